This is an optimization exercise on Yosys and OpenROAD, whose aim is small area, a short achievable clock period and few clock cycles per item, not a production implementation. Where RTL was checked, it was by simulation tests only, not by an equivalence proof against the original. Order is by start time. A run may have started before the one above it ended, and the first run may already hold edits. Some runs may be left out. An edit can pass the tests and still lose a function that they never use. No functional check of the RTL was part of run 2. Power is estimated from default activity; no workload was simulated.

===== flow/design.v =====
module learnCosts(clock, nrst, en, fsourceID, fbatteryStat, fValue, fclusterID, initial_epsilon, address, wr_en, data_in, data_out, done);
	input clock, nrst, en;
	input [16-1:0] fsourceID, fbatteryStat, fValue, fclusterID, data_in, initial_epsilon;
	output done, wr_en;
	output [10:0] address;
	output [16-1: 0] data_out;
	reg [10:0] address_count;
	reg [16-1:0] data_out_buf, neighborCount, neighborCount_buf, knownSinkCount, cur_nID, cur_knownSink, cur_qValue, sinkID_address_buf;
	reg done_buf, found, reinit, wr_en_buf;
	reg [16-1:0] n, k;
	reg [4:0] state;
	always @ (posedge clock) begin
		if (!nrst) begin
			done_buf <= 0;
			state <= 22;	 
			address_count <= 0;
			wr_en_buf <= 0;
			found <= 0;
			reinit <= 0;
			n = 0;
			k = 0;
		end
		else begin
			case (state)
				0: begin
					state <= 1;
					address_count <= 11'h68A;  
				end
				1: begin
					neighborCount <= data_in;
					state <= 2;
					address_count <= 11'h688;  
				end
				2: begin
					knownSinkCount <= data_in;
					state <= 3;
				end
				3: begin
					if (n == neighborCount)
						state <= 12;
					else begin
						address_count <= 11'h48 + n*2;  
						state <= 4;
					end
				end
				4: begin
					cur_nID = data_in;	 
					if (cur_nID == fsourceID) begin
						found <= 1;
						state <= 5;
						sinkID_address_buf <= 16'h248 + 16*n;
					end
					else begin
						n = n + 1;
						state <= 3;
					end
				end
				5: begin
					if (k == knownSinkCount) begin
						data_out_buf = k;
						address_count <= 11'h68E + 2*n;  
						wr_en_buf <= 1;
						state <= 8;
					end
					else begin
						address_count <= 11'h8 + k*2;  
						state <= 6;
					end
				end
				6: begin
					cur_knownSink = data_in;  
					data_out_buf = cur_knownSink;
					address_count <= sinkID_address_buf + k*2;	 
					wr_en_buf <= 1;
					state <= 7;
				end
				7: begin
					wr_en_buf <= 0;
					k = k + 1;
					state <= 5;
				end
				8: begin
					data_out_buf = fbatteryStat;
					address_count <= 11'h148 + n*2;  
					wr_en_buf <= 1;
					state <= 9;
				end
				9: begin
					wr_en_buf <= 0;
					address_count <= 11'h1C8 + n*2;  
					state <= 10;
				end
				10: begin
					cur_qValue = data_in;
					data_out_buf = cur_qValue;
					wr_en_buf <= 1;
					if (cur_qValue < fValue)
						reinit <= 1;
					else
						reinit <= 0;
					state <= 11;
				end
				11: begin
					if (found) begin
						if (reinit) begin
							data_out_buf = initial_epsilon;
							address_count <= 11'h4;	 
							wr_en_buf <= 1;
							state <= 20;
						end
						else begin
							wr_en_buf <= 0;
							state <= 21;  
						end
					end
					else begin
						wr_en_buf <= 0;
						state <= 21;	 
					end
				end
				12: begin
					address_count <= 11'h48 + neighborCount*2;  
					data_out_buf = fsourceID;
					wr_en_buf <= 1;
					state <= 13;
				end
				13: begin
					address_count <= 11'h148 + neighborCount*2;  
					data_out_buf = fbatteryStat;
					wr_en_buf <= 1;
					state <= 14;	
				end
				14: begin
					address_count <= 11'h1C8 + neighborCount*2;  
					data_out_buf = fValue;
					wr_en_buf <= 1;
					state <= 15;
				end
				15: begin
					address_count <= 11'hC8 + neighborCount*2;
					data_out_buf = fclusterID;
					wr_en_buf <= 1;
					k = 0;
					sinkID_address_buf <= 16'h248 + 16*neighborCount;
					state <= 16; 
				end
				16: begin
					if (k == knownSinkCount) begin
						state <= 19;
						address_count <= 11'h68E + 2*neighborCount;  
						data_out_buf = k;
						wr_en_buf <= 1;
					end
					else begin
						address_count <= 11'h8 + k*2;  
						wr_en_buf <= 0;
						state <= 17;
					end
				end
				17: begin
					cur_knownSink = data_in;
					data_out_buf = cur_knownSink;
					address_count <= sinkID_address_buf + 2*k;  
					wr_en_buf <= 1;
					state <= 18;
				end
				18: begin
					wr_en_buf <= 0;
					k = k + 1;
					state <= 16;
				end
				19: begin
					data_out_buf = neighborCount + 1;
					address_count <= 11'h68A;	 
					wr_en_buf <= 1;
					state <= 20;
				end
				20: begin
					wr_en_buf <= 0;
					state <= 21;
				end
				21: begin
					done_buf <= 1;
					state <= 22;
				end
				22: begin	 
					if (en) begin
						state <= 0;
						done_buf <= 0;
						wr_en_buf <= 0;
						found <= 0;
						reinit <= 0;
						n = 0;
						k = 0;
					end
					else
						state <= 22;
				end
				default: 
					state <= 22;
			endcase
		end
	end
	assign done = done_buf;
	assign address = address_count;
	assign data_out = data_out_buf;
	assign wr_en = wr_en_buf;
endmodule

===== flow/run.sh =====
#!/bin/bash
# synth_recipe.tcl (not shown) runs the flow's synth.tcl, then flattens the netlist and writes it again
# the make line also repeats each setting of config.mk as NAME=value (left out here)
make -C /OpenROAD-flow-scripts/flow DESIGN_CONFIG=/design/flow/config.mk WORK_HOME=/design/flow/orfs CLKGATE_MAP_FILE= SYNTH_SCRIPT=/design/flow/synth_recipe.tcl finish

===== flow/constraint.sdc =====
create_clock -name core_clock -period 10.0 [get_ports {clock}]
set_input_delay 2.0000 -clock core_clock [delete_from_list [all_inputs] [get_ports {clock}]]
set_output_delay 2.0000 -clock core_clock [all_outputs]
set_load 0.01 [all_outputs]

===== flow/config.mk =====
export PLATFORM = sky130hd
export DESIGN_NAME = learnCosts
export DESIGN_NICKNAME = learnCosts
export VERILOG_FILES = /design/flow/design.v
export SDC_FILE = /design/flow/constraint.sdc
export NUM_CORES = 4
export LEC_CHECK = 0
export CAP_MARGIN = 20
export CORE_MARGIN = 2
export CORE_UTILIZATION = 40
export PLACE_DENSITY = 0.6
export SLEW_MARGIN = 20

==> qor.yml, run 1 <==
critical_path:
  cp_slowest_cell: "a21boi_2"
  cp.arrival_ns: 4.67
  crit_buf_inv: 1
  reg2reg_depth: 5
  cp-end-kind: "register"
  critPathLaunchType: "input port"
  cp_cell_sequence: "clkdlybuf4s50_1 -> xor2_1 -> nor4_1 -> nand4_1 -> a21boi_2 -> nor3_1 -> xnor2_1 -> nor2_1"
  rrSetupSlack_ns: 6.44
  cp.required_ns: 10.24
  path_class: "input port to register"
  crit_family: "simple AND/OR/NAND/NOR gates"
  reg2reg_to: "sinkID_address_buf[6]$_DFFE_PP_"
  cp_max_fo: 14
  slowest_delay_ns: 0.66
  worstReg2RegStart: "state[3]$_SDFF_PN0_"
logic_synthesis:
  synth.area.top_cells: "edfxtp_1, dfxtp_1, xnor2_1, xor2_1, ha_1"
  synthAdderAreaFrac_pct: 5.933
  synthMuxAreaShare_pct: 1.404
  ys_seq_area_share_pct: 33.71
  synth_top_area_cell: "edfxtp_1"
  synth_area_um2: 7929
  synth_seq_cells: 106
  synth-async-reset-ratio_pct: 0
  synth-simple-area-share_pct: 18.84
  synth-edff-count: 55
  ys.warnings.count: 1
  synth.top_cell.area_share_pct: 20.83
  synth_top_family_by_area: "compound AO/OA/AOI/OAI gates"
  synth.avg_cell_area_um2: 8.849
  ys_types: 81
  synth-main-ff-cell: "edfxtp_1"
  yosys.area_share.xor_xnor_pct: 14.33
  synth_nets: 1032
  syn_inst: 896
  synth-compound-area-share_pct: 19.57
global_routing:
  grt-ovfl-total: 0
  grt_pass1_vias: 6858
  grt_usage_pct: 27.27
  met3_usage_pct: 5.067
  grtUsageMet2_pct: 42.40
  grt_most_used_layer: "met2"
  grt_antenna_before_repair: 0
  grt_max_degree: 30
  met1_usage_pct: 38.59
  grt_pass1_wl_mm: 42.11
finish:
  finalNonFillerCells: 1250
  layout_commonest_cell: "clkdlybuf4s50_1"
  n_antenna_cell: 0
  fin_util_pct: 49.24
  final_cell_mix: "clkdlybuf4s50_1, nand2_1, xnor2_1"
  drive_gt1_share_pct: 5.990
  area_delta_synth_final_pct: 20.88
  design_area_um2: 9584
  fin_nets: 1116
clock_tree:
  cts_made_buffers: 9
  path_clk_slew_ns: 0.08
  hold_buffers: 0
  cts-root-buf: "clkbuf_16"
  cts_tree: "yes"
  htreeDepth: 3
  clk_path_buf_depth: 2
  cts_sinks: 106
  clk-insertion-delay-late_ns: 0.37
  ctsResizeCount: 0
  post_cts_buffers: 0
pwr:
  powerDensity_nw_per_um2: 165.4
  leakagePower_nw: 3.416
  combPwrFrac_pct: 41.3
  finalPower_mw: 1.585
  power_switching_mw: 0.6324
  ir_worst_vdd_mv: 0.07873
  p_int_mw: 0.9524
  swShare_pct: 39.90
  p_seq_share_pct: 35.2
  p_clk_share_pct: 23.5
timing:
  finalSetupTns_ns: 0
  final-hold-violation-count: 0
  timing.fmax_ghz: 0.2254
  hold_ws_ns: 0.4763
  rsz0062_at_grt: "false"
  finalWorstSetupSlack_ns: 5.563
  drv_slew: 0
  fin_worst_skew_ns: 0.01448
  worstMarginPinSlew_ns: 0.9585
  period_share_pct: 44.37
  setup_viol: 0
  fin_crit_ns: 4.437
  slew_headroom_pct: 36.10
hold_path:
  hold_class: "register to register"
  hold_start: "address_count[8]$_SDFFE_PN0P_"
  worstHoldPathCells: 1
  worstHoldEndpoint: "address_count[8]$_SDFFE_PN0P_"
route:
  vias_per_cell: 5.870
  drt_first_pass_iters: 6
  initialDrtViolationCount: 976
  num_vias: 7337
  route.detailed.drc: 0
  wl_per_cell_um: 22.71
  drt.antenna.violating_nets: 0
  wl_mm: 28.39
placed_design:
  gp_congestion: 1.007
  dpl_cell_area_um2: 9260
  io_buffers: 126
  place_ws_ns: 5.288
  dp.cells: 1233
  dpl.hpwl_mm: 22.07
floorplanning:
  rows: 51
  die_h_um: 144.8
  die_w_um: 144.8
  io_pins: 128
  die_area_um2: 20960
  core_um2: 19460
  start_util_pct: 40.74
run:
  drv_cap: 0
run_status:
  status: "complete, no violations"
[worst register-to-register path: cells and delay by family, from the launching register on]
kind / cells / cell delay [ns]
and+or+nand+nor: 3 / 1.52
DFF: 1 / 0.88
AOI/OAI and AO/OA: 2 / 0.81
[cell families (layout without fill, tap and decap cells)]
family                   Yosys count  after routing
multiplexers                      11             11
buffers and inverters            100            189
other                              1              1
flip-flops                       106            106
XOR/XNOR                         128            128
adder cells (fa/ha/maj)           37             37
AO/OA/AOI/OAI                    228            228
AND/OR/NAND/NOR                  285            285
[state kept, by name (all words and copies together) (netlist names), 5 cells and up]
| register | count |
|---|---|
| address_count | 10 |
| data_out_buf | 16 |
| k | 16 |
| knownSinkCount | 16 |
| n | 16 |
| neighborCount | 16 |
| sinkID_address_buf | 7 |
| state | 5 |
[power groups by stage]
stage / registers [mW] / logic, mW / clock network [mW]
6_report: 0.557 / 0.655 / 0.373
5_1_grt: 0.562 / 0.708 / 0.397
4_1_cts: 0.558 / 0.646 / 0.382
3_5_place_dp: 0.568 / 0.643 / 0
3_3_place_gp: 0.566 / 0.645 / 0
2_1_floorplan: 0.564 / 0.387 / 0
[how the worst max path moves through the flow]
stage                from                          to  cells after the start
3_3_place_gp   data_in[4]           n[5]$_SDFFE_PN0P_                      8
4_1_cts        data_in[4]          n[10]$_SDFFE_PN0P_                      8
6_report       data_in[4]           n[5]$_SDFFE_PN0P_                      8
5_1_grt        data_in[4]           n[8]$_SDFFE_PN0P_                      8
2_1_floorplan        nrst  neighborCount[0]$_DFFE_PP_                      3
3_5_place_dp   data_in[4]           n[5]$_SDFFE_PN0P_                      8
[synth_stat cells (3+ instances only)]
master	n
a22oi_1	40
o21ai_1	11
a221o_1	3
nor2b_1	18
inv_1	32
a21boi_0	3
nor4_2	3
edfxtp_1	55
buf_2	42
nor2_1	53
buf_4	8
and3_1	10
a21oi_1	45
a31oi_1	4
or3_1	4
a21o_1	11
o22ai_1	13
nand3_1	28
o21a_1	3
nand2_1	81
xnor2_1	72
o21ai_0	37
dfxtp_1	51
nor4_1	7
buf_6	4
ha_1	36
nand4_1	20
nand3b_1	3
mux2i_1	10
nand2b_1	8
xor2_1	54
a222oi_1	12
nor3_1	22
a211oi_1	4
o211ai_1	5
clkbuf_1	11
o2bb2ai_1	3
o21bai_1	4
a221oi_1	6
a21boi_1	3
and2_1	6
[layer usage]
| metal | share of wire, % | up-vias |
|---|---|---|
| li1 | - | 3413 |
| met1 | 44 | 3571 |
| met2 | 46 | 309 |
| met3 | 7.5 | 44 |
| met4 | 2.6 | 0 |
| met5 | 0 | - |
[final cells by class]
class,count,area [um^2]
Inverter,34,127.6
Sequential cell,106,2673
Tap cell,265,331.6
Fill cell,1842,9878
Clock inverter,7,88.84
Timing Repair Buffer,139,1359
Clock buffer,9,225.2
Multi-Input combinational cell,690,4780
Testbench counts, summed over its fixed seeds: cycles 71,475, items 1,600.
==> inputs of run 2 (changes only) <==
==> flow/design.v (replaced) <==
module learnCosts(clock, nrst, en, fsourceID, fbatteryStat, fValue, fclusterID, initial_epsilon, address, wr_en, data_in, data_out, done);
	input clock, nrst, en;
	input [15:0] fsourceID, fbatteryStat, fValue, fclusterID, data_in, initial_epsilon;
	output done, wr_en;
	output [10:0] address;
	output [15:0] data_out;
	localparam S_IDLE = 4'd0,  S_SRCH = 4'd1,  S_CHK = 4'd2,  S_QRD = 4'd3,
	           S_KSC  = 4'd4,  S_SRD  = 4'd5,  S_CNT = 4'd6,  S_SWR = 4'd7,
	           S_BAT  = 4'd8,  S_EPS  = 4'd9,  S_IDW = 4'd10, S_QVW = 4'd11,
	           S_CLW  = 4'd12, S_NCW  = 4'd13;
	reg [3:0]  st;
	reg [10:0] addr;
	reg [15:0] dout;
	reg        wr, done_r;
	reg [6:0]  u;        
	reg [5:0]  rem;      
	reg        hj;       
	reg [3:0]  k;        
	reg        isnew, reinit;
	wire c1 = data_in[15:8] == fsourceID[7:0];
	wire c2 = data_in[7:0]  == fsourceID[15:8];
	wire c3 = data_in[15:8] == fsourceID[15:8];
	wire last0 = rem == 6'd1;
	wire last1 = rem == 6'd2;
	wire [6:0] u1 = u + 7'd1;
	wire [6:0] u2 = u + 7'd2;
	wire [7:0] ucnt = {1'b0, u} + 8'h23;
	wire [3:0] kd = k - 4'd1;
	wire [10:0] a_id  = {3'b000, u, 1'b0};
	wire [10:0] a_q   = {1'b0, u[6], ~u[6], ~u[6], u[5:0], 1'b0};
	wire [10:0] a_cl  = {3'b000, u[6], ~u[6], u[5:0], 1'b0};
	wire [10:0] a_bat = {3'b001, u, 1'b0};
	wire [10:0] a_cnt = {2'b11, ucnt, 1'b0};
	wire [10:0] a_dst = {k[2] ? u1 : u, ~k[2], k[1:0], 1'b0};
	wire [10:0] a_src = {6'd0, kd[2], ~kd[2], kd[1:0], 1'b0};
	task finish;
		begin
			st     <= S_IDLE;
			done_r <= 1'b1;
			wr     <= 1'b0;
			addr   <= 11'h68A;
		end
	endtask
	always @(posedge clock) begin
		if (!nrst) begin
			st     <= S_IDLE;
			done_r <= 1'b0;
			wr     <= 1'b0;
			addr   <= 11'h68A;
		end else begin
			case (st)
				S_IDLE: if (en) begin
					done_r <= 1'b0;
					rem    <= data_in[5:0];
					u      <= 7'h24;
					hj     <= 1'b0;
					isnew  <= 1'b1;
					if (data_in[5:0] == 6'd0) begin
						st   <= S_KSC;
						addr <= 11'h688;
					end else begin
						st   <= S_SRCH;
						addr <= 11'h049;
					end
				end
				S_SRCH: begin
					if (c1) begin
						st   <= hj ? S_QRD : S_CHK;
						addr <= hj ? a_q : a_id;
					end else if (last0) begin
						st   <= S_KSC;
						addr <= 11'h688;
						u    <= u1;
					end else if (c2) begin
						addr <= {3'b000, u1, 1'b1};
						u    <= u1;
						rem  <= rem - 6'd1;
						hj   <= 1'b1;
					end else if (last1) begin
						st   <= S_KSC;
						addr <= 11'h688;
						u    <= u2;
					end else begin
						addr <= {3'b000, u2, 1'b1};
						u    <= u2;
						rem  <= rem - 6'd2;
						hj   <= 1'b0;
					end
				end
				S_CHK: begin
					if (c3) begin
						st   <= S_QRD;
						addr <= a_q;
					end else begin
						st   <= last0 ? S_KSC : S_SRCH;
						addr <= last0 ? 11'h688 : {3'b000, u1, 1'b1};
						u    <= u1;
						rem  <= rem - 6'd1;
						hj   <= 1'b0;
					end
				end
				S_QRD: begin
					reinit <= data_in < fValue;
					isnew  <= 1'b0;
					st     <= S_KSC;
					addr   <= 11'h688;
				end
				S_KSC: begin
					dout <= data_in;
					k    <= data_in[3:0];
					st   <= S_CNT;
					addr <= a_cnt;
					wr   <= 1'b1;
				end
				S_CNT: begin
					k <= kd;
					if (k == 4'd0) begin
						dout <= fbatteryStat;
						st   <= S_BAT;
						addr <= a_bat;
					end else begin
						st   <= S_SRD;
						addr <= a_src;
						wr   <= 1'b0;
					end
				end
				S_SRD: begin
					dout <= data_in;
					st   <= S_SWR;
					addr <= a_dst;
					wr   <= 1'b1;
				end
				S_SWR: begin
					k <= kd;
					if (k[2:0] == 3'd0) begin
						dout <= fbatteryStat;
						st   <= S_BAT;
						addr <= a_bat;
					end else begin
						st   <= S_SRD;
						addr <= a_src;
						wr   <= 1'b0;
					end
				end
				S_BAT: begin
					if (isnew) begin
						dout <= fsourceID;
						st   <= S_IDW;
						addr <= a_id;
					end else if (reinit) begin
						dout <= initial_epsilon;
						st   <= S_EPS;
						addr <= 11'h004;
					end else
						finish;
				end
				S_IDW: begin
					dout <= fValue;
					st   <= S_QVW;
					addr <= a_q;
				end
				S_QVW: begin
					dout <= fclusterID;
					st   <= S_CLW;
					addr <= a_cl;
				end
				S_CLW: begin
					dout <= {9'd0, u - 7'h23};    
					st   <= S_NCW;
					addr <= 11'h68A;
				end
				default: finish;    
			endcase
		end
	end
	assign address  = addr;
	assign data_out = dout;
	assign wr_en    = wr;
	assign done     = done_r;
endmodule
==> run 2 against run 1 <==
Compared with the run above: still clean; final area shrank 30%; global-route usage grew 1.4 points; worst setup slack gained 0.16 ns; critical path type unchanged; largest cell class unchanged.
==> qor.yml, run 2 <==
critical_path:
  cp-end-kind: "register"  # unchanged
  cp_slowest_cell: "or4_4"  # was a21boi_2
  critPathLaunchType: "input port"  # unchanged
  rrSetupSlack_ns: 7.17  # was 6.44 ns
  cp.required_ns: 9.97  # was 10.24 ns
  cp_cell_sequence: "clkdlybuf4s50_1 -> xnor2_1 -> nand4_1 -> nor3_2 -> a21o_4 -> or4_4 -> a21oi_2"  # was clkdlybuf4s50_1 -> xor2_1 -> nor4_1 -> nand4_1 -> a21boi_2 -> nor3_1 -> xnor2_1 -> nor2_1
  cp_max_fo: 8  # was 14
  slowest_delay_ns: 0.58  # was 0.66 ns
  reg2reg_to: "hj$_SDFFCE_PN0P_"  # was sinkID_address_buf[6]$_DFFE_PP_
  worstReg2RegStart: "st[2]$_SDFFE_PN0P_"  # was state[3]$_SDFF_PN0_
  cp.arrival_ns: 4.25  # was 4.67 ns
  reg2reg_depth: 6  # was 5
  path_class: "input port to register"  # unchanged
clock_tree:
  clk_path_buf_depth: 2  # unchanged
  hold_buffers: 0  # unchanged
  cts_made_buffers: 5  # was 9
  clk-insertion-delay-late_ns: 0.31  # was 0.37 ns
  cts-root-buf: "clkbuf_16"  # unchanged
  path_clk_slew_ns: 0.08  # about the same
  cts_tree: "yes"  # unchanged
  htreeDepth: 2  # was 3
  ctsResizeCount: 0  # unchanged
  cts_sinks: 53  # was 106
  post_cts_buffers: 0  # unchanged
finish:
  reg.largest.list: "dout: 16 flops, addr: 11 flops, u: 7 flops"
  design_area_um2: 6705  # was 9584 um^2
  largest_reg_flops: 16
  fin_nets: 857  # was 1116
  final_cell_mix: "clkdlybuf4s50_1, nand2_1, nor2_1"  # was clkdlybuf4s50_1, nand2_1, xnor2_1
  n_antenna_cell: 0  # unchanged
  fin_util_pct: 53.13  # was 49.24%
  finalNonFillerCells: 903  # was 1250
  area_delta_synth_final_pct: 29.70  # was 20.88%
  top_register: "dout"
  drive_gt1_share_pct: 6.566  # was 5.990%
  layout_commonest_cell: "clkdlybuf4s50_1"  # unchanged
logic_synthesis:
  synth_common_cells: "nand2_1, nor2_1, edfxtp_1, o21ai_0"  # was nand2_1, xnor2_1, edfxtp_1
  synth.top_cell.area_share_pct: 20.91  # was 20.83%
  synth-async-reset-ratio_pct: 0  # unchanged
  synth_nets: 747  # was 1032
  synth_area_um2: 5170  # was 7929 um^2
  synth-edff-count: 36  # was 55
  synth_top_area_cell: "edfxtp_1"  # unchanged
  ys_seq_area_share_pct: 27.49  # was 33.71%
  synth_seq_cells: 53  # was 106
  synth-main-ff-cell: "edfxtp_1"  # unchanged
  ys.warnings.count: 1  # unchanged
  synth.area.top_cells: "edfxtp_1, ha_1, dfxtp_1, nand2_1, xnor2_1"  # was edfxtp_1, dfxtp_1, xnor2_1, xor2_1, ha_1
  ys_types: 81  # unchanged
  synth.avg_cell_area_um2: 8.339  # was 8.849 um^2
  syn_inst: 620  # was 896
  yosysMostFrequentCell: "nand2_1"  # unchanged
placed_design:
  dpl.hpwl_mm: 15.73  # was 22.07 mm
  dp.cells: 895  # was 1233
  place_ws_ns: 5.425  # was 5.288 ns
  dpl_cell_area_um2: 6563  # was 9260 um^2
  io_buffers: 127  # was 126
  gp_congestion: 0.9863  # was 1.007
timing:
  rsz0062_at_grt: "false"  # unchanged
  fin_crit_ns: 4.275  # was 4.437 ns
  worstMarginPinSlew_ns: 0.8301  # was 0.9585 ns
  setup_viol: 0  # unchanged
  drv_slew: 0  # unchanged
  final-hold-violation-count: 0  # unchanged
  finalSetupTns_ns: 0  # unchanged
  finalWorstSetupSlack_ns: 5.725  # was 5.563 ns
  hold_ws_ns: 0.5174  # was 0.4763 ns
  slew_headroom_pct: 44.45  # was 36.10%
  fin_worst_skew_ns: 0.008246  # was 0.01448 ns
  period_share_pct: 42.75  # was 44.37%
  timing.fmax_ghz: 0.2339  # was 0.2254 GHz
global_routing:
  grt_max_degree: 22  # was 30
  grt_antenna_before_repair: 0  # unchanged
  grt_pass1_vias: 5248  # was 6858
  grt_usage_pct: 28.68  # was 27.27%
  grt-ovfl-total: 0  # unchanged
  grt_pass1_wl_mm: 30.98  # was 42.11 mm
run:
  drv_cap: 0  # unchanged
route:
  num_vias: 5429  # was 7337
  wl_per_cell_um: 22.47  # was 22.71 um
  drt_first_pass_iters: 5  # was 6
  drt.antenna.violating_nets: 0  # unchanged
  vias_per_cell: 6.012  # was 5.870
  wl_mm: 20.29  # was 28.39 mm
  initialDrtViolationCount: 594  # was 976
  route.detailed.drc: 0  # unchanged
pwr:
  p_seq_share_pct: 32.3  # was 35.2%
  combPwrFrac_pct: 52.8  # was 41.3%
  p_clk_share_pct: 14.9  # was 23.5%
  swShare_pct: 44.84  # was 39.90%
  finalPower_mw: 1.201  # was 1.585 mW
  powerDensity_nw_per_um2: 179.1  # was 165.4 nW/um^2
  leakagePower_nw: 2.597  # was 3.416 nW
  p_int_mw: 0.6625  # was 0.9524 mW
  power_switching_mw: 0.5385  # was 0.6324 mW
  ir_worst_vdd_mv: 0.1028  # was 0.07873 mV
floorplanning:
  io_pins: 128  # unchanged
  die_h_um: 117.7  # was 144.8 um
  die_area_um2: 13850  # was 20960 um^2
  core_um2: 12620  # was 19460 um^2
  rows: 41  # was 51
  start_util_pct: 40.97  # was 40.74%
  die_w_um: 117.7  # was 144.8 um
hold_path:
  worstHoldEndpoint: "addr[10]$_SDFFE_PN1N_"  # was address_count[8]$_SDFFE_PN0P_
  worstHoldPathCells: 2  # was 1
  hold_class: "register to register"  # unchanged
  hold_start: "addr[10]$_SDFFE_PN1N_"  # was address_count[8]$_SDFFE_PN0P_
run_status:
  status: "complete, no violations"  # unchanged
## run 2: cell types whose count changed after synthesis, moves of 14 or more
cell / change
a21oi_1: -15
a22oi_1: -30
buf_2: -32
dfxtp_1: -34
edfxtp_1: -19
nor2b_1: -14
xnor2_1: -38
xor2_1: -37
## run 2: per-layer routing
layer	part of all wire (%)	track usage, %	wire, um	vias up
li1	-	-	-	2531
met3	7.6	6.250	1542	37
met1	44	39.43	9023	2574
met2	46	45.39	9286	287
met5	0	0	0	-
met4	2.2	7.907	440	0
## run 2: worst max-delay path by stage
stage,startpoint,to,slack [ns],cells after the start
2_1_floorplan,nrst,dout[0]$_DFFE_PP_,5.97,3
3_3_place_gp,data_in[8],rem[1]$_DFFE_PP_,5.46,7
3_5_place_dp,data_in[8],rem[4]$_DFFE_PP_,5.43,7
4_1_cts,data_in[8],hj$_SDFFCE_PN0P_,5.75,7
5_1_grt,data_in[8],hj$_SDFFCE_PN0P_,5.63,7
6_report,data_in[8],hj$_SDFFCE_PN0P_,5.72,7
## run 2: power by group through the flow
stage                     Sequential, mW  Combinational, mW  Clock (mW)
after floorplan                    0.347              0.413           0
after CTS                          0.383              0.625       0.181
after detailed placement           0.388              0.621           0
final                              0.387              0.634       0.179
after global routing               0.393              0.684       0.190
after global placement             0.387              0.626           0
## run 2: layout make-up
type | count | area [um^2]
fillers | 1230 | 5914
clock inverters | 3 | 17.52
well taps | 172 | 215.2
multi-input cells | 501 | 3471
clock buffers | 5 | 125.1
repair buffers | 134 | 1324
inverters | 35 | 131.4
flip-flops and latches | 53 | 1421
## run 2: kinds of logic (layout without fill, tap and decap cells)
| family | after synthesis | after routing | synth area share, % |
|---|---|---|---|
| AO/OA/AOI/OAI | 183 | 183 | 25.31 |
| buffers and inverters | 66 | 177 | 5.469 |
| AND/OR/NAND/NOR | 216 | 216 | 21.78 |
| multiplexers | 23 | 23 | 4.526 |
| flip-flops | 53 | 53 | 27.49 |
| XOR/XNOR | 51 | 51 | 8.640 |
| adder cells (fa/ha/maj) | 28 | 28 | 6.776 |
## run 2: worst max-delay path, delay by kind of cell
family | cells | cell delay, ns
simple gates | 3 | 0.93
compound gates | 2 | 0.57
buf+inv | 1 | 0.55
xor+xnor | 1 | 0.20
==> inputs of run 3 (changes only) <==
==> flow/design.v (replaced) <==
module learnCosts(clock, nrst, en, fsourceID, fbatteryStat, fValue, fclusterID, initial_epsilon, address, wr_en, data_in, data_out, done);
	input clock, nrst, en;
	input [15:0] fsourceID, fbatteryStat, fValue, fclusterID, data_in, initial_epsilon;
	output done, wr_en;
	output [10:0] address;
	output [15:0] data_out;
	localparam S_IDLE = 4'd0,  S_SRCH = 4'd1,  S_CHK = 4'd2,  S_QRD = 4'd3,
	           S_KSC  = 4'd4,  S_SRD  = 4'd5,  S_CNT = 4'd6,  S_SWR = 4'd7,
	           S_BAT  = 4'd8,  S_EPS  = 4'd9,  S_IDW = 4'd10, S_QVW = 4'd11,
	           S_CLW  = 4'd12, S_NCW  = 4'd13;
	reg [3:0]  st;
	reg [10:0] addr;
	reg        wr, done_r;
	reg [15:0] dout;
	reg [6:0]  u;        
	reg [5:0]  rem;      
	reg        hj;       
	reg [3:0]  k;        
	reg        isnew, reinit;
	wire c1 = data_in[15:8] == fsourceID[7:0];
	wire c2 = data_in[7:0]  == fsourceID[15:8];
	wire c3 = data_in[15:8] == fsourceID[15:8];
	wire last0 = rem == 6'd1;
	wire last1 = rem == 6'd2;
	wire [5:0] uh1 = u[6:1] + 6'd1;
	wire [6:0] u1 = u[0] ? {uh1, 1'b0} : {u[6:1], 1'b1};
	wire [6:0] u2 = {uh1, u[0]};
	wire [4:0] rh1 = rem[5:1] - 5'd1;
	wire [5:0] rem1 = rem[0] ? {rem[5:1], 1'b0} : {rh1, 1'b1};
	wire [5:0] rem2 = {rh1, rem[0]};
	wire [7:0] ucnt = {1'b0, u} + 8'h23;
	wire [3:0] kd = k - 4'd1;
	wire [10:0] a_id  = {3'b000, u, 1'b0};
	wire [10:0] a_q   = {1'b0, u[6], ~u[6], ~u[6], u[5:0], 1'b0};
	wire [10:0] a_cl  = {3'b000, u[6], ~u[6], u[5:0], 1'b0};
	wire [10:0] a_bat = {3'b001, u, 1'b0};
	wire [10:0] a_cnt = {2'b11, ucnt, 1'b0};
	wire [10:0] a_dst = {k[2] ? u1 : u, ~k[2], k[1:0], 1'b0};
	wire [10:0] a_src = {6'd0, kd[2], ~kd[2], kd[1:0], 1'b0};
	wire found = (st == S_SRCH) ? c1 & hj : c3;
	wire check = (st == S_SRCH) & c1 & ~hj;
	wire step1 = (st == S_SRCH) ? ~c1 & ~last0 & c2 : ~c3 & ~last0;
	wire isnw  = (st == S_SRCH) ? ~c1 & (last0 | ~c2 & last1) : ~c3 & last0;
	wire last_sink = (st == S_CNT) ? k == 4'd0 : k[2:0] == 3'd0;
	always @(posedge clock) begin
		if (!nrst) begin
			st     <= S_IDLE;
			done_r <= 1'b0;
			wr     <= 1'b0;
			addr   <= 11'h68A;
		end else begin
			case (st)
				S_IDLE: if (en) begin
					done_r <= 1'b0;
					if (data_in[5:0] == 6'd0) begin
						st   <= S_KSC;
						addr <= 11'h688;
					end else begin
						st   <= S_SRCH;
						addr <= 11'h049;
					end
				end
				S_SRCH, S_CHK: begin
					if (found) begin
						st   <= S_QRD;
						addr <= a_q;
					end else if (check) begin
						st   <= S_CHK;
						addr <= a_id;
					end else if (isnw) begin
						st   <= S_KSC;
						addr <= 11'h688;
					end else begin
						st   <= S_SRCH;
						addr <= {3'b000, step1 ? u1 : u2, 1'b1};
					end
				end
				S_QRD: begin
					st   <= S_KSC;
					addr <= 11'h688;
				end
				S_KSC: begin
					st   <= S_CNT;
					addr <= a_cnt;
					wr   <= 1'b1;
				end
				S_CNT, S_SWR: begin
					if (last_sink) begin
						st   <= S_BAT;
						addr <= a_bat;
					end else begin
						st   <= S_SRD;
						addr <= a_src;
						wr   <= 1'b0;
					end
				end
				S_SRD: begin
					st   <= S_SWR;
					addr <= a_dst;
					wr   <= 1'b1;
				end
				S_BAT: begin
					if (isnew) begin
						st   <= S_IDW;
						addr <= a_id;
					end else if (reinit) begin
						st   <= S_EPS;
						addr <= 11'h004;
					end else begin
						st     <= S_IDLE;
						done_r <= 1'b1;
						wr     <= 1'b0;
						addr   <= 11'h68A;
					end
				end
				S_IDW: begin
					st   <= S_QVW;
					addr <= a_q;
				end
				S_QVW: begin
					st   <= S_CLW;
					addr <= a_cl;
				end
				S_CLW: begin
					st   <= S_NCW;
					addr <= 11'h68A;
				end
				default: begin    
					st     <= S_IDLE;
					done_r <= 1'b1;
					wr     <= 1'b0;
					addr   <= 11'h68A;
				end
			endcase
		end
	end
	always @(posedge clock) begin
		case (st)
			S_BAT:   dout <= isnew ? fsourceID : initial_epsilon;
			S_IDW:   dout <= fValue;
			S_QVW:   dout <= fclusterID;
			S_CLW:   dout <= {9'd0, u - 7'h23};    
			default: dout <= (st == S_CNT || st == S_SWR) && last_sink ? fbatteryStat : data_in;
		endcase
		if (st == S_IDLE) begin
			rem   <= data_in[5:0];
			u     <= 7'h24;
			hj    <= 1'b0;
			isnew <= 1'b1;
		end else if ((st == S_SRCH || st == S_CHK) && !found && !check) begin
			u     <= last0 | step1 ? u1 : u2;
			rem   <= step1 ? rem1 : rem2;
			hj    <= step1 & (st == S_SRCH);
		end
		if (st == S_QRD) begin
			reinit <= data_in < fValue;
			isnew  <= 1'b0;
		end
		if (st == S_KSC)
			k <= data_in[3:0];
		else if (st == S_CNT || st == S_SWR)
			k <= kd;
	end
	assign address  = addr;
	assign data_out = dout;
	assign wr_en    = wr;
	assign done     = done_r;
endmodule
==> flow/flow/run.sh (new file) <==
#!/bin/bash
# The standard layout (standard.sh: standard synthesis, floorplan, place, CTS, route),
# with two changes to how it is made:
#  - the port buffers are plain buf_1 cells instead of the default delay cells;
#  - repair_timing aims for 6.5 ns of setup slack, so that it shortens the paths
#    that the 10 ns clock alone would leave slow.
# Clock, constraints, power grid and tap cells are the standard flow's.
set -euo pipefail
export BUFFER_PORTS_ARGS="-buffer_cell sky130_fd_sc_hd__buf_1"
export SETUP_SLACK_MARGIN=6.5
bash standard.sh > standard.log 2>&1
==> flow/standard.sh (new file) <==
#!/bin/bash
# synth_recipe.tcl (not shown) runs the flow's synth.tcl, then flattens the netlist and writes it again
# the make line also repeats each setting of config.mk as NAME=value (left out here)
make -C /OpenROAD-flow-scripts/flow DESIGN_CONFIG=/design/flow/config.mk WORK_HOME=/design/flow/orfs CLKGATE_MAP_FILE= SYNTH_SCRIPT=/design/flow/synth_recipe.tcl "${@:-finish}"
removed: flow/run.sh
==> run 3 against run 2 <==
Compared with the run above: routed wire length down 5.0%; via count shrank 0.53%; hold slack lost 0.024 ns; non-clock buffer count is 20 higher; final area down 11%; cell count down 4.0%; fmax rose by 20%; first-iteration DRC count down 5.9%; utilization fell by 1.6 points; sequential power down 6.7%; critical path depth up 1; critical endpoint is now rem[3]$_DFFE_PP_; largest cell class unchanged.
==> qor.yml, run 3 <==
run_status:
  status: "complete, no violations"  # unchanged
floorplanning:
  die_area_um2: 12870  # was 13850 um^2
  die_h_um: 113.4  # was 117.7 um
  start_util_pct: 41.43  # was 40.97%
  die_w_um: 113.4  # was 117.7 um
  rows: 39  # was 41
  io_pins: 128  # unchanged
  core_um2: 11560  # was 12620 um^2
critical_path:
  cp.arrival_ns: 3.58  # was 4.25 ns
  startpoint: "fsourceID[15]"  # was data_in[8]
  crit_family: "compound AO/OA/AOI/OAI gates"  # was simple AND/OR/NAND/NOR gates
  path_class: "input port to register"  # unchanged
  cp-end-kind: "register"  # unchanged
  slowest_delay_ns: 0.32  # was 0.58 ns
  cp.required_ns: 10.01  # was 9.97 ns
  cp_max_fo: 7  # was 8
  cpMostUsedCell: "o21ai_4"
  worstReg2RegStart: "st[2]$_SDFFE_PN0N_"  # was st[2]$_SDFFE_PN0P_
  crit_buf_inv: 2  # was 1
  cp_cell_sequence: "buf_1 -> xnor2_2 -> nand4_1 -> buf_6 -> o21ai_4 -> o22ai_4 -> and2_4 -> o21ai_4"  # was clkdlybuf4s50_1 -> xnor2_1 -> nand4_1 -> nor3_2 -> a21o_4 -> or4_4 -> a21oi_2
  critPathLaunchType: "input port"  # unchanged
  cp_slowest_cell: "o21ai_4"  # was or4_4
global_routing:
  grt_pass1_wl_mm: 29.21  # was 30.98 mm
  grt_pass1_vias: 5129  # was 5248
  grt-ovfl-total: 0  # unchanged
  grt_antenna_before_repair: 0  # unchanged
  grt_max_degree: 26  # was 22
  grt_usage_pct: 29.65  # was 28.68%
finish:
  layout_commonest_cell: "buf_1"  # was clkdlybuf4s50_1
  fin_util_pct: 51.56  # was 53.13%
  top_register: "dout"  # unchanged
  largest_reg_flops: 16  # unchanged
  num-fill-cells: 1125  # was 1230
  design_area_um2: 5963  # was 6705 um^2
  n_antenna_cell: 0  # unchanged
  area_delta_synth_final_pct: 24.47  # was 29.70%
  fin_nets: 845  # was 857
  final_cell_mix: "buf_1, nor2_1, nand2_1"  # was clkdlybuf4s50_1, nand2_1, nor2_1
  drive_gt1_share_pct: 14.64  # was 6.566%
  reg.largest.list: "dout: 16 flops, addr: 11 flops, u: 7 flops"  # unchanged
logic_synthesis:
  synth_common_cells: "nor2_1, nand2_1, dfxtp_1"  # was nand2_1, nor2_1, edfxtp_1, o21ai_0
  synth.top_cell.area_share_pct: 17.55  # was 20.91%
  synth_area_um2: 4791  # was 5170 um^2
  synth.area.top_cells: "dfxtp_1, mux2i_1, edfxtp_1, xnor2_1, ha_1"  # was edfxtp_1, ha_1, dfxtp_1, nand2_1, xnor2_1
  ys.warnings.count: 1  # unchanged
  syn_inst: 601  # was 620
  synth-main-ff-cell: "dfxtp_1"  # was edfxtp_1
  synth_nets: 723  # was 747
  yosysMostFrequentCell: "nor2_1"  # was nand2_1
  ys_seq_area_share_pct: 24.45  # was 27.49%
  synth-async-reset-ratio_pct: 0  # unchanged
  synth_seq_cells: 53  # unchanged
  synth-edff-count: 11  # was 36
  synth.avg_cell_area_um2: 7.971  # was 8.339 um^2
  ys_types: 71  # was 81
  synth_top_area_cell: "dfxtp_1"  # was edfxtp_1
route:
  num_vias: 5400  # was 5429
  drt.antenna.violating_nets: 0  # unchanged
  initialDrtViolationCount: 559  # was 594
  wl_per_cell_um: 22.24  # was 22.47 um
  route.detailed.drc: 0  # unchanged
  vias_per_cell: 6.228  # was 6.012
  drt_first_pass_iters: 8  # was 5
  wl_mm: 19.28  # was 20.29 mm
timing:
  fin_crit_ns: 3.565  # was 4.275 ns
  fin_worst_skew_ns: 0.006157  # was 0.008246 ns
  setup_viol: 0  # unchanged
  period_share_pct: 35.65  # was 42.75%
  worstMarginPinSlew_ns: 0.9996  # was 0.8301 ns
  finalSetupTns_ns: 0  # unchanged
  drv_slew: 0  # unchanged
  timing.fmax_ghz: 0.2805  # was 0.2339 GHz
  slew_headroom_pct: 33.19  # was 44.45%
  final-hold-violation-count: 0  # unchanged
  rsz0062_at_grt: "true"  # was false
placed_design:
  gp_congestion: 0.9433  # was 0.9863
  dpl_cell_area_um2: 5403  # was 6563 um^2
  dpl.hpwl_mm: 14.46  # was 15.73 mm
  io_buffers: 127  # unchanged
hold_path:
  hold_start: "wr$_SDFFE_PN0P_"  # was addr[10]$_SDFFE_PN1N_
  hold_class: "register to register"  # unchanged
clock_tree:
  cts-root-buf: "clkbuf_16"  # unchanged
  path_clk_slew_ns: 0.07  # was 0.08 ns
  htreeDepth: 2  # unchanged
  clk-insertion-delay-late_ns: 0.32  # was 0.31 ns
  clk_path_buf_depth: 2  # unchanged
  cts_sinks: 53  # unchanged
  cts_tree: "yes"  # unchanged
  hold_buffers: 0  # unchanged
  cts_made_buffers: 5  # unchanged
pwr:
  ir_worst_vdd_mv: 0.2073  # was 0.1028 mV
  leakagePower_nw: 2.285  # was 2.597 nW
  powerDensity_nw_per_um2: 226.1  # was 179.1 nW/um^2
run:
  drv_cap: 0  # unchanged
==> run 3: changes by cell type in the layout (fill, tap and decap cells not counted), sizes merged, moves of 7 or more <==
cell / previous run / this run
buf: 7 / 147
clkbuf: 5 / 13
a21oi: 32 / 42
clkdlybuf4s50: 127 / 0
mux2i: 20 / 37
edfxtp: 36 / 11
a221oi: 12 / 5
dfxtp: 17 / 42
nand2: 85 / 46
nand3: 19 / 11
==> run 3: worst register-to-register path: cells and delay by family, from the launching register on <==
family	cells	cell delay, ns
compound gates	2	0.43
flops	1	0.88
simple gates	4	1.42
==> run 3: area by class of cell <==
class	count	area, um^2	area share (%)
inverter	32	120.1	2.014
clock inverter	2	11.26	0.1888
clock buffer	6	128.9	2.161
sequential	53	1171	19.64
multi-input combinational	477	3623	60.76
tap	143	178.9	3.000
timing repair buffer	154	729.5	12.23
==> run 3: logic make-up (layout without fill, tap and decap cells) <==
group	count (synthesis)	count (layout)	share of synthesized area, %
adders and majority gates	23	23	6.007
buffers and inverters	71	194	6.294
and+or+nand+nor	171	171	18.13
AOI/OAI and AO/OA	196	196	28.05
xor gates and xnor gates	46	46	8.409
DFF	53	53	24.45
muxes	41	41	8.671
==> run 3: metrics by stage <==
step	hold WS [ns]	power, mW	setup WS [ns]	instances
5_1_grt	0.5370	1.434	6.416	867
2_1_floorplan	0.5044	0.8619	6.442	601
4_1_cts	0.4966	1.279	6.487	862
3_3_place_gp	0.4788	1.064	5.661	841
3_5_place_dp	0.4790	1.067	5.529	841
6_report	0.4939	1.348	6.435	867
==> run 3: routing by layer <==
| metal | routed length, um | track usage (%) |
|---|---|---|
| met1 | 8495 | 40.59 |
| met2 | 8864 | 48.06 |
| met3 | 1446 | 4.198 |
| met4 | 474 | 10.16 |
| met5 | 0 | 0 |
==> run 3: repair_timing <==
action	CTS	global route
buffers inserted	13	5
gates resized for setup	25	43
gates cloned	0	0
endpoints found under the setup margin	33	30
pin swaps	14	19
endpoints found under the hold margin	0	0
==> run 3: path summary, 6_finish.rpt <==
kind	slack, ns	to	cells after the start
max reg2reg	7.15	addr[6]$_SDFFE_PN0N_	6
min reg2reg	0.49	wr$_SDFFE_PN0P_	2
max	6.43	rem[3]$_DFFE_PP_	8
min	0.49	wr$_SDFFE_PN0P_	2
==> run 3: where the power goes <==
part           internal [mW]  switching [mW]  leakage, nW
logic                  0.309           0.497         1.77
registers              0.286          0.0750        0.455
clock network         0.0925          0.0881       0.0645
Testbench counts for the RTL of run 3, summed over its fixed seeds: cycles 32,982, items 1,600.
==> inputs of run 4 (changes only) <==
==> flow/design.v (replaced) <==
module learnCosts(clock, nrst, en, fsourceID, fbatteryStat, fValue, fclusterID, initial_epsilon, address, wr_en, data_in, data_out, done);
	input clock, nrst, en;
	input [15:0] fsourceID, fbatteryStat, fValue, fclusterID, data_in, initial_epsilon;
	output done, wr_en;
	output [10:0] address;
	output [15:0] data_out;
	localparam S_IDLE = 4'd0,  S_DONE = 4'd1,  S_SRCH = 4'd2,  S_CHK = 4'd3,
	           S_QRD  = 4'd4,  S_KSC  = 4'd5,  S_SRD  = 4'd6,
	           S_CNT  = 4'd8,  S_SWR  = 4'd9,  S_BAT  = 4'd10, S_EPS = 4'd11,
	           S_IDW  = 4'd12, S_QVW  = 4'd13, S_CLW  = 4'd14, S_NCW = 4'd15;
	reg [3:0]  st;
	reg [10:0] addr;
	reg [15:0] dout;
	reg        done_r;
	reg [6:0]  u;        
	reg [6:0]  r;        
	reg        hj;       
	reg        reinit;
	wire srch = st == S_SRCH;
	wire c1 = data_in[15:8] == fsourceID[7:0];
	wire c2 = data_in[7:0]  == fsourceID[15:8];
	wire c3 = data_in[15:8] == fsourceID[15:8];
	wire [6:0] us = addr[7:1];
	wire [5:0] uh1 = us[6:1] + 6'd1;
	wire [6:0] u1 = us[0] ? {uh1, 1'b0} : {us[6:1], 1'b1};
	wire [6:0] u2 = {uh1, us[0]};
	wire last0 = us == r;
	wire last1 = u1 == r;
	wire [7:0]  ucnt  = {1'b0, u} + 8'h23;
	wire [2:0]  kd    = r[2:0] - 3'd1;
	wire [10:0] a_qs  = {1'b0, us[6], ~us[6], ~us[6], us[5:0], 1'b0};
	wire [10:0] a_q   = {1'b0, u[6], ~u[6], ~u[6], u[5:0], 1'b0};
	wire [10:0] a_cl  = {3'b000, u[6], ~u[6], u[5:0], 1'b0};
	wire [10:0] a_bat = {3'b001, u, 1'b0};
	wire [10:0] a_cnt = {2'b11, ucnt, 1'b0};
	wire [10:0] a_dst = {r[2] ? u + 7'd1 : u, ~r[2], r[1:0], 1'b0};
	wire [10:0] a_src = {6'd0, kd[2], ~kd[2], kd[1:0], 1'b0};
	wire last_sink = (st == S_CNT) ? r[3:0] == 4'd0 : r[2:0] == 3'd0;
	wire [3:0]  st_1 = last0 ? S_IDW : S_SRCH;                     
	wire [10:0] ad_1 = {3'b000, u1, ~last0};
	wire [3:0]  st_2 = last0 | last1 ? S_IDW : S_SRCH;             
	wire [10:0] ad_2 = last0 ? {3'b000, u1, 1'b0} : {3'b000, u2, ~last1};
	wire [10:0] ad_m = hj ? a_qs : {3'b000, us, 1'b0};
	wire [3:0]  st_m = hj ? S_QRD : S_CHK;
	always @(posedge clock) begin
		if (!nrst) begin
			st     <= S_IDLE;
			addr   <= 11'h68A;
			done_r <= 1'b0;
		end else begin
			case (st)
				S_IDLE, S_DONE: if (en) begin
					done_r <= 1'b0;
					if (data_in[5:0] == 6'd0) begin
						st   <= S_IDW;
						addr <= 11'h048;
					end else begin
						st   <= S_SRCH;
						addr <= 11'h049;
					end
				end
				S_SRCH: begin
					st   <= c1 ? st_m : c2 ? st_1 : st_2;
					addr <= c1 ? ad_m : c2 ? ad_1 : ad_2;
				end
				S_CHK: begin
					st   <= c3 ? S_QRD : st_1;
					addr <= c3 ? a_qs : ad_1;
				end
				S_IDW: begin
					st   <= S_QVW;
					addr <= a_qs;
				end
				S_QVW: begin
					st   <= S_CLW;
					addr <= a_cl;
				end
				S_CLW: begin
					st   <= S_NCW;
					addr <= 11'h68A;
				end
				S_QRD, S_NCW: begin
					st   <= S_KSC;
					addr <= 11'h688;
				end
				S_KSC: begin
					st   <= S_CNT;
					addr <= a_cnt;
				end
				S_CNT, S_SWR: begin
					if (last_sink) begin
						st   <= S_BAT;
						addr <= a_bat;
					end else begin
						st   <= S_SRD;
						addr <= a_src;
					end
				end
				S_SRD: begin
					st   <= S_SWR;
					addr <= a_dst;
				end
				S_BAT: begin
					st     <= reinit ? S_EPS : S_DONE;
					addr   <= reinit ? 11'h004 : 11'h68A;
					done_r <= ~reinit;
				end
				default: begin    
					st     <= S_DONE;
					addr   <= 11'h68A;
					done_r <= 1'b1;
				end
			endcase
		end
	end
	always @(posedge clock) begin
		case (st)
			S_IDLE, S_DONE, S_SRCH, S_CHK:
			         dout <= fsourceID;
			S_IDW:   dout <= fValue;
			S_QVW:   dout <= fclusterID;
			S_CLW:   dout <= {9'd0, u - 7'h23};    
			S_BAT:   dout <= initial_epsilon;
			default: dout <= (st == S_CNT || st == S_SWR) && last_sink ? fbatteryStat : data_in;
		endcase
		if (st == S_SRCH || st == S_CHK || st == S_IDW)
			u <= us;
		if (st == S_IDLE || st == S_DONE)
			r <= {1'b0, data_in[5:0]} + 7'h23;
		else if (st == S_KSC)
			r <= {3'b000, data_in[3:0]};
		else if (st == S_CNT || st == S_SWR)
			r <= {4'b0000, kd};
		if (st == S_IDLE || st == S_DONE)
			hj <= 1'b0;
		else if (srch)
			hj <= ~c1 & c2;
		else
			hj <= 1'b0;
		if (st == S_IDLE || st == S_DONE)
			reinit <= 1'b0;
		else if (st == S_QRD)
			reinit <= data_in < fValue;
	end
	assign address  = addr;
	assign data_out = dout;
	assign wr_en    = st[3];
	assign done     = done_r;
endmodule
--- a/flow/config.mk
+++ b/flow/config.mk
@@ -5,8 +5,10 @@
 export SDC_FILE = /design/flow/constraint.sdc
 export NUM_CORES = 4
 export LEC_CHECK = 0
+export ABC_AREA = 1
 export CAP_MARGIN = 20
 export CORE_MARGIN = 2
 export CORE_UTILIZATION = 40
+export CTS_BUF_LIST = sky130_fd_sc_hd__clkbuf_8
 export PLACE_DENSITY = 0.6
 export SLEW_MARGIN = 20
==> run 4 against run 3 <==
Compared with the run above: synthesized cell count grew 18%; clock power fell by about 20%; first-iteration DRC count is 3.2% lower; final area decreased by 14%; critical endpoint is now addr[0]$_SDFFE_PN0P_; sequential share of layout area increased by 2.0 points; hold slack got worse by 0.021 ns; largest cell class unchanged; via count fell by 0.31%; critical path depth is 6 higher; power down 55%.
==> qor.yml, run 4 <==
run_status:
  status: "complete, no violations"  # unchanged
finish:
  drive_gt1_share_pct: 3.739  # was 14.64%
  fin_nets: 948  # was 845
  reg.largest.list: "dout: 16 flops, addr: 11 flops"  # was dout: 16 flops, addr: 11 flops, u: 7 flops
  largest_reg_flops: 16  # unchanged
  area_delta_synth_final_pct: 15.99  # was 24.47%
  top_register: "dout"  # unchanged
  n_antenna_cell: 0  # unchanged
  layout_commonest_cell: "nand2_1"  # was buf_1
  final_cell_mix: "nand2_1, buf_1, inv_1"  # was buf_1, nor2_1, nand2_1
route:
  initialDrtViolationCount: 541  # was 559
  num_vias: 5383  # was 5400
  wl_mm: 16.27  # was 19.28 mm
  drt.antenna.violating_nets: 0  # unchanged
  wl_per_cell_um: 16.79  # was 22.24 um
  route.detailed.drc: 0  # unchanged
  vias_per_cell: 5.555  # was 6.228
  drt_first_pass_iters: 6  # was 8
critical_path:
  cp.required_ns: 10.25  # was 10.01 ns
  worstReg2RegStart: "st[2]$_SDFFE_PN0P_"  # was st[2]$_SDFFE_PN0N_
  cp.arrival_ns: 3.57  # was 3.58 ns
  path_class: "input port to register"  # unchanged
  critPathLaunchType: "input port"  # unchanged
  startpoint: "data_in[0]"  # was fsourceID[15]
  cp_slowest_cell: "nand2_1"  # was o21ai_4
  reg2reg_depth: 11  # was 6
  cp_cell_sequence: "buf_1 -> inv_1 -> nand2_1 -> nand2_1 -> nand2_1 -> nor2_1 -> nand2_1 -> nand2_1 -> nor2_1 -> nand3_1 -> nand3_1 -> nand2_1 -> nand2_1 -> a21oi_1"  # was buf_1 -> xnor2_2 -> nand4_1 -> buf_6 -> o21ai_4 -> o22ai_4 -> and2_4 -> o21ai_4
  cp_max_fo: 6  # was 7
  reg2reg_to: "addr[7]$_SDFFE_PN1P_"  # was addr[6]$_SDFFE_PN0N_
  crit_path_end: "addr[0]$_SDFFE_PN0P_"  # was rem[3]$_DFFE_PP_
  rrSetupSlack_ns: 7.26  # was 7.15 ns
  slowest_delay_ns: 0.22  # was 0.32 ns
  cp-end-kind: "register"  # unchanged
  cpMostUsedCell: "nand2_1"  # was o21ai_4
timing:
  drv_slew: 0  # unchanged
  fin_worst_skew_ns: 0.02278  # was 0.006157 ns
  fin_crit_ns: 3.320  # was 3.565 ns
  worstMarginPinSlew_ns: 0.9121  # was 0.9996 ns
  setup_viol: 0  # unchanged
  period_share_pct: 33.20  # was 35.65%
  rsz0062_at_grt: "false"  # was true
  final-hold-violation-count: 0  # unchanged
  slew_headroom_pct: 39.13  # was 33.19%
  finalSetupTns_ns: 0  # unchanged
  timing.fmax_ghz: 0.3012  # was 0.2805 GHz
clock_tree:
  path_clk_slew_ns: 0.08  # was 0.07 ns
  hold_buffers: 0  # unchanged
  cts_sinks: 48  # was 53
  post_cts_buffers: 0  # was 13
  ctsResizeCount: 0  # was 25
  clk_path_buf_depth: 2  # unchanged
  htreeDepth: 2  # unchanged
  clk-insertion-delay-late_ns: 0.34  # was 0.32 ns
  cts_made_buffers: 5  # unchanged
  cts-root-buf: "clkbuf_8"  # was clkbuf_16
  cts_tree: "yes"  # unchanged
floorplanning:
  rows: 38  # was 39
  die_w_um: 108.8  # was 113.4 um
  start_util_pct: 40.74  # was 41.43%
  core_um2: 10790  # was 11560 um^2
  die_h_um: 108.8  # was 113.4 um
  die_area_um2: 11850  # was 12870 um^2
  io_pins: 128  # unchanged
logic_synthesis:
  synth_seq_cells: 48  # was 53
  synth_area_um2: 4397  # was 4791 um^2
  yosys.area_share.xor_xnor_pct: 4.183  # was 8.410%
  synth.top_cell.area_share_pct: 15.62  # was 17.55%
  synth_common_cells: "nand2_1, inv_1, nor2_1"  # was nor2_1, nand2_1, dfxtp_1
  syn_inst: 711  # was 601
  synth-main-ff-cell: "dfxtp_1"  # unchanged
  synth.avg_cell_area_um2: 6.184  # was 7.971 um^2
  synthAdderAreaFrac_pct: 5.976  # was 6.007%
  yosysMostFrequentCell: "nand2_1"  # was nor2_1
  synth-async-reset-ratio_pct: 0  # unchanged
  synthMuxAreaShare_pct: 0  # was 8.671%
  synth-simple-area-share_pct: 34.01  # was 18.12%
  synth-edff-count: 14  # was 11
  ys.warnings.count: 1  # unchanged
  ys_types: 36  # was 71
  synth_top_family_by_area: "simple AND/OR/NAND/NOR gates"  # was compound AO/OA/AOI/OAI gates
  synth_top_area_cell: "nand2_1"  # was dfxtp_1
  synth_nets: 831  # was 723
  synth-compound-area-share_pct: 20.09  # was 28.05%
  ys_seq_area_share_pct: 25.04  # was 24.45%
  synth.area.top_cells: "nand2_1, dfxtp_1, edfxtp_1, inv_1, o21ai_0"  # was dfxtp_1, mux2i_1, edfxtp_1, xnor2_1, ha_1
global_routing:
  grt_pass1_vias: 5062  # was 5129
  grt_antenna_before_repair: 0  # unchanged
  grt_max_degree: 37  # was 26
  grt_pass1_wl_mm: 25.66  # was 29.21 mm
  grt-ovfl-total: 0  # unchanged
  grt_usage_pct: 28.37  # was 29.65%
placed_design:
  io_buffers: 127  # unchanged
  gp_congestion: 1.003  # was 0.9433
  dpl.hpwl_mm: 13.01  # was 14.46 mm
hold_path:
  hold_class: "register to register"  # unchanged
pwr:
  swShare_pct: 38.71  # was 48.98%
  power_switching_mw: 0.2350  # was 0.6604 mW
  p_clk_share_pct: 23.7  # was 13.4%
  leakagePower_nw: 2.346  # was 2.285 nW
  powerDensity_nw_per_um2: 119.1  # was 226.1 nW/um^2
  p_seq_share_pct: 42.3  # was 26.8%
  ir_worst_vdd_mv: 0.06246  # was 0.2073 mV
  finalPower_mw: 0.6072  # was 1.348 mW
  p_int_mw: 0.3722  # was 0.6879 mW
  combPwrFrac_pct: 34.1  # was 59.8%
run:
  drv_cap: 0  # unchanged
run 4: worst max-delay path, delay by kind of cell:
| kind | cells | cell delay [ns] |
|---|---|---|
| buffers and inverters | 2 | 0.28 |
| AND/OR/NAND/NOR | 11 | 1.16 |
| AO/OA/AOI/OAI | 1 | 0.11 |
run 4: power groups by stage:
stage	Sequential, mW	Combinational, mW	Clock, mW
6_report	0.257	0.207	0.144
5_1_grt	0.259	0.235	0.153
4_1_cts	0.257	0.204	0.146
3_5_place_dp	0.261	0.203	0
3_3_place_gp	0.261	0.202	0
2_1_floorplan	0.248	0.138	0
run 4: area by class of cell:
cell class                      instances  area (um^2)
Fill cell                            1169         5693
Multi-Input combinational cell        540         2835
Tap cell                              140        175.2
Inverter                              105        394.1
Timing Repair Buffer                  128        488.0
Sequential cell                        48         1101
Clock inverter                          3        37.54
Clock buffer                            5        68.82
run 4: logic make-up after synthesis:
group	count (synthesis)
DFF	48
adders and majority gates	21
and+or+nand+nor	348
AOI/OAI and AO/OA	150
xor gates and xnor gates	21
buffers and inverters	123
run 4: worst min path at each step:
stage | start | endpoint | depth (start not counted)
finish | addr[0]$_SDFFE_PN0P_ | addr[0]$_SDFFE_PN0P_ | 2
global route | addr[0]$_SDFFE_PN0P_ | addr[0]$_SDFFE_PN0P_ | 2
CTS | addr[0]$_SDFFE_PN0P_ | addr[0]$_SDFFE_PN0P_ | 2
detailed placement | addr[0]$_SDFFE_PN0P_ | addr[0]$_SDFFE_PN0P_ | 2
global placement | addr[10]$_SDFFE_PN1P_ | addr[10]$_SDFFE_PN1P_ | 2
floorplan | reinit$_SDFFE_PN0P_ | reinit$_SDFFE_PN0P_ | 2
run 4: metrics by stage:
| step | cell area (um^2) | setup WS, ns | util (%) | std cells | hold WS (ns) |
|---|---|---|---|---|---|
| floorplan | 4397 | 6.847 | - | 711 | 0.4574 |
| global placement | 4980 | 6.156 | 46.14 | 961 | 0.4626 |
| detailed placement | 4980 | 6.211 | 46.14 | 961 | 0.4667 |
| CTS | 5086 | 6.553 | 47.13 | 969 | 0.4794 |
| global route | 5100 | 6.523 | 47.25 | 969 | 0.4953 |
| finish | 5100 | 6.680 | 47.25 | 969 | 0.4734 |
run 4: routing by layer:
layer  global-route usage [%]  vias up  part of all wire (%)
li1                         -     2615                     -
met1                    37.82     2465                    44
met2                    46.12      266                    45
met3                    4.722       37                   7.6
met4                    10.35        0                   2.8
met5                        0        -                     0
Testbench counts for the RTL of run 4, summed over its fixed seeds: cycles 32,982, items 1,600.
==> inputs of run 5 (changes only) <==
==> flow/flow/run.sh (replaced) <==
#!/bin/bash
# The standard layout (standard.sh: standard synthesis, floorplan, place, CTS, route),
# with two changes to how it is made:
#  - the port buffers are plain buf_1 cells instead of the default delay cells;
#  - repair_timing aims for 6.8 ns of setup slack, so that it shortens the paths
#    that the 10 ns clock alone would leave slow.
# Clock, constraints, power grid and tap cells are the standard flow's.
set -euo pipefail
export BUFFER_PORTS_ARGS="-buffer_cell sky130_fd_sc_hd__buf_1"
export SETUP_SLACK_MARGIN=6.8
bash standard.sh > standard.log 2>&1
==> run 5 against run 4 <==
Compared with the run above: die area stayed put; still clean; first-iteration DRC count grew 9.8%; via count rose by 0.15%; critical endpoint is now st[3]$_SDFFE_PN0P_; routed wire length rose by 0.47%; clock-buffer cell count stayed put; flip-flop and latch count unchanged; hold slack worse by 0.0020 ns; final area grew 2.2%; clock skew increased by 0.0073 ns; largest power group unchanged; critical path type unchanged; register-to-register slack better by 0.02 ns; combinational power up 3%; worst setup slack improved by 0.16 ns.
==> qor.yml, run 5 <==
logic_synthesis:
  synth.avg_cell_area_um2: 6.184  # unchanged
  synth_area_um2: 4397  # unchanged
  ys_types: 36  # unchanged
  synth-main-ff-cell: "dfxtp_1"  # unchanged
  synth_common_cells: "nand2_1, inv_1, nor2_1"  # unchanged
  ys_seq_area_share_pct: 25.04  # unchanged
  synth_nets: 831  # unchanged
  synth_top_area_cell: "nand2_1"  # unchanged
  syn_inst: 711  # unchanged
  ys.warnings.count: 1  # unchanged
  synth.top_cell.area_share_pct: 15.62  # unchanged
  synth_seq_cells: 48  # unchanged
  synth.area.top_cells: "nand2_1, dfxtp_1, edfxtp_1, inv_1, o21ai_0"  # unchanged
  yosysMostFrequentCell: "nand2_1"  # unchanged
  synth-edff-count: 14  # unchanged
  synth-async-reset-ratio_pct: 0  # unchanged
run_status:
  status: "complete, no violations"  # unchanged
clock_tree:
  cts-root-buf: "clkbuf_8"  # unchanged
  clk_path_buf_depth: 2  # unchanged
  cts_sinks: 48  # unchanged
  cts_made_buffers: 5  # unchanged
  htreeDepth: 2  # unchanged
  path_clk_slew_ns: 0.08  # about the same
  cts_tree: "yes"  # unchanged
  hold_buffers: 0  # unchanged
  clk-insertion-delay-late_ns: 0.35  # was 0.34 ns
timing:
  period_share_pct: 31.59  # was 33.20%
  drv_slew: 0  # unchanged
  setup_viol: 0  # unchanged
  finalSetupTns_ns: 0  # unchanged
  fin_worst_skew_ns: 0.03006  # was 0.02278 ns
  timing.fmax_ghz: 0.3166  # was 0.3012 GHz
  fin_crit_ns: 3.159  # was 3.320 ns
  rsz0062_at_grt: "true"  # was false
  final-hold-violation-count: 0  # unchanged
  slew_headroom_pct: 38.23  # was 39.13%
  worstMarginPinSlew_ns: 0.9256  # was 0.9121 ns
  hold_ws_ns: 0.4714  # was 0.4734 ns
route:
  route.detailed.drc: 0  # unchanged
  drt_first_pass_iters: 6  # unchanged
  num_vias: 5391  # was 5383
  wl_mm: 16.35  # was 16.27 mm
  vias_per_cell: 5.546  # was 5.555
  wl_per_cell_um: 16.82  # was 16.79 um
  drt.antenna.violating_nets: 0  # unchanged
  initialDrtViolationCount: 594  # was 541
floorplanning:
  die_h_um: 108.8  # unchanged
  io_pins: 128  # unchanged
  core_um2: 10790  # unchanged
  rows: 38  # unchanged
  die_area_um2: 11850  # unchanged
  start_util_pct: 40.74  # unchanged
  die_w_um: 108.8  # unchanged
global_routing:
  grt-ovfl-total: 0  # unchanged
  grt_antenna_before_repair: 0  # unchanged
  grt_pass1_vias: 5084  # was 5062
  grt_usage_pct: 28.39  # was 28.37%
  grt_max_degree: 37  # unchanged
  grt_pass1_wl_mm: 25.71  # was 25.66 mm
pwr:
  ir_worst_vdd_mv: 0.06226  # was 0.06246 mV
  powerDensity_nw_per_um2: 118.1  # was 119.1 nW/um^2
  finalPower_mw: 0.6155  # was 0.6072 mW
  leakagePower_nw: 2.429  # was 2.346 nW
finish:
  reg.largest.list: "dout: 16 flops, addr: 11 flops"  # unchanged
  n_antenna_cell: 0  # unchanged
  largest_reg_flops: 16  # unchanged
  fin_nets: 951  # was 948
  top_register: "dout"  # unchanged
  drive_gt1_share_pct: 7.933  # was 3.739%
  final_cell_mix: "nand2_1, buf_1, inv_1"  # unchanged
  area_delta_synth_final_pct: 18.50  # was 15.99%
  layout_commonest_cell: "nand2_1"  # unchanged
  fin_util_pct: 48.27  # was 47.25%
  design_area_um2: 5210  # was 5100 um^2
placed_design:
  dpl_cell_area_um2: 4980  # unchanged
  io_buffers: 127  # unchanged
  gp_congestion: 1.003  # unchanged
  dpl.hpwl_mm: 13.01  # unchanged
critical_path:
  path_class: "input port to register"  # unchanged
  cp_slowest_cell: "or2_4"  # was nand2_1
  cp-end-kind: "register"  # unchanged
  cp.arrival_ns: 3.40  # was 3.57 ns
  slowest_delay_ns: 0.28  # was 0.22 ns
  crit_buf_inv: 3  # was 2
  critPathLaunchType: "input port"  # unchanged
  cp.required_ns: 10.24  # was 10.25 ns
  cp_cell_sequence: "clkbuf_2 -> inv_2 -> ha_2 -> inv_1 -> nor2_2 -> nand4_1 -> or2_4 -> nand4_1 -> a21oi_1 -> a21oi_1"  # was buf_1 -> inv_1 -> nand2_1 -> nand2_1 -> nand2_1 -> nor2_1 -> nand2_1 -> nand2_1 -> nor2_1 -> nand3_1 -> nand3_1 -> nand2_1 -> nand2_1 -> a21oi_1
  cp_max_fo: 4  # was 6
  crit_family: "simple AND/OR/NAND/NOR gates"  # unchanged
hold_path:
  hold_class: "register to register"  # unchanged
run:
  drv_cap: 0  # unchanged
## run 5: where the power goes
part | internal, mW | leakage, nW | switching (mW)
Combinational | 0.0780 | 1.96 | 0.135
Clock | 0.0729 | 0.0532 | 0.0730
Sequential | 0.225 | 0.419 | 0.0320
Total | 0.376 | 2.43 | 0.240
## run 5: worst paths after layout
path	start	end	slack, ns	depth (start not counted)
setup reg to reg	st[3]$_SDFFE_PN0P_	addr[7]$_SDFFE_PN1P_	7.28	11
hold / removal	addr[0]$_SDFFE_PN0P_	addr[0]$_SDFFE_PN0P_	0.47	2
hold reg to reg	addr[0]$_SDFFE_PN0P_	addr[0]$_SDFFE_PN0P_	0.47	2
setup / recovery	data_in[1]	st[3]$_SDFFE_PN0P_	6.84	10
## run 5: per-stage QoR
step                std cells  setup WS [ns]
detailed placement        961          6.211
global route              972          6.776
CTS                       969          6.805
floorplan                 711          6.847
global placement          961          6.156
finish                    972          6.841
## run 5: worst min-delay path: stages (launching register included)
cell	delay, ns
dfxtp_1	0.31
nand2_1	0.06
a21oi_1	0.06
## run 5: per-layer routing
layer  wire [um]  GRT usage (%)  share of wire, %
met4         556          10.26               3.4
met5           0              0                 0
met2        7342          46.47                45
met3        1274          4.662               7.8
met1        7176          37.67                44
## run 5: area by class of cell
| class | instances | area (um^2) |
|---|---|---|
| Sequential cell | 48 | 1102 |
| Timing Repair Buffer | 131 | 533.0 |
| Clock buffer | 5 | 68.82 |
| Multi-Input combinational cell | 540 | 2899 |
| Tap cell | 140 | 175.2 |
| Inverter | 105 | 394.1 |
| Fill cell | 1154 | 5583 |
| Clock inverter | 3 | 37.54 |
## run 5: what timing repair did
action	4_1_cts	5_1_grt
setup buffers	0	3
gates resized for setup	14	38
setup endpoints to repair	14	12
pin swaps	2	13
## run 5: logic make-up after synthesis
kind of cell             Yosys count  synth area share [%]
AO/OA/AOI/OAI                    150                 20.09
XOR/XNOR                          21                 4.183
adder cells (fa/ha/maj)           21                 5.976
buffers and inverters            123                 10.70
flip-flops                        48                 25.04
AND/OR/NAND/NOR                  348                 34.01
==> inputs of run 6 (changes only) <==
--- a/flow/design.v
+++ b/flow/design.v
@@ -24,8 +24,9 @@
 	wire [5:0] uh1 = us[6:1] + 6'd1;
 	wire [6:0] u1 = us[0] ? {uh1, 1'b0} : {us[6:1], 1'b1};
 	wire [6:0] u2 = {uh1, us[0]};
-	wire last0 = us == r;
-	wire last1 = u1 == r;
+	wire [6:0] ulast = r + 7'h23;    
+	wire last0 = us == ulast;
+	wire last1 = u1 == ulast;
 	wire [7:0]  ucnt  = {1'b0, u} + 8'h23;
 	wire [2:0]  kd    = r[2:0] - 3'd1;
 	wire [10:0] a_qs  = {1'b0, us[6], ~us[6], ~us[6], us[5:0], 1'b0};
@@ -126,7 +127,7 @@
 		if (st == S_SRCH || st == S_CHK || st == S_IDW)
 			u <= us;
 		if (st == S_IDLE || st == S_DONE)
-			r <= {1'b0, data_in[5:0]} + 7'h23;
+			r <= {1'b0, data_in[5:0]};
 		else if (st == S_KSC)
 			r <= {3'b000, data_in[3:0]};
 		else if (st == S_CNT || st == S_SWR)
==> run 6 against run 5 <==
Compared with the run above: still clean on timing, DRC and antenna; combinational power grew 25%; critical path type unchanged; critical path depth shrank 5; worst setup slack lost 0.0073 ns; largest cell class unchanged; power grew 4.2%.
==> qor.yml, run 6 <==
route:
  drt_first_pass_iters: 6  # unchanged
  wl_mm: 16.64  # was 16.35 mm
  drt.antenna.violating_nets: 0  # unchanged
  initialDrtViolationCount: 487  # was 594
  wl_per_cell_um: 17.32  # was 16.82 um
  num_vias: 5354  # was 5391
  route.detailed.drc: 0  # unchanged
  vias_per_cell: 5.571  # was 5.546
critical_path:
  reg2reg_to: "dout[4]$_DFF_P_"  # was addr[7]$_SDFFE_PN1P_
  cp-end-kind: "register"  # unchanged
  cp.required_ns: 10.13  # was 10.24 ns
  reg2reg_depth: 7  # was 11
  crit_path_end: "dout[4]$_DFF_P_"  # was st[3]$_SDFFE_PN0P_
  cp.arrival_ns: 3.30  # was 3.40 ns
  rrSetupSlack_ns: 7.57  # was 7.28 ns
  worstReg2RegStart: "st[1]$_SDFFE_PN0P_"  # was st[3]$_SDFFE_PN0P_
  startpoint: "fsourceID[4]"  # was data_in[1]
  path_class: "input port to register"  # unchanged
  critPathLaunchType: "input port"  # unchanged
  cp_max_fo: 2  # was 4
logic_synthesis:
  synth.area.top_cells: "dfxtp_1, nand2_1, edfxtp_1, inv_1, nand3_1"  # was nand2_1, dfxtp_1, edfxtp_1, inv_1, o21ai_0
  ys_seq_area_share_pct: 24.75  # was 25.04%
  synth-async-reset-ratio_pct: 0  # unchanged
  synth.avg_cell_area_um2: 6.218  # was 6.184 um^2
  ys.warnings.count: 1  # unchanged
  yosysMostFrequentCell: "nand2_1"  # unchanged
  synth_common_cells: "nand2_1, inv_1, nor2_1"  # unchanged
  ys_types: 41  # was 36
  synth-edff-count: 13  # was 14
  synth.top_cell.area_share_pct: 15.73  # was 15.62%
  syn_inst: 696  # was 711
  synth_nets: 815  # was 831
  synth_top_area_cell: "dfxtp_1"  # was nand2_1
  synth-main-ff-cell: "dfxtp_1"  # unchanged
  synth_area_um2: 4328  # was 4397 um^2
  synth_seq_cells: 47  # was 48
timing:
  finalWorstSetupSlack_ns: 6.834  # was 6.841 ns
  final-hold-violation-count: 0  # unchanged
  period_share_pct: 31.66  # was 31.59%
  worstMarginPinSlew_ns: 1.063  # was 0.9256 ns
  timing.fmax_ghz: 0.3158  # was 0.3166 GHz
  hold_ws_ns: 0.4936  # was 0.4714 ns
  fin_worst_skew_ns: 0.009289  # was 0.03006 ns
  drv_slew: 0  # unchanged
  fin_crit_ns: 3.166  # was 3.159 ns
  rsz0062_at_grt: "true"  # unchanged
  setup_viol: 0  # unchanged
  slew_headroom_pct: 27.27  # was 38.23%
  finalSetupTns_ns: 0  # unchanged
pwr:
  p_clk_share_pct: 19.1  # was 23.7%
  p_seq_share_pct: 39.3  # was 41.7%
  combPwrFrac_pct: 41.6  # was 34.6%
  p_int_mw: 0.3656  # was 0.3758 mW
  powerDensity_nw_per_um2: 122.4  # was 118.1 nW/um^2
  swShare_pct: 42.97  # was 38.94%
  ir_worst_vdd_mv: 0.05915  # was 0.06226 mV
  power_switching_mw: 0.2755  # was 0.2397 mW
  leakagePower_nw: 2.430  # was 2.429 nW
clock_tree:
  hold_buffers: 0  # unchanged
  clk_path_buf_depth: 2  # unchanged
  cts_sinks: 47  # was 48
  cts-root-buf: "clkbuf_8"  # unchanged
  path_clk_slew_ns: 0.09  # was 0.08 ns
  cts_tree: "yes"  # unchanged
  clk-insertion-delay-late_ns: 0.30  # was 0.35 ns
  htreeDepth: 2  # unchanged
  cts_made_buffers: 5  # unchanged
run:
  drv_cap: 0  # unchanged
finish:
  fin_nets: 943  # was 951
  largest_reg_flops: 16  # unchanged
  reg.largest.list: "dout: 16 flops, addr: 11 flops, u: 7 flops"  # was dout: 16 flops, addr: 11 flops
  drive_gt1_share_pct: 11.76  # was 7.933%
  fin_util_pct: 50.29  # was 48.27%
  top_register: "dout"  # unchanged
  layout_commonest_cell: "nand2_1"  # unchanged
  area_delta_synth_final_pct: 21.05  # was 18.50%
  n_antenna_cell: 0  # unchanged
  final_cell_mix: "nand2_1, buf_1, inv_1"  # unchanged
floorplanning:
  die_w_um: 108.0  # was 108.8 um
  io_pins: 128  # unchanged
  core_um2: 10420  # was 10790 um^2
  rows: 37  # was 38
  die_h_um: 108.0  # was 108.8 um
  start_util_pct: 41.55  # was 40.74%
  die_area_um2: 11670  # was 11850 um^2
hold_path:
  hold_class: "register to register"  # unchanged
global_routing:
  grt_antenna_before_repair: 0  # unchanged
  grt_pass1_wl_mm: 26.10  # was 25.71 mm
  grt_usage_pct: 28.82  # was 28.39%
  grt-ovfl-total: 0  # unchanged
  grt_pass1_vias: 5125  # was 5084
  grt_max_degree: 28  # was 37
placed_design:
  dpl.hpwl_mm: 13.14  # was 13.01 mm
  place_ws_ns: 6.227  # was 6.211 ns
  io_buffers: 127  # unchanged
  gp_congestion: 1.016  # was 1.003
run_status:
  status: "complete, no violations"  # unchanged
==> run 6: changes by cell type after synthesis, moves of 5 or more <==
cell,previous run,this run
nand3_1,43,53
nor2_2,2,7
o21ai_1,1,8
inv_2,4,18
o211ai_1,16,9
inv_1,101,84
nand2_1,183,177
o21ai_0,58,50
o22ai_1,4,12
==> run 6: logic make-up (layout without fill, tap and decap cells) <==
group	count (synthesis)	in the layout	share of synthesized area, %
and+or+nand+nor	343	343	34.72
AOI/OAI and AO/OA	149	149	20.21
buffers and inverters	118	247	10.70
DFF	47	47	24.75
adders and majority gates	20	20	5.782
xor gates and xnor gates	19	19	3.845
==> run 6: worst min path at each step <==
stage	start	end	depth (start not counted)
after detailed placement	addr[9]$_SDFFE_PN1P_	addr[9]$_SDFFE_PN1P_	2
after global routing	addr[0]$_SDFFE_PN0P_	addr[0]$_SDFFE_PN0P_	2
final	addr[0]$_SDFFE_PN0P_	addr[0]$_SDFFE_PN0P_	2
after global placement	addr[10]$_SDFFE_PN1P_	addr[10]$_SDFFE_PN1P_	2
after floorplan	reinit$_SDFFE_PN0P_	reinit$_SDFFE_PN0P_	2
after CTS	addr[0]$_SDFFE_PN0P_	addr[0]$_SDFFE_PN0P_	2
==> run 6: power groups by stage <==
stage	Sequential [mW]	Clock [mW]	Combinational [mW]
2_1_floorplan	0.244	0	0.174
3_3_place_gp	0.255	0	0.249
3_5_place_dp	0.255	0	0.250
4_1_cts	0.251	0.125	0.252
5_1_grt	0.256	0.134	0.299
6_report	0.252	0.123	0.267
==> run 6: area by class of cell <==
type / instances / area [um^2]
tap: 136 / 170.2
clock buffer: 6 / 82.58
clock inverter: 2 / 8.758
multi-input combinational: 531 / 2912
sequential: 47 / 1072
inverter: 103 / 394.1
fill: 1154 / 5177
timing repair buffer: 136 / 599.3
==> run 6: metrics by stage <==
step | area, um^2 | std cells | power (mW)
2_1_floorplan | 4328 | 696 | 0.4188
3_3_place_gp | 4923 | 947 | 0.5037
3_5_place_dp | 4923 | 947 | 0.5050
4_1_cts | 5042 | 957 | 0.6287
5_1_grt | 5239 | 961 | 0.6888
6_report | 5239 | 961 | 0.6411
==> run 6: repair_timing <==
action / CTS / global route
pin swaps: 1 / 12
setup buffers: 2 / 4
gates resized for setup: 6 / 63
endpoints found under the setup margin: 11 / 15
==> run 6: worst max-delay path, cell delays in order <==
cell       delay, ns
buf_1           0.11
nand2_1         0.07
o21ai_0         0.07
a2111oi_0       0.91
nand2_1         0.13
==> run 6: routing by layer <==
layer | GRT usage (%) | part of all wire (%) | wire (um)
met5 | 0 | 0 | 0
met4 | 8.425 | 2.2 | 372
met3 | 2.592 | 6.4 | 1059
met2 | 47.66 | 46 | 7661
met1 | 39.96 | 45 | 7547
Testbench counts for the RTL of run 6, summed over its fixed seeds: cycles 32,982, items 1,600.
==> inputs of run 7 (changes only) <==
--- a/flow/design.v
+++ b/flow/design.v
@@ -24,9 +24,8 @@
 	wire [5:0] uh1 = us[6:1] + 6'd1;
 	wire [6:0] u1 = us[0] ? {uh1, 1'b0} : {us[6:1], 1'b1};
 	wire [6:0] u2 = {uh1, us[0]};
-	wire [6:0] ulast = r + 7'h23;    
-	wire last0 = us == ulast;
-	wire last1 = u1 == ulast;
+	wire last0 = us == r;
+	wire last1 = u1 == r;
 	wire [7:0]  ucnt  = {1'b0, u} + 8'h23;
 	wire [2:0]  kd    = r[2:0] - 3'd1;
 	wire [10:0] a_qs  = {1'b0, us[6], ~us[6], ~us[6], us[5:0], 1'b0};
@@ -127,7 +126,7 @@
 		if (st == S_SRCH || st == S_CHK || st == S_IDW)
 			u <= us;
 		if (st == S_IDLE || st == S_DONE)
-			r <= {1'b0, data_in[5:0]};
+			r <= {1'b0, data_in[5:0]} + 7'h23;
 		else if (st == S_KSC)
 			r <= {3'b000, data_in[3:0]};
 		else if (st == S_CNT || st == S_SWR)
--- a/flow/config.mk
+++ b/flow/config.mk
@@ -8,7 +8,7 @@
 export ABC_AREA = 1
 export CAP_MARGIN = 20
 export CORE_MARGIN = 2
-export CORE_UTILIZATION = 40
+export CORE_UTILIZATION = 55
 export CTS_BUF_LIST = sky130_fd_sc_hd__clkbuf_8
-export PLACE_DENSITY = 0.6
+export PLACE_DENSITY = 0.7
 export SLEW_MARGIN = 20
==> run 7 against run 6 <==
Compared with the run above: synthesized cell count is 2.2% higher; first-iteration DRC count is 68% higher; clock power is 41% higher; area after synthesis is 1.6% higher; via count is 4.8% higher; register-to-register slack worse by 0.38 ns; combinational power is about 20% lower; critical path depth is 4 lower; worst setup slack worse by 0.0080 ns; sequential power is 3% higher; global-route usage is 7.0 points higher; highest routed layer unchanged.
==> qor.yml, run 7 <==
route:
  wl_per_cell_um: 17.11  # was 17.32 um
  drt_first_pass_iters: 8  # was 6
  drt.antenna.violating_nets: 0  # unchanged
  initialDrtViolationCount: 820  # was 487
  route.detailed.drc: 0  # unchanged
  wl_mm: 16.01  # was 16.64 mm
  num_vias: 5611  # was 5354
  vias_per_cell: 5.995  # was 5.571
finish:
  finalNonFillerCells: 936  # was 961
  drive_gt1_share_pct: 8.633  # was 11.76%
  layout_commonest_cell: "nand2_1"  # unchanged
  n_antenna_cell: 0  # unchanged
  fin_nets: 953  # was 943
  final_cell_mix: "nand2_1, buf_1, inv_1"  # unchanged
  reg.largest.list: "dout: 16 flops, addr: 11 flops"  # was dout: 16 flops, addr: 11 flops, u: 7 flops
  fin_util_pct: 67.44  # was 50.29%
  largest_reg_flops: 16  # unchanged
  top_register: "dout"  # unchanged
  design_area_um2: 5211  # was 5239 um^2
  area_delta_synth_final_pct: 18.53  # was 21.05%
logic_synthesis:
  synth_top_area_cell: "nand2_1"  # was dfxtp_1
  synth_common_cells: "nand2_1, inv_1, nor2_1"  # unchanged
  synth-edff-count: 14  # was 13
  synth-async-reset-ratio_pct: 0  # unchanged
  synth_seq_cells: 48  # was 47
  synth.area.top_cells: "nand2_1, dfxtp_1, edfxtp_1, inv_1, o21ai_0"  # was dfxtp_1, nand2_1, edfxtp_1, inv_1, nand3_1
  ys_types: 36  # was 41
  syn_inst: 711  # was 696
  synth.top_cell.area_share_pct: 15.62  # was 15.73%
  ys_seq_area_share_pct: 25.04  # was 24.75%
  ys.warnings.count: 1  # unchanged
  synth-main-ff-cell: "dfxtp_1"  # unchanged
  synth_nets: 831  # was 815
  synth_area_um2: 4397  # was 4328 um^2
  synth.avg_cell_area_um2: 6.184  # was 6.218 um^2
  yosysMostFrequentCell: "nand2_1"  # unchanged
critical_path:
  path_class: "register to output port"  # was input port to register
  cp_max_fo: 12  # was 2
  worst-path-stages: 1  # was 5
  slowest_delay_ns: 0.66  # was 0.91 ns
  cp_cell_sequence: "buf_1"  # was buf_1 -> nand2_1 -> o21ai_0 -> a2111oi_0 -> nand2_1
  critPathLaunchType: "register"  # was input port
  cp.required_ns: 8.00  # was 10.13 ns
  reg2reg_depth: 13  # was 7
  cp-end-kind: "output port"  # was register
  crit_buf_inv: 1  # unchanged
  cp_slowest_cell: "dfxtp_1"  # was a2111oi_0
  crit_family: "flip-flops"  # was compound AO/OA/AOI/OAI gates
  cp.arrival_ns: 1.17  # was 3.30 ns
placed_design:
  gp_congestion: 0.9919  # was 1.016
  dpl.hpwl_mm: 12.20  # was 13.14 mm
  io_buffers: 127  # unchanged
  dpl_cell_area_um2: 4925  # was 4923 um^2
  place_ws_ns: 6.319  # was 6.227 ns
  dp.cells: 922  # was 947
pwr:
  powerDensity_nw_per_um2: 123.9  # was 122.4 nW/um^2
  leakagePower_nw: 2.439  # was 2.430 nW
  ir_worst_vdd_mv: 0.09229  # was 0.05915 mV
  finalPower_mw: 0.6456  # was 0.6411 mW
timing:
  rsz0062_at_grt: "true"  # unchanged
  hold_ws_ns: 0.4855  # was 0.4936 ns
  setup_viol: 0  # unchanged
  fin_crit_ns: 3.174  # was 3.166 ns
  finalSetupTns_ns: 0  # unchanged
  slew_headroom_pct: 36.31  # was 27.27%
  final-hold-violation-count: 0  # unchanged
  timing.fmax_ghz: 0.3151  # was 0.3158 GHz
  drv_slew: 0  # unchanged
  worstMarginPinSlew_ns: 0.9544  # was 1.063 ns
  period_share_pct: 31.74  # was 31.66%
  finalWorstSetupSlack_ns: 6.826  # was 6.834 ns
  fin_worst_skew_ns: 0.004436  # was 0.009289 ns
hold_path:
  worstHoldPathCells: 2  # unchanged
  hold_class: "register to register"  # unchanged
floorplanning:
  die_area_um2: 8725  # was 11670 um^2
  io_pins: 128  # unchanged
  die_w_um: 93.41  # was 108.0 um
  start_util_pct: 56.90  # was 41.55%
  rows: 32  # was 37
  core_um2: 7727  # was 10420 um^2
  die_h_um: 93.41  # was 108.0 um
clock_tree:
  path_clk_slew_ns: 0.10  # was 0.09 ns
  cts_tree: "yes"  # unchanged
  cts-root-buf: "clkbuf_8"  # unchanged
  clk-insertion-delay-late_ns: 0.31  # was 0.30 ns
  cts_sinks: 48  # was 47
  cts_made_buffers: 5  # unchanged
  htreeDepth: 2  # unchanged
  clk_path_buf_depth: 2  # unchanged
global_routing:
  grt-ovfl-total: 0  # unchanged
  grt_max_degree: 37  # was 28
  grt_pass1_vias: 4999  # was 5125
  grt_pass1_wl_mm: 24.57  # was 26.10 mm
  grt_usage_pct: 35.85  # was 28.82%
  grt_antenna_before_repair: 0  # unchanged
run:
  drv_cap: 0  # unchanged
run_status:
  status: "complete, no violations"  # unchanged
run 7: cells by family (layout without fill, tap and decap cells):
kind of cell / after synthesis / after routing / share of synthesized area (%)
adders and majority gates: 21 / 21 / 5.976
AOI/OAI and AO/OA: 150 / 150 / 20.09
xor gates and xnor gates: 21 / 21 / 4.183
buffers and inverters: 123 / 246 / 10.70
and+or+nand+nor: 348 / 348 / 34.01
DFF: 48 / 48 / 25.04
run 7: power breakdown:
group	internal [mW]	switching, mW
clock network	0.0991	0.0735
logic	0.0774	0.137
registers	0.225	0.0338
run 7: routing by layer:
layer  wire [um]  GRT usage, %
met5           0             0
met4         337         9.314
met3        2068         6.124
met2        7041         57.13
met1        6564         50.20
run 7: tightest hold or removal path: stages (launching register included):
cell,delay [ns]
dfxtp_1,0.33
nand2_1,0.06
a21oi_1,0.06
run 7: final cells by class:
| type | count | area [um^2] |
|---|---|---|
| Clock buffer | 5 | 68.82 |
| Clock inverter | 3 | 63.81 |
| Fill cell | 669 | 2516 |
| Inverter | 105 | 394.1 |
| Multi-Input combinational cell | 540 | 2910 |
| Sequential cell | 48 | 1102 |
| Tap cell | 102 | 127.6 |
| Timing Repair Buffer | 133 | 544.3 |
run 7: timing repair:
action / CTS / global route
setup buffers: 1 / 5
resized for setup: 9 / 43
pin swaps: 1 / 16
setup endpoints to repair: 12 / 13
hold buffers: 0 / 0
run 7: final timing paths:
path                        start                   end  slack (ns)
min          addr[0]$_SDFFE_PN0P_  addr[0]$_SDFFE_PN0P_        0.49
min reg2reg  addr[0]$_SDFFE_PN0P_  addr[0]$_SDFFE_PN0P_        0.49
max reg2reg    st[2]$_SDFFE_PN0P_  addr[5]$_SDFFE_PN0P_        7.19
max          addr[4]$_SDFFE_PN0P_            address[4]        6.83
Testbench counts for the RTL of run 7, summed over its fixed seeds: cycles 32,982, items 1,600.
==> inputs of run 8 (changes only) <==
==> flow/run.sh (new file) <==
#!/bin/bash
# synth_recipe.tcl (not shown) runs the flow's synth.tcl, then flattens the netlist and writes it again
# the make line also repeats each setting of config.mk as NAME=value (left out here)
make -C /OpenROAD-flow-scripts/flow DESIGN_CONFIG=/design/flow/config.mk WORK_HOME=/design/flow/orfs CLKGATE_MAP_FILE= SYNTH_SCRIPT=/design/flow/synth_recipe.tcl finish
--- a/flow/config.mk
+++ b/flow/config.mk
@@ -8,7 +8,8 @@
 export ABC_AREA = 1
 export CAP_MARGIN = 20
 export CORE_MARGIN = 2
-export CORE_UTILIZATION = 55
+export CORE_UTILIZATION = 40
 export CTS_BUF_LIST = sky130_fd_sc_hd__clkbuf_8
-export PLACE_DENSITY = 0.7
+export PLACE_DENSITY = 0.6
+export SETUP_SLACK_MARGIN = 5
 export SLEW_MARGIN = 20
removed: flow/flow/run.sh
removed: flow/standard.sh
==> run 8 against run 7 <==
Compared with the run above: routed wire length up 9.6%; clock-buffer cell count increased by 1; clock power decreased by 23%; non-clock buffer count shrank 6; highest routed layer unchanged; sequential share of layout area decreased by 2.4 points; register-to-register slack lost 0.18 ns; combinational power is 15% higher; critical path depth is 12 higher.
==> qor.yml, run 8 <==
route:
  drt.antenna.violating_nets: 0  # unchanged
  num_vias: 5358  # was 5611
  vias_per_cell: 5.535  # was 5.995
  initialDrtViolationCount: 497  # was 820
  drt_first_pass_iters: 5  # was 8
  route.detailed.drc: 0  # unchanged
  wl_per_cell_um: 18.13  # was 17.11 um
  wl_mm: 17.55  # was 16.01 mm
logic_synthesis:
  synth.area.top_cells: "nand2_1, dfxtp_1, edfxtp_1, inv_1, o21ai_0"  # unchanged
  ys_seq_area_share_pct: 25.04  # unchanged
  synth-async-reset-ratio_pct: 0  # unchanged
  yosysMostFrequentCell: "nand2_1"  # unchanged
  synth_common_cells: "nand2_1, inv_1, nor2_1"  # unchanged
  syn_inst: 711  # unchanged
  synth.top_cell.area_share_pct: 15.62  # unchanged
  ys_types: 36  # unchanged
  synth_nets: 831  # unchanged
  synth.avg_cell_area_um2: 6.184  # unchanged
  synth_seq_cells: 48  # unchanged
  ys.warnings.count: 1  # unchanged
  synth_area_um2: 4397  # unchanged
  synth-main-ff-cell: "dfxtp_1"  # unchanged
  synth-edff-count: 14  # unchanged
  synth_top_area_cell: "nand2_1"  # unchanged
global_routing:
  grt_antenna_before_repair: 0  # unchanged
  grt_pass1_vias: 5233  # was 4999
  grt_usage_pct: 29.88  # was 35.85%
  grt_max_degree: 37  # unchanged
  grt_pass1_wl_mm: 26.79  # was 24.57 mm
  grt-ovfl-total: 0  # unchanged
run:
  drv_cap: 0  # unchanged
finish:
  finalNonFillerCells: 968  # was 936
  final_cell_mix: "nand2_1, clkdlybuf4s50_1, inv_1"  # was nand2_1, buf_1, inv_1
  largest_reg_flops: 16  # unchanged
  reg.largest.list: "dout: 16 flops, addr: 11 flops"  # unchanged
  drive_gt1_share_pct: 2.899  # was 8.633%
  area_delta_synth_final_pct: 33.32  # was 18.53%
  top_register: "dout"  # unchanged
  fin_nets: 947  # was 953
  n_antenna_cell: 0  # unchanged
  num-fill-cells: 1104  # was 669
  layout_commonest_cell: "nand2_1"  # unchanged
clock_tree:
  clk_path_buf_depth: 2  # unchanged
  path_clk_slew_ns: 0.10  # about the same
  htreeDepth: 2  # unchanged
  cts_made_buffers: 5  # unchanged
  cts_sinks: 48  # unchanged
  cts_tree: "yes"  # unchanged
  hold_buffers: 0  # unchanged
  clk-insertion-delay-late_ns: 0.33  # was 0.31 ns
  post_cts_buffers: 0  # was 1
  cts-root-buf: "clkbuf_8"  # unchanged
  ctsResizeCount: 0  # was 9
run_status:
  status: "complete, no violations"  # unchanged
floorplanning:
  die_h_um: 108.8  # was 93.41 um
  rows: 38  # was 32
  core_um2: 10790  # was 7727 um^2
  die_area_um2: 11850  # was 8725 um^2
  io_pins: 128  # unchanged
  start_util_pct: 40.74  # was 56.90%
  die_w_um: 108.8  # was 93.41 um
timing:
  fin_worst_skew_ns: 0.01756  # was 0.004436 ns
  drv_slew: 0  # unchanged
  period_share_pct: 39.83  # was 31.74%
  final-hold-violation-count: 0  # unchanged
  slew_headroom_pct: 36.59  # was 36.31%
  fin_crit_ns: 3.983  # was 3.174 ns
  rsz0062_at_grt: "false"  # was true
  worstMarginPinSlew_ns: 0.9476  # was 0.9544 ns
  finalSetupTns_ns: 0  # unchanged
  setup_viol: 0  # unchanged
  finalWorstSetupSlack_ns: 6.017  # was 6.826 ns
  timing.fmax_ghz: 0.2511  # was 0.3151 GHz
critical_path:
  path_class: "input port to register"  # was register to output port
  cp.arrival_ns: 4.20  # was 1.17 ns
  cp-end-kind: "register"  # was output port
  critPathLaunchType: "input port"  # was register
  cp_max_fo: 7  # was 12
  cp.required_ns: 10.22  # was 8.00 ns
placed_design:
  io_buffers: 127  # unchanged
  dpl.hpwl_mm: 14.16  # was 12.20 mm
  place_ws_ns: 5.737  # was 6.319 ns
  dp.cells: 960  # was 922
  gp_congestion: 0.9699  # was 0.9919
pwr:
  ir_worst_vdd_mv: 0.1062  # was 0.09229 mV
  finalPower_mw: 0.6353  # was 0.6456 mW
  powerDensity_nw_per_um2: 108.4  # was 123.9 nW/um^2
  leakagePower_nw: 2.677  # was 2.439 nW
hold_path:
  hold_class: "register to register"  # unchanged
[run 8: where the power goes]
| part | leakage (nW) | internal, mW | switching (mW) |
|---|---|---|---|
| registers | 0.420 | 0.225 | 0.0316 |
| logic | 2.21 | 0.111 | 0.135 |
| clock network | 0.0521 | 0.0567 | 0.0765 |
[run 8: final timing paths]
| kind | end | cells past startpoint | startpoint | slack [ns] |
|---|---|---|---|---|
| worst max-delay path | addr[4]$_SDFFE_PN0P_ | 13 | data_in[5] | 6.02 |
| worst min-delay path | addr[0]$_SDFFE_PN0P_ | 2 | addr[0]$_SDFFE_PN0P_ | 0.49 |
| worst max register to register | addr[4]$_SDFFE_PN0P_ | 13 | st[2]$_SDFFE_PN0P_ | 7.01 |
| worst min register to register | addr[0]$_SDFFE_PN0P_ | 2 | addr[0]$_SDFFE_PN0P_ | 0.49 |
[run 8: metrics by stage]
step	utilization (%)	hold slack [ns]	area, um^2
2_1_floorplan	-	0.4574	4397
3_3_place_gp	53.43	0.4538	5767
3_5_place_dp	53.43	0.4739	5767
4_1_cts	54.31	0.4901	5862
5_1_grt	54.31	0.5283	5862
6_report	54.31	0.4884	5862
[run 8: critical path: stages]
cell and delay [ns]:
clkdlybuf4s50_1 0.60, inv_1 0.23, nand2_1 0.07, nand2_1 0.06
nand2_1 0.05, nor2_1 0.12, nand2_1 0.22, nand2_1 0.26
inv_1 0.15, o211ai_1 0.23, nand3_1 0.10, nand2_1 0.07
inv_1 0.04
[run 8: cell type report]
class                   instances  area [um^2]  area share (%)
clock inverters                 2        12.51          0.2134
clock buffers                   6        82.58           1.409
well taps                     140        175.2           2.988
flip-flops and latches         48         1101           18.78
repair buffers                127         1271           21.69
inverters                     105        394.1           6.724
multi-input cells             540         2825           48.20
[run 8: logic make-up after synthesis]
kind of cell / after synthesis / share of synthesized area (%)
AND/OR/NAND/NOR: 348 / 34.01
AO/OA/AOI/OAI: 150 / 20.09
flip-flops: 48 / 25.04
adder cells (fa/ha/maj): 21 / 5.976
buffers and inverters: 123 / 10.70
XOR/XNOR: 21 / 4.183
[run 8: routing by layer]
layer	vias up	part of all wire (%)	GRT usage, %
li1	2615	-	-
met1	2469	44	38.16
met2	240	47	51.52
met3	34	6.7	5.320
met4	0	2.5	8.425
met5	-	0	0

## separate check: timing with driven ports
The results above use ideal ports. As a check the final layouts listed here were re-extracted and re-timed, cells and wires unchanged. Step 1, drivers: a clkbuf_16 drives clock and a buf_2 each remaining input, both assumed. Step 2 moves the port delays by t, midway between the first and last clock arrival at a register: inputs arrive t later, outputs are due t later. That takes back most of the time a late clock gives input paths. Three values: ideal, step 1, step 2; two values: the first two.
run | shift t [ns] | setup WS [ns] | clock arrival spread, ns
run 1 | 0.412 | 5.563 / 5.578 / 5.165 | 0.015 / 0.015
run 2 | 0.344 | 5.725 / 5.746 / 5.402 | 0.008 / 0.008
run 3 | 0.354 | 6.435 / 6.450 / 6.096 | 0.008 / 0.008
run 4 | 0.359 | 6.680 / 6.682 / 6.335 | 0.023 / 0.023
run 5 | 0.363 | 6.841 / 6.833 / 6.484 | 0.030 / 0.030
run 6 | 0.332 | 6.834 / 6.850 / 6.518 | 0.010 / 0.010
run 7 | 0.338 | 6.826 / 6.796 / 6.547 | 0.006 / 0.007
run 8 | 0.357 | 6.017 / 6.013 / 5.656 | 0.018 / 0.018
After both steps setup and hold are still met in every run listed. The setup slack of run 1, which loses most, moves by +0.015 ns with the drivers and by -0.398 ns with both steps.
